What follows belongs to an exercise in optimizing a design on an open flow for small area; a production flow would make more cautious choices.
The RTL was checked by simulation tests, not by an equivalence proof against the original design.
The runs stand in the order in which they began. Some may have run side by side, so a run need not build on the results above it, and the first need not be the original design.
The series may have gaps, and a smaller design here may also do less where the tests do not look.
In runs 7 to 9 the design's own scripts or RTL, not TritonCTS, make the clock network.
The flow treats the clock pin as an ideal source. Dropping or thinning the clock tree relies on that and would not hold on a real chip.
Power and IR drop assume default switching activity.

==> run.sh <==
#!/bin/bash
# synth_recipe.tcl (not shown) runs the flow's synth.tcl, then flattens the netlist and writes it again
# the make line also repeats each setting of config.mk as NAME=value (left out here)
make -C /OpenROAD-flow-scripts/flow DESIGN_CONFIG=/design/flow/config.mk WORK_HOME=/design/flow/orfs CLKGATE_MAP_FILE= SYNTH_SCRIPT=/design/flow/synth_recipe.tcl finish
==> config.mk <==
export PLATFORM = sky130hd
export DESIGN_NAME = lab4_2
export DESIGN_NICKNAME = lab4_2
export VERILOG_FILES = /design/flow/design.v
export SDC_FILE = /design/flow/constraint.sdc
export NUM_CORES = 4
export LEC_CHECK = 0
export CAP_MARGIN = 20
export CORE_MARGIN = 2
export CORE_UTILIZATION = 40
export SLEW_MARGIN = 20
==> constraint.sdc <==
create_clock -name core_clock -period 10.0 [get_ports {CLK}]
set_input_delay 2.0000 -clock core_clock [delete_from_list [all_inputs] [get_ports {CLK}]]
set_output_delay 2.0000 -clock core_clock [all_outputs]
set_load 0.01 [all_outputs]
==> design.v <==
`timescale 1ns / 1ps
module lab4_2(
	input[3:0] userID, 
	input CLK, 
	input RST,
	input team,
	input [1:0] mode,
	output reg  [7:0] numPlyLP,
	output reg  [7:0] numPlyCF,
	output reg  teamWng,
	output reg capWngLP,
	output reg capWngCF,
	output reg findRes,
	output reg [3:0] listOut,
	output reg  listMode
    );
	reg [3:0] LogicPowerRam[0:4];
	reg [3:0] CengForceRam[0:4];
	integer counterLP;
	integer counterCF;
	always@(posedge CLK) begin
		if (RST) begin
			numPlyLP <= 8'd0;
			numPlyCF <= 8'd0;
			teamWng <= 1'b0;
			capWngLP <= 1'b1;
			capWngCF <= 1'b1;
			findRes <= 1'b0;
			listOut <= 4'b0000;
			listMode <= 1'b0;
			LogicPowerRam[0] <= 4'b0000;
			LogicPowerRam[1] <= 4'b0000;
			LogicPowerRam[2] <= 4'b0000;
			LogicPowerRam[3] <= 4'b0000;
			LogicPowerRam[4] <= 4'b0000;
			CengForceRam[0] <= 4'b0000;
			CengForceRam[1] <= 4'b0000;
			CengForceRam[2] <= 4'b0000;
			CengForceRam[3] <= 4'b0000;
			CengForceRam[4] <= 4'b0000;
			counterLP <= 0;
			counterCF <= 0;
		end
		else if (mode == 2'b00) begin
			counterLP <= 0;
			counterCF <= 0;
			if (team != userID[3] || userID == 4'b0000) begin
				numPlyLP <= numPlyLP;
				numPlyCF <= numPlyCF;
				teamWng <= 1'b0;
				capWngLP <= capWngLP; 
				capWngCF <= capWngCF;
				findRes <= 1'b0;
				listMode <= 1'b0;
			end
			else begin
				case (userID)
					LogicPowerRam[0]: begin
						LogicPowerRam[0] <= 4'b0000;
						numPlyLP <= numPlyLP - 1;
						numPlyCF <= numPlyCF;
						teamWng <= 1'b0;
						capWngLP <= ((numPlyLP - 1 == 0) ? 1'b1 : 1'b0); 
						capWngCF <= capWngCF;
						findRes <= 1'b0;
						listMode <= 1'b0;
					end
					LogicPowerRam[1]: begin
						LogicPowerRam[1] <= 4'b0000;
						numPlyLP <= numPlyLP - 1;
						numPlyCF <= numPlyCF;
						teamWng <= 1'b0;
						capWngLP <= ((numPlyLP - 1 == 0) ? 1'b1 : 1'b0); 
						capWngCF <= capWngCF;
						findRes <= 1'b0;
						listMode <= 1'b0;				
					end
					LogicPowerRam[2]: begin
						LogicPowerRam[2] <= 4'b0000;
						numPlyLP <= numPlyLP - 1;
						numPlyCF <= numPlyCF;
						teamWng <= 1'b0;
						capWngLP <= ((numPlyLP - 1 == 0) ? 1'b1 : 1'b0); 
						capWngCF <= capWngCF;
						findRes <= 1'b0;
						listMode <= 1'b0;				
					end
					LogicPowerRam[3]: begin
						LogicPowerRam[3] <= 4'b0000;
						numPlyLP <= numPlyLP - 1;
						numPlyCF <= numPlyCF;
						teamWng <= 1'b0;
						capWngLP <= ((numPlyLP - 1 == 0) ? 1'b1 : 1'b0); 
						capWngCF <= capWngCF;
						findRes <= 1'b0;
						listMode <= 1'b0;
					end
					LogicPowerRam[4]: begin
						LogicPowerRam[4] <= 4'b0000;
						numPlyLP <= numPlyLP - 1;
						numPlyCF <= numPlyCF;
						teamWng <= 1'b0;
						capWngLP <= ((numPlyLP - 1 == 0) ? 1'b1 : 1'b0); 
						capWngCF <= capWngCF;
						findRes <= 1'b0;
						listMode <= 1'b0;				
					end
					CengForceRam[0]: begin
						CengForceRam[0] <= 4'b0000;
						numPlyLP <= numPlyLP;
						numPlyCF <= numPlyCF - 1;
						teamWng <= 1'b0;
						capWngLP <= capWngLP;
						capWngCF <= ((numPlyCF - 1 == 0) ? 1'b1 : 1'b0); 
						findRes <= 1'b0;
						listMode <= 1'b0;
					end
					CengForceRam[1]: begin
						CengForceRam[1] <= 4'b0000;
						numPlyLP <= numPlyLP;
						numPlyCF <= numPlyCF - 1;
						teamWng <= 1'b0;
						capWngLP <= capWngLP;
						capWngCF <= ((numPlyCF - 1 == 0) ? 1'b1 : 1'b0); 
						findRes <= 1'b0;
						listMode <= 1'b0;
					end
					CengForceRam[2]: begin
						CengForceRam[2] <= 4'b0000;
						numPlyLP <= numPlyLP;
						numPlyCF <= numPlyCF - 1;
						teamWng <= 1'b0;
						capWngLP <= capWngLP;
						capWngCF <= ((numPlyCF - 1 == 0) ? 1'b1 : 1'b0); 
						findRes <= 1'b0;
						listMode <= 1'b0;
					end
					CengForceRam[3]: begin
						CengForceRam[3] <= 4'b0000;
						numPlyLP <= numPlyLP;
						numPlyCF <= numPlyCF - 1;
						teamWng <= 1'b0;
						capWngLP <= capWngLP;
						capWngCF <= ((numPlyCF - 1 == 0) ? 1'b1 : 1'b0); 
						findRes <= 1'b0;
						listMode <= 1'b0;
					end
					CengForceRam[4]: begin
						CengForceRam[4] <= 4'b0000;
						numPlyLP <= numPlyLP;
						numPlyCF <= numPlyCF - 1;
						teamWng <= 1'b0;
						capWngLP <= capWngLP;
						capWngCF <= ((numPlyCF - 1 == 0) ? 1'b1 : 1'b0); 
						findRes <= 1'b0;
						listMode <= 1'b0;
					end
				endcase
			end
		end
		else if (mode == 2'b01) begin
			counterLP <= 0;
			counterCF <= 0;
			if (userID == 4'b0000) begin
				numPlyLP <= numPlyLP;
				numPlyCF <= numPlyCF;
				teamWng <= 1'b0;
				capWngLP <= capWngLP;
				capWngCF <= capWngCF;
				findRes <= 1'b0;
				listMode <= 1'b0;
			end
			else if (team != userID[3]) begin
				numPlyLP <= numPlyLP;
				numPlyCF <= numPlyCF;
				teamWng <= 1'b1;
				capWngLP <= capWngLP;
				capWngCF <= capWngCF;
				findRes <= 1'b0;
				listMode <= 1'b0;
			end
			else begin
				if (team == 1'b0) begin
					if (numPlyLP >= 8'd5) begin
							numPlyLP <= numPlyLP;
							numPlyCF <= numPlyCF;
							teamWng <= 1'b0;
							capWngLP <= 1'b1;
							capWngCF <= capWngCF;
							findRes <= 1'b0;
							listMode <= 1'b0;			
					end
					else begin
						if (LogicPowerRam[0] == userID
						 || LogicPowerRam[1] == userID
						 || LogicPowerRam[2] == userID
						 || LogicPowerRam[3] == userID
						 || LogicPowerRam[4] == userID) begin
							numPlyLP <= numPlyLP;
							numPlyCF <= numPlyCF;
							teamWng <= 1'b0;
							capWngLP <= capWngLP;
							capWngCF <= capWngCF;
							findRes <= 1'b0;
							listMode <= 1'b0;					 
						end
						else begin
							if (LogicPowerRam[0] == 4'b0000) begin
								LogicPowerRam[0] <= userID;
								numPlyLP <= numPlyLP + 1;
								numPlyCF <= numPlyCF;
								teamWng <= 1'b0;
								capWngLP <= ((numPlyLP + 1 == 5) ? 1'b1 : 1'b0);
								capWngCF <= capWngCF;
								findRes <= 1'b0;
								listMode <= 1'b0;
							end
							else if (LogicPowerRam[1] == 4'b0000) begin
								LogicPowerRam[1] <= userID;
								numPlyLP <= numPlyLP + 1;
								numPlyCF <= numPlyCF;
								teamWng <= 1'b0;
								capWngLP <= ((numPlyLP + 1 == 5) ? 1'b1 : 1'b0);
								capWngCF <= capWngCF;
								findRes <= 1'b0;
								listMode <= 1'b0;								
							end
							else if (LogicPowerRam[2] == 4'b0000) begin
								LogicPowerRam[2] <= userID;
								numPlyLP <= numPlyLP + 1;
								numPlyCF <= numPlyCF;
								teamWng <= 1'b0;
								capWngLP <= ((numPlyLP + 1 == 5) ? 1'b1 : 1'b0);
								capWngCF <= capWngCF;
								findRes <= 1'b0;
								listMode <= 1'b0;
							end
							else if (LogicPowerRam[3] == 4'b0000) begin
								LogicPowerRam[3] <= userID;
								numPlyLP <= numPlyLP + 1;
								numPlyCF <= numPlyCF;
								teamWng <= 1'b0;
								capWngLP <= ((numPlyLP + 1 == 5) ? 1'b1 : 1'b0);
								capWngCF <= capWngCF;
								findRes <= 1'b0;
								listMode <= 1'b0;
							end
							else begin
								LogicPowerRam[4] <= userID;
								numPlyLP <= numPlyLP + 1;
								numPlyCF <= numPlyCF;
								teamWng <= 1'b0;
								capWngLP <= ((numPlyLP + 1 == 5) ? 1'b1 : 1'b0);
								capWngCF <= capWngCF;
								findRes <= 1'b0;
								listMode <= 1'b0;
							end
						end
					end	
				end
				else begin
					if (numPlyCF >= 8'd5) begin
							numPlyLP <= numPlyLP;
							numPlyCF <= numPlyCF;
							teamWng <= 1'b0;
							capWngLP <= capWngLP;
							capWngCF <= 1'b1;
							findRes <= 1'b0;
							listMode <= 1'b0;			
					end
					else begin
						if (CengForceRam[0] == userID
						 || CengForceRam[1] == userID
						 || CengForceRam[2] == userID
						 || CengForceRam[3] == userID
						 || CengForceRam[4] == userID) begin
							numPlyLP <= numPlyLP;
							numPlyCF <= numPlyCF;
							teamWng <= 1'b0;
							capWngLP <= capWngLP;
							capWngCF <= capWngCF;
							findRes <= 1'b0;
							listMode <= 1'b0;					 
						end
						else begin
							if (CengForceRam[0] == 4'b0000) begin
								CengForceRam[0] <= userID;
								numPlyLP <= numPlyLP;
								numPlyCF <= numPlyCF + 1;
								teamWng <= 1'b0;
								capWngLP <= capWngLP;
								capWngCF <= ((numPlyCF + 1 == 5) ? 1'b1 : 1'b0);
								findRes <= 1'b0;
								listMode <= 1'b0;
							end
							else if (CengForceRam[1] == 4'b0000) begin
								CengForceRam[1] <= userID;
								numPlyLP <= numPlyLP;
								numPlyCF <= numPlyCF + 1;
								teamWng <= 1'b0;
								capWngLP <= capWngLP;
								capWngCF <= ((numPlyCF + 1 == 5) ? 1'b1 : 1'b0);
								findRes <= 1'b0;
								listMode <= 1'b0;							
							end
							else if (CengForceRam[2] == 4'b0000) begin
								CengForceRam[2] <= userID;
								numPlyLP <= numPlyLP;
								numPlyCF <= numPlyCF + 1;
								teamWng <= 1'b0;
								capWngLP <= capWngLP;
								capWngCF <= ((numPlyCF + 1 == 5) ? 1'b1 : 1'b0);
								findRes <= 1'b0;
								listMode <= 1'b0;
							end
							else if (CengForceRam[3] == 4'b0000) begin
								CengForceRam[3] <= userID;
								numPlyLP <= numPlyLP;
								numPlyCF <= numPlyCF + 1;
								teamWng <= 1'b0;
								capWngLP <= capWngLP;
								capWngCF <= ((numPlyCF + 1 == 5) ? 1'b1 : 1'b0);
								findRes <= 1'b0;
								listMode <= 1'b0;
							end
							else begin
								CengForceRam[4] <= userID;
								numPlyLP <= numPlyLP;
								numPlyCF <= numPlyCF + 1;
								teamWng <= 1'b0;
								capWngLP <= capWngLP;
								capWngCF <= ((numPlyCF + 1 == 5) ? 1'b1 : 1'b0);
								findRes <= 1'b0;
								listMode <= 1'b0;
							end
						end
					end				
				end
			end
		end
		else if (mode == 2'b10) begin
			counterLP <= 0;
			counterCF <= 0;
			if (userID == LogicPowerRam[0] || userID == CengForceRam[0]
			 || userID == LogicPowerRam[1] || userID == CengForceRam[1]
			 || userID == LogicPowerRam[2] || userID == CengForceRam[2]
			 || userID == LogicPowerRam[3] || userID == CengForceRam[3]
			 || userID == LogicPowerRam[4] || userID == CengForceRam[4]) begin
				numPlyLP <= numPlyLP;
				numPlyCF <= numPlyCF;
				teamWng <= 1'b0;
				capWngLP <= capWngLP;
				capWngCF <= capWngCF;
				findRes <= 1'b1;
				listMode <= 1'b0;
			end
			else begin
				numPlyLP <= numPlyLP;
				numPlyCF <= numPlyCF;
				teamWng <= 1'b0;
				capWngLP <= capWngLP;
				capWngCF <= capWngCF;
				findRes <= 1'b0;
				listMode <= 1'b0;
			end
		end
		else begin
			if (team == 1'b0) begin
				numPlyLP <= numPlyLP;
				numPlyCF <= numPlyCF;
				teamWng <= 1'b0;
				capWngLP <= capWngLP;
				capWngCF <= capWngCF;
				findRes <= 1'b0;
				listOut <= LogicPowerRam[counterLP];
				listMode <= 1'b1;
				counterLP <= ((counterLP == 4) ? 0 : (counterLP + 1));
			end
			else begin
				numPlyLP <= numPlyLP;
				numPlyCF <= numPlyCF;
				teamWng <= 1'b0;
				capWngLP <= capWngLP;
				capWngCF <= capWngCF;
				findRes <= 1'b0;
				listOut <= CengForceRam[counterCF];
				listMode <= 1'b1;
				counterCF <= ((counterCF == 4) ? 0 : (counterCF + 1));
			end
		end
	end
endmodule
==> results of run 1 <==
[layout by cell type (no fill, tap or decap), drive strengths merged, types with 4 or more instances in the layout]
cell type	n
dfxtp	129
nor2	126
xor2	66
nand2	44
nand3	42
xnor2	41
a21oi	40
nand2b	35
mux2i	35
inv	34
clkdlybuf4s50	32
o21ai	32
nor4	31
nand4	24
nor3	24
ha	22
clkbuf	19
or3	15
or4	11
and3	11
a211oi	11
a31oi	9
a22oi	8
nor3b	8
and4	7
and2	6
buf	6
a21o	4
mux2	4
a221o	4
a32oi	4
clkinvlp	4
or2	4
nor4b	4
[worst max-delay path by stage]
stage,cells past startpoint,start,to
after CTS,8,userID[3],numPlyCF[7]$_SDFFE_PP0P_
after detailed placement,8,userID[3],numPlyCF[7]$_SDFFE_PP0P_
after global placement,8,userID[3],numPlyCF[5]$_SDFFE_PP0P_
after floorplan,9,userID[1],numPlyLP[5]$_SDFFE_PP0P_
after global routing,8,userID[3],numPlyCF[7]$_SDFFE_PP0P_
final,8,userID[3],numPlyCF[7]$_SDFFE_PP0P_
[registers in the layout (all words and copies together) (netlist names)]
| register | count |
|---|---|
| LogicPowerRam | 20 |
| findRes | 1 |
| listOut | 4 |
| numPlyLP | 8 |
| capWngLP | 1 |
| teamWng | 1 |
| counterLP | 32 |
| listMode | 1 |
| counterCF | 32 |
| numPlyCF | 8 |
| CengForceRam | 20 |
| capWngCF | 1 |
[tightest hold or removal path, stage by stage (launching register included)]
cell and delay, ns:
sky130_fd_sc_hd__dfxtp_1 0.32, sky130_fd_sc_hd__o21ai_0 0.07, sky130_fd_sc_hd__a21oi_1 0.06
[per-layer routing]
layer | vias up | wire [microns] | global-route usage [%]
li1 | 3222 | - | -
met5 | - | 0 | 0
met3 | 23 | 833 | 4.008
met4 | 0 | 309 | 6.474
met2 | 155 | 7979 | 28.74
met1 | 2989 | 8919 | 25.24
[stage by stage]
stage	power, mW	utilization (%)	area, sq um	std cells
final	1.305	46.15	8576	1164
after global routing	1.357	46.15	8576	1164
after CTS	1.316	46.15	8576	1164
after detailed placement	0.6798	42.93	7976	1133
after global placement	0.6786	42.93	7976	1133
after floorplan	0.6410	-	7516	904
[cells by family (layout without fill, tap and decap cells)]
logic type	Yosys count	in the layout	share of synthesized area, %
AO/OA/AOI/OAI	135	135	11.87
XOR/XNOR	107	107	12.47
adder cells (fa/ha/maj)	22	22	3.662
buffers and inverters	75	101	4.295
flip-flops	129	129	34.36
multiplexers	39	39	5.261
AND/OR/NAND/NOR	397	397	28.08
[power groups by stage]
stage | logic, mW | clock network, mW | registers, mW
6_report | 0.137 | 0.636 | 0.532
3_5_place_dp | 0.137 | 0 | 0.543
5_1_grt | 0.152 | 0.672 | 0.533
4_1_cts | 0.137 | 0.647 | 0.532
2_1_floorplan | 0.0999 | 0 | 0.541
3_3_place_gp | 0.136 | 0 | 0.543
[area by class of cell]
class                   count  area, sq um  area share [%]
repair buffers             38        362.8           4.231
well taps                 234        292.8           3.414
clock buffers              19        442.9           5.165
inverters                  32        120.1           1.401
flip-flops and latches    129         2582           30.11
clock inverters            12        156.4           1.824
multi-input cells         700         4618           53.85
==> out/results.env, run 1 <==
STATUS='timing/DRC/antenna clean'
GRT_OVERFLOW=0
ROW_COUNT=50
FINAL_NETS=949
R2R_CELLS=9
IR_WORST_VDD_mV=0.1323
CLK_ROOT_BUFFER_CELL='sky130_fd_sc_hd__clkbuf_16'
DETAIL_ROUTED_NET_LENGTH_PER_STANDARD_CELL_MICRONS=15.50
GP_ROUTABILITY_CONGESTION=0.8675
FINAL_WORST_SLACK_NS=5.014
HOLDPATHSTAGES=2
MAX-CAP-VIOLATIONS=0
FIN_WORST_SKEW_NS=0.005108
CLOCK_POWER_SHARE_PCT=48.7
POST-ROUTE-DRC-COUNT=0
SYNTH_ENABLE_FLOP_CELLS=0
TIMING.FINAL.CRIT_SHARE_PCT=49.86
SYNTHTOLAYOUTAREAGROWTH_PCT=14.10
POWER_SWITCHING_SHARE_PCT=25.49
IO_PINS=34
DRT-INITIAL-DRC-COUNT=429
YS_FF_LATCH=129
ASYNCSETRESETFLOPFRACSYNTH_PCT=0
RSZ_0062_RAISED_AFTER_GLOBAL_ROUTING='no'
WORST_TRAN_PIN_VALUE_NS=0.9043
FILLERS=1836
WORST-SETUP-PATH-TYPE='input port to register'
FINAL_ANTENNA_NET_COUNT=0
TOTAL_OF_CELLS_RESIZED_AFTER_CLOCK_TREE_SYNTHESIS=0
TIMING.FINAL.SETUP_VIOLATIONS=0
DRV_SLEW=0
PATH_BUF_INV=1
FLOORPLAN.DIE_AREA_SQ_MM=0.01990
POSTCTSSETUPREPAIRBUFS=0
HTREE_LEVELS=4
WORST_PATH_CELL_WITH_THE_LONGEST_STAGE_DELAY='sky130_fd_sc_hd__clkdlybuf4s50_1'
CRIT_FANOUT=16
POST_SYNTH_MOST_FREQUENT_CELLS='sky130_fd_sc_hd__dfxtp_1 (129), sky130_fd_sc_hd__nor2_1 (124), sky130_fd_sc_hd__xor2_1 (66)'
CELL_AREA_AFTER_TECHNOLOGY_MAPPING_SQ_MM=0.007516
SHARE_COMB_OF_TOTAL_POWER_PCT=10.5
POST-SYNTH-TOP-COUNT-CELL='sky130_fd_sc_hd__dfxtp_1'
POWER_DENSITY_OVER_THE_CELLS_mW_PER_MM2=152.2
CLOCK_PATH_BUFFERS=2
HOLD_PATH_END='counterCF[31]$_SDFFE_PP0P_'
WORST-ENDPOINT-REQUIRED_NS=10.32
YOSYSTOPAREACELL='sky130_fd_sc_hd__dfxtp_1'
NUMPORTBUFFERS=33
VIAS=6389
POST_SYNTH_INST_COUNT=904
DOMINANTREGCELLSYNTH='sky130_fd_sc_hd__dfxtp_1'
SYNTH-WARNING-COUNT=3
WORSTPATHARRIVAL_NS=5.30
PATH_DELAY_FAMILY='compound AO/OA/AOI/OAI gates'
PLACE_HPWL_MICRONS=12800
FIRSTDRTPASSITERS=5
GRT_FIRST_PASS_WIRELENGTH_MICRONS=29980
CTS_HOLD_REPAIR.BUFFERS=0
START_UTIL_PCT=40.45
MAXIMUM_NUMBER_OF_PINS_ON_ONE_NET_BEFORE_GLOBAL_ROUTE_REPAIR=71
ANTENNA_FOUND_INITIAL=0
INTPOWER_mW=0.9726
DP_SLACK_NS=4.578
SETUP_TOTAL_NEG_SLACK_NS=0
STATIC-LEAKAGE-POWER_nW=3.005
P_SW_mW=0.3327
CRIT-REG2REG-CAPTURE='numPlyCF[7]$_SDFFE_PP0P_'
MIN_DELAY_WORST_TYPE='register to register'
NUMBER_OF_GLOBAL_ROUTE_VIAS_BEFORE_REPAIR=5929
YS_TYPES=64
TIMING.FMAX_MHz=200.6
TIMING.FINAL.HOLD_VIOLATIONS=0
WHS_NS=0.4894
WORSTSETUPENDPOINTTYPE='register'
MIN_PERIOD_NS=4.986
DIE-HEIGHT_MICRONS=141.1
AVG_SYNTHESIZED_CELL_AREA_SQ_UM=8.314
RELSLEWSLACK_PCT=39.60
SEQPWRFRAC_PCT=40.7
POST_SYNTH_MAIN_AREA_CONTRIBUTORS='sky130_fd_sc_hd__dfxtp_1 (34%), sky130_fd_sc_hd__xor2_1 (7.7%), sky130_fd_sc_hd__nor2_1 (6.2%), sky130_fd_sc_hd__xnor2_1 (4.8%), sky130_fd_sc_hd__mux2i_1 (4.7%)'
DRT-VIAS-PER-INSTANCE=5.489
NUM_ANTENNA_CELLS=0
NETLIST.AREA_LEADER.SHARE_PCT=34.36
DETAIL_ROUTE.WIRELENGTH_MICRONS=18040
GRT.TOTAL_USAGE_PCT=18.45
TIMING.CRITICAL_PATH.CELLS='clkdlybuf4s50_1 -> xor2_1 -> nor4_1 -> or3_1 -> o21bai_1 -> a211oi_2 -> a21oi_1 -> o21ba_2'
CLK_LAT_WORST_SKEW_NS=0.42
DIE_WIDTH_MICRONS=141.1
NUMCLOCKSINKS=129
REG2REG_SLACK_NS=6.86
CTS_INSERTED_BUFFERS=17
HOLD_PATH.STARTPOINT='counterCF[31]$_SDFFE_PP0P_'
CTS_TREE='yes'
MAX_STAGE_DELAY_NS=0.84
REGISTER_AREA_SHARE_AFTER_SYNTHESIS_PCT=34.36
DRIVE_GT1_SHARE_PCT=6.989
WORST_R2R_SRC='numPlyCF[1]$_SDFFE_PP0P_'
CRIT_PATH_START_KIND='input port'
COREAREA_SQ_MM=0.01858
CLOCK_EDGE_TRANSITION_AT_THE_REGISTERS_ON_THE_REPORTED_SETUP_AND_HOLD_PATHS_NS=0.06
==> inputs of run 2 (changes only) <==
==> design.v (replaced) <==
`timescale 1ns / 1ps
module lab4_2(
	input [3:0] userID,
	input CLK,
	input RST,
	input team,
	input [1:0] mode,
	output [7:0] numPlyLP,
	output [7:0] numPlyCF,
	output reg teamWng,
	output capWngLP,
	output capWngCF,
	output reg findRes,
	output reg [3:0] listOut,
	output reg listMode
    );
	reg [2:0] lp [0:4];
	reg [3:0] cf [0:4];
	reg [2:0] cntLP;
	reg [2:0] cntCF;
	wire m_out  = (mode == 2'd0);
	wire m_in   = (mode == 2'd1);
	wire m_find = (mode == 2'd2);
	wire m_list = (mode == 2'd3);
	wire uid_ok = |userID;
	wire tmatch = (team == userID[3]);
	wire [4:0] lpv, cfv, mlp, mcf;
	genvar i;
	generate
		for (i = 0; i < 5; i = i + 1) begin : g_slot
			assign lpv[i] = |lp[i];
			assign cfv[i] = cf[i][3];
			assign mlp[i] = ({1'b0, lp[i]} == userID);
			assign mcf[i] = (cf[i] == userID);
		end
	endgenerate
	wire anymatch = |{mlp, mcf};
	wire [4:0] ffl = {lpv[3:0] == 4'hf & ~lpv[4], lpv[2:0] == 3'h7 & ~lpv[3],
	                  lpv[1:0] == 2'h3 & ~lpv[2], lpv[0] & ~lpv[1], ~lpv[0]};
	wire [4:0] ffc = {cfv[3:0] == 4'hf & ~cfv[4], cfv[2:0] == 3'h7 & ~cfv[3],
	                  cfv[1:0] == 2'h3 & ~cfv[2], cfv[0] & ~cfv[1], ~cfv[0]};
	wire add_lp = m_in & ~team & ~userID[3] & ~anymatch;
	wire add_cf = m_in & team & userID[3] & ~anymatch;
	wire del_lp = m_out & ~team;
	wire del_cf = m_out & team;
	wire keep = m_out & tmatch & uid_ok & ~anymatch;
	integer k;
	always @(posedge CLK) begin
		for (k = 0; k < 5; k = k + 1) begin
			if (RST || (del_lp && mlp[k]))
				lp[k] <= 3'd0;
			else if (add_lp && ffl[k])
				lp[k] <= userID[2:0];
			if (RST || (del_cf && mcf[k]))
				cf[k] <= 4'd0;
			else if (add_cf && ffc[k])
				cf[k] <= userID;
		end
	end
	always @(posedge CLK) begin
		if (RST) begin
			teamWng <= 1'b0;
			findRes <= 1'b0;
			listMode <= 1'b0;
			cntLP <= 3'd0;
			cntCF <= 3'd0;
			listOut <= 4'd0;
		end else begin
			teamWng <= (keep & teamWng) | (m_in & uid_ok & ~tmatch);
			findRes <= (keep & findRes) | (m_find & anymatch);
			listMode <= (keep & listMode) | m_list;
			if (m_list) begin
				if (team) begin
					listOut <= cf[cntCF];
					cntCF <= (cntCF == 3'd4) ? 3'd0 : cntCF + 3'd1;
				end else begin
					listOut <= {1'b0, lp[cntLP]};
					cntLP <= (cntLP == 3'd4) ? 3'd0 : cntLP + 3'd1;
				end
			end else begin
				cntLP <= 3'd0;
				cntCF <= 3'd0;
			end
		end
	end
	wire [2:0] nlp = lpv[0] + lpv[1] + lpv[2] + lpv[3] + lpv[4];
	wire [2:0] ncf = cfv[0] + cfv[1] + cfv[2] + cfv[3] + cfv[4];
	assign numPlyLP = {5'd0, nlp};
	assign numPlyCF = {5'd0, ncf};
	assign capWngLP = ~|lpv | &lpv;
	assign capWngCF = ~|cfv | &cfv;
endmodule
==> out/results.env, run 2 <==
STATUS='timing/DRC/antenna clean'
IR_WORST_VDD_mV=0.05170  # -61%
PLACED_CELLS=489  # -57%
MIN_DELAY_WORST_TYPE='register to register'
IO_PINS=34  # unchanged
SYNTH_ENABLE_FLOP_CELLS=0  # unchanged
STATIC-LEAKAGE-POWER_nW=1.448  # -52%
TIMING.FINAL.HOLD_VIOLATIONS=0  # unchanged
SYNTH-WARNING-COUNT=3  # unchanged
AVG_SYNTHESIZED_CELL_AREA_SQ_UM=8.370  # +0.67%
R2R_CELLS=6  # -3
CRIT_PATH_START_KIND='register'
CTS_TREE='yes'
YS_TYPES=48  # -25%
FINAL_WORST_SLACK_NS=5.108  # +0.09342 ns
HTREE_LEVELS=2  # -2
CLOCK_EDGE_TRANSITION_AT_THE_REGISTERS_ON_THE_REPORTED_SETUP_AND_HOLD_PATHS_NS=0.08  # +0.02 ns
WORSTSETUPENDPOINTTYPE='output pin'
P_SW_mW=0.09675  # -71%
HOLD_PATH_END='listOut[3]$_SDFFE_PP0N_'
WORST_PATH_CELL_WITH_THE_LONGEST_STAGE_DELAY='sky130_fd_sc_hd__nor3_1'
POST_SYNTH_INST_COUNT=383  # -58%
MAX_FLOP_REGISTER='cf'
GRT_FIRST_PASS_WIRELENGTH_MICRONS=12530  # -58%
GRT.TOTAL_USAGE_PCT=18.40  # -0.054 points
CLK_ROOT_BUFFER_CELL='sky130_fd_sc_hd__clkbuf_8'
DOMINANTREGCELLSYNTH='sky130_fd_sc_hd__dfxtp_1'
LAYOUT.CELLS.MOST_COMMON_LIST='sky130_fd_sc_hd__dfxtp_1 (48), sky130_fd_sc_hd__nand2_1 (35), sky130_fd_sc_hd__xor2_1 (35)'
NUMCLOCKSINKS=48  # -63%
DIE_WIDTH_MICRONS=93.52  # -34%
REG2REG_SLACK_NS=7.83  # +0.97 ns
CRIT_FANOUT=7  # -9
TIMING.FINAL.SETUP_VIOLATIONS=0  # unchanged
POST-SYNTH-TOP-COUNT-CELL='sky130_fd_sc_hd__dfxtp_1'
HOLD_PATH.STARTPOINT='listOut[3]$_SDFFE_PP0N_'
DRT-INITIAL-DRC-COUNT=168  # -61%
COREAREA_SQ_MM=0.007727  # -58%
FINAL_NETS=424  # -55%
INTPOWER_mW=0.2678  # -72%
WORST-ENDPOINT-REQUIRED_NS=8.00  # -2.32 ns
TIMING.FINAL.CRIT_SHARE_PCT=48.92  # -0.93 points
DIE-HEIGHT_MICRONS=93.52  # -34%
VIAS=2708  # -58%
WORST_R2R_SRC='cf[2][3]$_SDFFE_PP0P_'
CLOCK_PATH_BUFFERS=2  # unchanged
DETAILED_PLACE.AREA_SQ_MM=0.003420  # -57%
FINAL_ANTENNA_NET_COUNT=0  # unchanged
POWER_SWITCHING_SHARE_PCT=26.54  # +1.0 points
REGISTER_AREA_SHARE_AFTER_SYNTHESIS_PCT=29.98  # -4.4 points
DETAIL_ROUTE.WIRELENGTH_MICRONS=7646  # -58%
NUMPORTBUFFERS=23  # -30%
MOSTFREQUENTLAYOUTCELL='sky130_fd_sc_hd__dfxtp_1'
NETLIST.AREA_LEADER.SHARE_PCT=29.98  # -4.4 points
RELSLEWSLACK_PCT=28.72  # -11 points
WORST_TRAN_PIN_VALUE_NS=1.066  # +0.1615 ns
MAX_STAGE_DELAY_NS=0.66  # -0.18 ns
WORST-SETUP-PATH-TYPE='register to output pin'
PATH_BUF_INV=2  # +1
DESIGN_AREA_SQ_MM=0.003510  # -59%
DP_SLACK_NS=4.973  # +0.3945 ns
CELL_AREA_AFTER_TECHNOLOGY_MAPPING_SQ_MM=0.003206  # -57%
BIGGESTREGSBYFLOPS='cf x20, lp x15, listOut x4'
LARGEST_REGISTER_FF_COUNT=20
PLACE_HPWL_MICRONS=5745  # -55%
FINISH.UTILIZATION_PCT=45.42  # -0.74 points
CELL_REPEATED_MOST_ALONG_THE_WORST_PATH='sky130_fd_sc_hd__fa_1'
ROW_COUNT=32  # -36%
DRT-VIAS-PER-INSTANCE=5.449  # -0.73%
YOSYSTOPAREACELL='sky130_fd_sc_hd__dfxtp_1'
POWER_DENSITY_OVER_THE_CELLS_mW_PER_MM2=103.9  # -32%
HOLDPATHSTAGES=2  # unchanged
NUMBER_OF_GLOBAL_ROUTE_VIAS_BEFORE_REPAIR=2479  # -58%
POST_SYNTH_MAIN_AREA_CONTRIBUTORS='sky130_fd_sc_hd__dfxtp_1 (30%), sky130_fd_sc_hd__xor2_1 (9.6%), sky130_fd_sc_hd__mux2i_1 (6.9%), sky130_fd_sc_hd__ha_1 (6.6%), sky130_fd_sc_hd__nand2_1 (4.1%)'
TIMING.FMAX_MHz=204.4  # +1.9%
START_UTIL_PCT=41.48  # +1.0 points
POST-ROUTE-DRC-COUNT=0  # unchanged
FIN_WORST_SKEW_NS=0.007455  # +0.002347 ns
YS_FF_LATCH=48  # -63%
MIN_PERIOD_NS=4.892  # -0.09342 ns
CLK_LAT_WORST_SKEW_NS=0.30  # -0.12 ns
GP_ROUTABILITY_CONGESTION=0.8750  # +0.86%
SEQPWRFRAC_PCT=53.5  # +13 points
GRT_OVERFLOW=0  # unchanged
NUM_ANTENNA_CELLS=0  # unchanged
RSZ_0062_RAISED_AFTER_GLOBAL_ROUTING='no'
SHARE_COMB_OF_TOTAL_POWER_PCT=13.5  # +3.0 points
ASYNCSETRESETFLOPFRACSYNTH_PCT=0  # unchanged
PATH_DELAY_FAMILY='adder cells'
MAXIMUM_NUMBER_OF_PINS_ON_ONE_NET_BEFORE_GLOBAL_ROUTE_REPAIR=24  # -66%
CTS_HOLD_REPAIR.BUFFERS=0  # unchanged
DRIVE_GT1_SHARE_PCT=5.570  # -1.4 points
SYNTHTOLAYOUTAREAGROWTH_PCT=9.485
CLOCK_POWER_SHARE_PCT=33.0  # -16 points
POST_SYNTH_MOST_FREQUENT_CELLS='sky130_fd_sc_hd__dfxtp_1 (48), sky130_fd_sc_hd__nand2_1 (35), sky130_fd_sc_hd__xor2_1 (35)'
DRV_SLEW=0  # unchanged
SETUP_TOTAL_NEG_SLACK_NS=0  # unchanged
TIMING.CRITICAL_PATH.CELLS='nor3_1 -> fa_1 -> inv_1 -> fa_1 -> ha_1 -> clkdlybuf4s50_1'
WORSTPATHARRIVAL_NS=2.89  # -2.41 ns
ANTENNA_FOUND_INITIAL=0  # unchanged
FLOORPLAN.DIE_AREA_SQ_MM=0.008746  # -56%
DETAIL_ROUTED_NET_LENGTH_PER_STANDARD_CELL_MICRONS=15.38  # -0.74%
CRIT-REG2REG-CAPTURE='lp[2][2]$_SDFFE_PP0P_'
LAYOUTNONFILLERINSTCOUNT=497  # -57%
CTS_INSERTED_BUFFERS=5  # -12
POSTCTSSETUPREPAIRBUFS=0  # unchanged
TOTAL_OF_CELLS_RESIZED_AFTER_CLOCK_TREE_SYNTHESIS=0  # unchanged
MAX-CAP-VIOLATIONS=0  # unchanged
FIRSTDRTPASSITERS=4  # -1
[run 2: cell types whose count changed in the layout (fill, tap and decap cells not counted), sizes merged, moves of 19 or more]
cell	before	now
dfxtp	129	48
inv	34	15
nand2b	35	2
nand3	42	17
nor2	126	34
nor4	31	10
xnor2	41	1
xor2	66	35
[run 2: metrics by stage]
step | hold slack, ns | total power, mW
after CTS | 0.4667 | 0.3681
after detailed placement | 0.4552 | 0.2487
final | 0.4668 | 0.3646
after floorplan | 0.4595 | 0.2380
after global placement | 0.4534 | 0.2482
after global routing | 0.5082 | 0.3820
[run 2: how the worst max path moves through the flow]
| stage | from | endpoint | cells past startpoint |
|---|---|---|---|
| 4_1_cts | lp[3][2]$_SDFFE_PP0P_ | numPlyLP[1] | 6 |
| 6_report | lp[3][2]$_SDFFE_PP0P_ | numPlyLP[1] | 6 |
| 3_3_place_gp | userID[1] | lp[3][2]$_SDFFE_PP0P_ | 7 |
| 3_5_place_dp | userID[1] | lp[2][2]$_SDFFE_PP0P_ | 7 |
| 2_1_floorplan | lp[3][2]$_SDFFE_PP0P_ | numPlyLP[1] | 5 |
| 5_1_grt | lp[3][0]$_SDFFE_PP0P_ | numPlyLP[1] | 6 |
[run 2: cells by family (layout without fill, tap and decap cells)]
family | after synthesis | after routing | synth area share (%)
other | 1 | 10 | 0.1170
flip-flops | 48 | 48 | 29.98
AO/OA/AOI/OAI | 76 | 76 | 15.97
multiplexers | 22 | 22 | 6.870
buffers and inverters | 43 | 46 | 7.299
adder cells (fa/ha/maj) | 21 | 21 | 9.133
AND/OR/NAND/NOR | 136 | 136 | 20.80
XOR/XNOR | 36 | 36 | 9.836
[run 2: power by group through the flow]
stage / Combinational (mW) / Sequential [mW] / Clock [mW]
after CTS: 0.0491 / 0.195 / 0.124
final: 0.0492 / 0.195 / 0.120
after floorplan: 0.0383 / 0.200 / 0
after global routing: 0.0543 / 0.196 / 0.132
after global placement: 0.0485 / 0.200 / 0
after detailed placement: 0.0491 / 0.200 / 0
[run 2: worst reg2reg max path: cells and delay by family (launching register included)]
kind | cells | cell delay (ns)
AO/OA/AOI/OAI | 1 | 0.11
XOR/XNOR | 1 | 0.11
flip-flops | 1 | 0.48
AND/OR/NAND/NOR | 4 | 1.35
[run 2: area by class of cell]
type | instances | area [sq um]
Timing Repair Buffer | 23 | 230.2
Clock buffer | 8 | 90.09
Fill cell | 772 | 4218
Multi-Input combinational cell | 301 | 2044
Tap cell | 102 | 127.6
Sequential cell | 48 | 960.9
Inverter | 15 | 56.30
[run 2: layer usage]
metal / routed length (microns) / track usage (%) / vias up
met5: 0 / 0 / -
met4: 69 / 4.167 / 0
met3: 510 / 3.626 / 5
met2: 3298 / 27.58 / 73
met1: 3767 / 27.10 / 1288
li1: - / - / 1342
==> inputs of run 3 (changes only) <==
--- a/design.v
+++ b/design.v
@@ -45,17 +45,32 @@
 	wire del_cf = m_out & team;
 	wire keep = m_out & tmatch & uid_ok & ~anymatch;
+	wire [2:0] dlp = userID[2:0] & {3{add_lp & ~RST}};
+	wire [3:0] dcf = userID & {4{add_cf & ~RST}};
+	wire [4:0] wlp = {5{RST}} | (mlp & {5{del_lp}}) | (ffl & {5{add_lp}});
+	wire [4:0] wcf = {5{RST}} | (mcf & {5{del_cf}}) | (ffc & {5{add_cf}});
 	integer k;
 	always @(posedge CLK) begin
 		for (k = 0; k < 5; k = k + 1) begin
-			if (RST || (del_lp && mlp[k]))
-				lp[k] <= 3'd0;
-			else if (add_lp && ffl[k])
-				lp[k] <= userID[2:0];
-			if (RST || (del_cf && mcf[k]))
-				cf[k] <= 4'd0;
-			else if (add_cf && ffc[k])
-				cf[k] <= userID;
+			if (wlp[k])
+				lp[k] <= dlp;
+			if (wcf[k])
+				cf[k] <= dcf;
 		end
 	end
+	function [2:0] nxt;
+		input [2:0] c;
+		nxt = {c[1] & c[0], c[0], ~c[2]};
+	endfunction
+	function [3:0] pick;
+		input [2:0] c;
+		input [3:0] s0, s1, s2, s3, s4;
+		case (c)
+			3'b001: pick = s1;
+			3'b011: pick = s2;
+			3'b111: pick = s3;
+			3'b110: pick = s4;
+			default: pick = s0;
+		endcase
+	endfunction
 	always @(posedge CLK) begin
 		if (RST) begin
@@ -72,9 +87,9 @@
 			if (m_list) begin
 				if (team) begin
-					listOut <= cf[cntCF];
-					cntCF <= (cntCF == 3'd4) ? 3'd0 : cntCF + 3'd1;
+					listOut <= pick(cntCF, cf[0], cf[1], cf[2], cf[3], cf[4]);
+					cntCF <= nxt(cntCF);
 				end else begin
-					listOut <= {1'b0, lp[cntLP]};
-					cntLP <= (cntLP == 3'd4) ? 3'd0 : cntLP + 3'd1;
+					listOut <= pick(cntLP, {1'b0, lp[0]}, {1'b0, lp[1]}, {1'b0, lp[2]}, {1'b0, lp[3]}, {1'b0, lp[4]});
+					cntLP <= nxt(cntLP);
 				end
 			end else begin
==> out/results.env, run 3 <==
CLOCK_POWER_SHARE_PCT=28.4  # -4.6 points
STATIC-LEAKAGE-POWER_nW=1.182  # -18%
START_UTIL_PCT=41.80  # +0.32 points
MAX-CAP-VIOLATIONS=0  # unchanged
NUM_ANTENNA_CELLS=0  # unchanged
CRIT_FANOUT=5  # -2
WORST_R2R_SRC='cf[0][3]$_DFFE_PP_'
POST_SYNTH_MAIN_AREA_CONTRIBUTORS='sky130_fd_sc_hd__edfxtp_1 (34%), sky130_fd_sc_hd__dfxtp_1 (8.4%), sky130_fd_sc_hd__xor2_1 (7.7%), sky130_fd_sc_hd__buf_4 (3.2%), sky130_fd_sc_hd__ha_1 (2.8%)'
FLOORPLAN.DIE_AREA_SQ_MM=0.008419  # -3.7%
MET1_GLOBAL_ROUTE_USAGE_PCT=24.76  # -2.3 points
MIN_PERIOD_NS=5.088  # +0.1955 ns
CELL_AREA_AFTER_TECHNOLOGY_MAPPING_SQ_MM=0.003080  # -3.9%
NETLIST.AREA_LEADER.SHARE_PCT=34.12  # +4.1 points
R2R_CELLS=5  # -1
FINAL_ANTENNA_NET_COUNT=0  # unchanged
CLOCK_PATH_BUFFERS=2  # unchanged
IR_WORST_VDD_mV=0.05476  # +5.9%
TIMING.FINAL.SETUP_VIOLATIONS=0  # unchanged
NUMCLOCKSINKS=48  # unchanged
CLK_LAT_WORST_SKEW_NS=0.31  # about the same
LAYOUTNONFILLERINSTCOUNT=409  # -18%
RELSLEWSLACK_PCT=32.57  # +3.8 points
CLK_ROOT_BUFFER_CELL='sky130_fd_sc_hd__clkbuf_8'
POST-ROUTE-DRC-COUNT=0  # unchanged
DP_SLACK_NS=4.745  # -0.2282 ns
STATUS='timing/DRC/antenna clean'
TIMING.FMAX_MHz=196.5  # -3.8%
FINISH.UTILIZATION_PCT=45.91  # +0.49 points
CTS_INSERTED_BUFFERS=5  # unchanged
YS_FF_LATCH=48  # unchanged
RSZ_0062_RAISED_AFTER_GLOBAL_ROUTING='no'
SEQPWRFRAC_PCT=53.5  # about the same
POWER_DENSITY_OVER_THE_CELLS_mW_PER_MM2=127.3  # +23%
IO_PINS=34  # unchanged
MAXIMUM_NUMBER_OF_PINS_ON_ONE_NET_BEFORE_GLOBAL_ROUTE_REPAIR=27  # +13%
POST_SYNTH_INST_COUNT=300  # -22%
NUMBER_OF_GLOBAL_ROUTE_VIAS_BEFORE_REPAIR=2240  # -9.6%
DETAIL_ROUTED_NET_LENGTH_PER_STANDARD_CELL_MICRONS=16.59  # +7.8%
FINAL_NETS=329  # -22%
SETUP_TOTAL_NEG_SLACK_NS=0  # unchanged
PLACED_CELLS=401  # -18%
REGISTER_AREA_SHARE_AFTER_SYNTHESIS_PCT=42.57  # +13 points
POWER_mW=0.4307  # +18%
SYNTH_ENABLE_FLOP_CELLS=35  # +35
COREAREA_SQ_MM=0.007370  # -4.6%
DIE-HEIGHT_MICRONS=91.76  # -1.9%
TOTAL_OF_CELLS_RESIZED_AFTER_CLOCK_TREE_SYNTHESIS=0  # unchanged
SHARE_COMB_OF_TOTAL_POWER_PCT=18.1  # +4.6 points
BIGGESTREGSBYFLOPS='cf x20, lp x15, listOut x4'
DETAIL_ROUTE.WIRELENGTH_MICRONS=6784  # -11%
HOLDPATHSTAGES=2  # unchanged
LAYOUT.CELLS.MOST_COMMON_LIST='sky130_fd_sc_hd__edfxtp_1 (35), sky130_fd_sc_hd__xor2_1 (27), sky130_fd_sc_hd__clkdlybuf4s50_1 (23)'
GLOBAL_ROUTE_HOTTEST_LAYER='met2'
P_SW_mW=0.1244  # +29%
CRIT-REG2REG-CAPTURE='lp[4][1]$_DFFE_PP_'
SYNTHTOLAYOUTAREAGROWTH_PCT=9.829
MOSTFREQUENTLAYOUTCELL='sky130_fd_sc_hd__edfxtp_1'
POST-SYNTH-TOP-COUNT-CELL='sky130_fd_sc_hd__edfxtp_1'
FINAL_WORST_SLACK_NS=4.912  # -0.1955 ns
POWER_SWITCHING_SHARE_PCT=28.89  # +2.4 points
DOMINANTREGCELLSYNTH='sky130_fd_sc_hd__edfxtp_1'
GRT_USE_MET3_PCT=3.287  # -0.34 points
GRT_OVERFLOW=0  # unchanged
ANTENNA_FOUND_INITIAL=0  # unchanged
HOLD_PATH_END='listOut[2]$_SDFFE_PP0N_'
MET2_USAGE_PCT=25.43  # -2.1 points
ROW_COUNT=31  # -3.1%
CTS_HOLD_REPAIR.BUFFERS=0  # unchanged
DETAILED_PLACE.AREA_SQ_MM=0.003289  # -3.8%
VIAS=2216  # -18%
FILLERS=713  # -7.6%
FIN_WORST_SKEW_NS=0.01279  # +0.005331 ns
GP_ROUTABILITY_CONGESTION=0.8392  # -4.1%
WORSTPATHARRIVAL_NS=3.09  # +0.20 ns
YOSYSTOPAREACELL='sky130_fd_sc_hd__edfxtp_1'
WORSTSETUPENDPOINTTYPE='output pin'
WHS_NS=0.4851  # +0.01835 ns
FIRSTDRTPASSITERS=4  # unchanged
DESIGN_AREA_SQ_MM=0.003383  # -3.6%
AVG_SYNTHESIZED_CELL_AREA_SQ_UM=10.27  # +23%
HTREE_LEVELS=2  # unchanged
CRIT_PATH_START_KIND='register'
LARGEST_REGISTER_FF_COUNT=20  # unchanged
WORST-SETUP-PATH-TYPE='register to output pin'
REG2REG_SLACK_NS=7.12  # -0.71 ns
DRIVE_GT1_SHARE_PCT=7.742  # +2.2 points
WORST_TRAN_PIN_VALUE_NS=1.008  # -0.05753 ns
MAX_FLOP_REGISTER='cf'
POST_SYNTH_MOST_FREQUENT_CELLS='sky130_fd_sc_hd__edfxtp_1 (35), sky130_fd_sc_hd__xor2_1 (27), sky130_fd_sc_hd__nor2_1 (20)'
MIN_DELAY_WORST_TYPE='register to register'
DRT-VIAS-PER-INSTANCE=5.418  # -0.56%
YS_TYPES=53  # +10%
SYNTH-WARNING-COUNT=3  # unchanged
GRT_FIRST_PASS_WIRELENGTH_MICRONS=11360  # -9.4%
POSTCTSSETUPREPAIRBUFS=0  # unchanged
INTPOWER_mW=0.3062  # +14%
HOLD_PATH.STARTPOINT='listOut[2]$_SDFFE_PP0N_'
DRV_SLEW=0  # unchanged
TIMING.FINAL.CRIT_SHARE_PCT=50.88  # +2.0 points
CTS_TREE='yes'
DRT-INITIAL-DRC-COUNT=161  # -4.2%
CLOCK_EDGE_TRANSITION_AT_THE_REGISTERS_ON_THE_REPORTED_SETUP_AND_HOLD_PATHS_NS=0.10  # +0.02 ns
PLACE_HPWL_MICRONS=5043  # -12%
WORST-ENDPOINT-REQUIRED_NS=8.00  # about the same
DIE_WIDTH_MICRONS=91.76  # -1.9%
GRT.TOTAL_USAGE_PCT=17.01  # -1.4 points
NUMPORTBUFFERS=23  # unchanged
TIMING.FINAL.HOLD_VIOLATIONS=0  # unchanged
ASYNCSETRESETFLOPFRACSYNTH_PCT=0  # unchanged
## run 3: power by group through the flow
stage	Clock (mW)	Sequential, mW	Combinational (mW)
after floorplan	0	0.232	0.0580
after global placement	0	0.235	0.0773
after detailed placement	0	0.235	0.0780
after CTS	0.126	0.230	0.0786
after global routing	0.133	0.232	0.0876
final	0.122	0.230	0.0781
## run 3: cells by family (layout without fill, tap and decap cells)
family	count (synthesis)	count (layout)	share of synthesized area, %
other cells	1	10	0.1217
buf+inv	45	46	7.636
compound gates	60	60	13.97
flops	48	48	42.57
simple gates	92	92	17.06
mux	10	10	3.331
fa+ha+maj	11	11	5.443
xor+xnor	33	33	9.870
## run 3: layout make-up
| type | instances | area, sq um | share of cell area [%] |
|---|---|---|---|
| multi-input cells | 216 | 1568 | 46.34 |
| repair buffers | 23 | 230.2 | 6.805 |
| clock buffers | 5 | 68.82 | 2.034 |
| clock inverters | 3 | 25.02 | 0.7396 |
| well taps | 99 | 123.9 | 3.661 |
| inverters | 15 | 56.30 | 1.664 |
| flip-flops and latches | 48 | 1311 | 38.76 |
## run 3: worst max-delay path, stage by stage, from the launching register on
cell and delay [ns]:
sky130_fd_sc_hd__edfxtp_1 0.47, sky130_fd_sc_hd__or3_1 0.52, sky130_fd_sc_hd__fa_1 0.55, sky130_fd_sc_hd__fa_1 0.44, sky130_fd_sc_hd__ha_1 0.28, sky130_fd_sc_hd__clkdlybuf4s50_1 0.52
## run 3: routing by layer
layer / wire length [microns] / vias to the layer above
met5: 0 / -
met4: 114 / 0
met3: 390 / 8
met2: 3087 / 61
met1: 3192 / 1059
li1: - / 1088
## run 3: worst max path at each step
stage / end / from
final: numPlyLP[1] / lp[0][2]$_DFFE_PP_
after CTS: numPlyLP[1] / lp[0][2]$_DFFE_PP_
after detailed placement: lp[4][2]$_DFFE_PP_ / userID[2]
after floorplan: numPlyLP[1] / lp[0][2]$_DFFE_PP_
after global routing: numPlyLP[1] / lp[0][2]$_DFFE_PP_
after global placement: lp[4][0]$_DFFE_PP_ / userID[1]
==> inputs of run 4 (changes only) <==
--- a/config.mk
+++ b/config.mk
@@ -9,3 +9,6 @@
 export CORE_MARGIN = 2
 export CORE_UTILIZATION = 40
+export CTS_BUF_LIST = sky130_fd_sc_hd__clkbuf_8
+export CTS_CLUSTER_DIAMETER = 200
+export CTS_CLUSTER_SIZE = 50
 export SLEW_MARGIN = 20
==> out/results.env, run 4 <==
WORST_PATH_CELL_WITH_THE_LONGEST_STAGE_DELAY='sky130_fd_sc_hd__fa_1'
HTREE_LEVELS=2  # unchanged
WORST-ENDPOINT-REQUIRED_NS=8.00  # about the same
CRIT_FANOUT=5  # unchanged
DIE_WIDTH_MICRONS=91.76  # unchanged
POWER_mW=0.4307  # unchanged
SYNTHTOLAYOUTAREAGROWTH_PCT=9.829  # unchanged
DRT-VIAS-PER-INSTANCE=5.418  # unchanged
MAX-CAP-VIOLATIONS=0  # unchanged
PLACE_HPWL_MICRONS=5043  # unchanged
TIMING.FMAX_MHz=196.5  # unchanged
DETAIL_ROUTED_NET_LENGTH_PER_STANDARD_CELL_MICRONS=16.59  # unchanged
STATUS='timing/DRC/antenna clean'
HOLD_PATH_END='listOut[2]$_SDFFE_PP0N_'
CLK_ROOT_BUFFER_CELL='sky130_fd_sc_hd__clkbuf_8'
POST_SYNTH_MOST_FREQUENT_CELLS='sky130_fd_sc_hd__edfxtp_1 (35), sky130_fd_sc_hd__xor2_1 (27), sky130_fd_sc_hd__nor2_1 (20)'
YOSYS.AREA_SHARE.ADDER_PCT=5.443  # unchanged
WORSTSETUPENDPOINTTYPE='output pin'
WORST-SETUP-PATH-TYPE='register to output pin'
FINAL_NETS=329  # unchanged
HOLDPATHSTAGES=2  # unchanged
TOTAL_OF_CELLS_RESIZED_AFTER_CLOCK_TREE_SYNTHESIS=0  # unchanged
LAYOUT.CELLS.MOST_COMMON_LIST='sky130_fd_sc_hd__edfxtp_1 (35), sky130_fd_sc_hd__xor2_1 (27), sky130_fd_sc_hd__clkdlybuf4s50_1 (23)'
CLK_LAT_WORST_SKEW_NS=0.31  # about the same
CELL_REPEATED_MOST_ALONG_THE_WORST_PATH='sky130_fd_sc_hd__fa_1'
CTS_HOLD_REPAIR.BUFFERS=0  # unchanged
DRIVE_GT1_SHARE_PCT=7.742  # unchanged
CRIT_PATH_START_KIND='register'
CTS_INSERTED_BUFFERS=5  # unchanged
SYNTH_COMPOUND_AREA_SHARE_PCT=13.97  # unchanged
NETLIST.AREA_LEADER.SHARE_PCT=34.12  # unchanged
INTPOWER_mW=0.3062  # unchanged
YS_FF_LATCH=48  # unchanged
FLOORPLAN.DIE_AREA_SQ_MM=0.008419  # unchanged
DRV_SLEW=0  # unchanged
POWER_DENSITY_OVER_THE_CELLS_mW_PER_MM2=127.3  # unchanged
LARGEST_REGISTER_FF_COUNT=20  # unchanged
SEQPWRFRAC_PCT=53.5  # about the same
GRT_FIRST_PASS_WIRELENGTH_MICRONS=11360  # unchanged
NUMBER_OF_GLOBAL_ROUTE_VIAS_BEFORE_REPAIR=2240  # unchanged
START_UTIL_PCT=41.80  # unchanged
FINAL_ANTENNA_NET_COUNT=0  # unchanged
REGISTER_AREA_SHARE_AFTER_SYNTHESIS_PCT=42.57  # unchanged
IR_WORST_VDD_mV=0.05476  # unchanged
ANTENNA_FOUND_INITIAL=0  # unchanged
TIMING.FINAL.HOLD_VIOLATIONS=0  # unchanged
WORST_R2R_SRC='cf[0][3]$_DFFE_PP_'
RSZ_0062_RAISED_AFTER_GLOBAL_ROUTING='no'
WHS_NS=0.4851  # unchanged
AVG_SYNTHESIZED_CELL_AREA_SQ_UM=10.27  # unchanged
SYNTH_TOP_FAMILY_BY_AREA='simple AND/OR/NAND/NOR gates'
WORSTPATHARRIVAL_NS=3.09  # about the same
STATIC-LEAKAGE-POWER_nW=1.182  # unchanged
FINISH.UTILIZATION_PCT=45.91  # unchanged
R2R_CELLS=5  # unchanged
POST_SYNTH_INST_COUNT=300  # unchanged
MOSTFREQUENTLAYOUTCELL='sky130_fd_sc_hd__edfxtp_1'
BIGGESTREGSBYFLOPS='cf x20, lp x15, listOut x4'
CELL_AREA_AFTER_TECHNOLOGY_MAPPING_SQ_MM=0.003080  # unchanged
NUM_ANTENNA_CELLS=0  # unchanged
TIMING.FINAL.CRIT_SHARE_PCT=50.88  # unchanged
MAX_STAGE_DELAY_NS=0.55  # about the same
VIAS=2216  # unchanged
GRT_OVERFLOW=0  # unchanged
POST-SYNTH-TOP-COUNT-CELL='sky130_fd_sc_hd__edfxtp_1'
GRT.TOTAL_USAGE_PCT=17.01  # unchanged
SETUP_TOTAL_NEG_SLACK_NS=0  # unchanged
POST-ROUTE-DRC-COUNT=0  # unchanged
MIN_PERIOD_NS=5.088  # unchanged
MAXIMUM_NUMBER_OF_PINS_ON_ONE_NET_BEFORE_GLOBAL_ROUTE_REPAIR=27  # unchanged
PATH_DELAY_FAMILY='adder cells'
PATH_BUF_INV=1  # unchanged
FIRSTDRTPASSITERS=4  # unchanged
CLOCK_EDGE_TRANSITION_AT_THE_REGISTERS_ON_THE_REPORTED_SETUP_AND_HOLD_PATHS_NS=0.10  # about the same
YS_TYPES=53  # unchanged
ASYNCSETRESETFLOPFRACSYNTH_PCT=0  # unchanged
FIN_WORST_SKEW_NS=0.01279  # unchanged
PLACED_CELLS=401  # unchanged
SYNTH_ENABLE_FLOP_CELLS=35  # unchanged
CLOCK_POWER_SHARE_PCT=28.4  # about the same
WORST_TRAN_PIN_VALUE_NS=1.008  # unchanged
REG2REG_SLACK_NS=7.12  # about the same
CRIT-REG2REG-CAPTURE='lp[4][1]$_DFFE_PP_'
POST_SYNTH_MAIN_AREA_CONTRIBUTORS='sky130_fd_sc_hd__edfxtp_1 (34%), sky130_fd_sc_hd__dfxtp_1 (8.4%), sky130_fd_sc_hd__xor2_1 (7.7%), sky130_fd_sc_hd__buf_4 (3.2%), sky130_fd_sc_hd__ha_1 (2.8%)'
ROW_COUNT=31  # unchanged
MULTIPLEXER_AREA_FRACTION_AFTER_SYNTHESIS_PCT=3.331  # unchanged
GP_ROUTABILITY_CONGESTION=0.8392  # unchanged
POWER_SWITCHING_SHARE_PCT=28.89  # unchanged
NUMCLOCKSINKS=48  # unchanged
MAX_FLOP_REGISTER='cf'
SYNTH_XOR_XNOR_AREA_SHARE_PCT=9.870  # unchanged
HOLD_PATH.STARTPOINT='listOut[2]$_SDFFE_PP0N_'
P_SW_mW=0.1244  # unchanged
DIE-HEIGHT_MICRONS=91.76  # unchanged
SYNTH-WARNING-COUNT=3  # unchanged
TIMING.CRITICAL_PATH.CELLS='or3_1 -> fa_1 -> fa_1 -> ha_1 -> clkdlybuf4s50_1'
SYNTH_SIMPLE_GATE_AREA_SHARE_PCT=17.06  # unchanged
RELSLEWSLACK_PCT=32.57  # unchanged
CTS_TREE='yes'
TIMING.FINAL.SETUP_VIOLATIONS=0  # unchanged
LAYOUTNONFILLERINSTCOUNT=409  # unchanged
DRT-INITIAL-DRC-COUNT=161  # unchanged
YOSYSTOPAREACELL='sky130_fd_sc_hd__edfxtp_1'
CLOCK_PATH_BUFFERS=2  # unchanged
MIN_DELAY_WORST_TYPE='register to register'
COREAREA_SQ_MM=0.007370  # unchanged
NUMPORTBUFFERS=23  # unchanged
DOMINANTREGCELLSYNTH='sky130_fd_sc_hd__edfxtp_1'
POSTCTSSETUPREPAIRBUFS=0  # unchanged
DETAIL_ROUTE.WIRELENGTH_MICRONS=6784  # unchanged
IO_PINS=34  # unchanged
SHARE_COMB_OF_TOTAL_POWER_PCT=18.1  # about the same
==> run 4: worst max path at each step <==
stage | start | endpoint | slack (ns) | cells past startpoint
floorplan | lp[0][2]$_DFFE_PP_ | numPlyLP[1] | 5.86 | 4
detailed placement | userID[2] | lp[4][2]$_DFFE_PP_ | 4.74 | 6
global placement | userID[1] | lp[4][0]$_DFFE_PP_ | 4.82 | 6
finish | lp[0][2]$_DFFE_PP_ | numPlyLP[1] | 4.91 | 5
global route | lp[0][2]$_DFFE_PP_ | numPlyLP[1] | 4.76 | 5
CTS | lp[0][2]$_DFFE_PP_ | numPlyLP[1] | 4.88 | 5
==> run 4: worst register-to-register path: stages (launching register included) <==
cell and delay, ns:
sky130_fd_sc_hd__edfxtp_1 0.56, sky130_fd_sc_hd__xor2_1 0.25, sky130_fd_sc_hd__nor4_1 0.10, sky130_fd_sc_hd__nor4_2 0.31, sky130_fd_sc_hd__nand3_1 0.50, sky130_fd_sc_hd__o41ai_1 0.81
==> run 4: logic make-up after synthesis <==
kind of cell	Yosys count
adders and majority gates	11
AOI/OAI and AO/OA	60
xor gates and xnor gates	33
muxes	10
DFF	48
and+or+nand+nor	92
buffers and inverters	45
other	1
==> run 4: layout make-up <==
type                    instances  area (sq um)
repair buffers                 23         230.2
clock inverters                 3         25.02
multi-input cells             216          1568
fillers                       713          3986
well taps                      99         123.9
flip-flops and latches         48          1311
inverters                      15         56.30
clock buffers                   5         68.82
==> run 4: routing by layer <==
| metal | global-route usage (%) | up-vias | share of wire, % |
|---|---|---|---|
| met5 | 0 | - | 0 |
| met1 | 24.76 | 1059 | 47 |
| met3 | 3.287 | 8 | 5.7 |
| li1 | - | 1088 | - |
| met4 | 5.597 | 0 | 1.7 |
| met2 | 25.43 | 61 | 46 |
==> run 4: power by group through the flow <==
stage               Sequential (mW)  Combinational (mW)  Clock (mW)
floorplan                     0.232              0.0580           0
global placement              0.235              0.0773           0
detailed placement            0.235              0.0780           0
CTS                           0.230              0.0786       0.126
global route                  0.232              0.0876       0.133
finish                        0.230              0.0781       0.122
==> run 4: through the flow <==
stage,area [sq um],setup slack [ns]
2_1_floorplan,3114,5.863
3_3_place_gp,3289,4.819
3_5_place_dp,3289,4.745
4_1_cts,3383,4.884
5_1_grt,3383,4.761
6_report,3383,4.912
==> inputs of run 5 (changes only) <==
==> flow/run.sh (new file) <==
#!/bin/bash
# Layout flow: the standard flow, with two changes:
#  - synthesis maps with an area-oriented ABC script (flow/area.abc) and
#    without full/half-adder extraction; registers are unchanged;
#  - port buffers use the smallest buffer, sky130_fd_sc_hd__buf_1.
set -euo pipefail
W=$(pwd)
cat flow/abc_wrap.tcl synth_recipe.tcl > area_synth.tcl
export AREA_ABC_SCRIPT=$W/flow/area.abc
export BUFFER_PORTS_ARGS="-buffer_cell sky130_fd_sc_hd__buf_1"
export CTS_ARGS="-sink_clustering_enable -repair_clock_nets -dont_use_dummy_load -sink_clustering_size 50 -sink_clustering_max_diameter 500 -buf_list sky130_fd_sc_hd__clkbuf_8"
bash standard.sh SYNTH_SCRIPT=$W/area_synth.tcl ADDER_MAP_FILE= finish > flow.log 2>&1
==> flow/abc_wrap.tcl (new file) <==
# Run ABC with the area script in flow/area.abc instead of ORFS's speed script.
proc abc {args} {
  set i [lsearch -exact $args -script]
  if {$i >= 0} {
    set args [lreplace $args $i [expr {$i + 1}] -script $::env(AREA_ABC_SCRIPT)]
  }
  yosys abc {*}$args
}
==> flow/area.abc (new file) <==
strash; dc2; dch -f; amap; topo
==> standard.sh (new file) <==
#!/bin/bash
# synth_recipe.tcl (not shown) runs the flow's synth.tcl, then flattens the netlist and writes it again
# the make line also repeats each setting of config.mk as NAME=value (left out here)
make -C /OpenROAD-flow-scripts/flow DESIGN_CONFIG=/design/flow/config.mk WORK_HOME=/design/flow/orfs CLKGATE_MAP_FILE= SYNTH_SCRIPT=/design/flow/synth_recipe.tcl "${@:-finish}"
--- a/config.mk
+++ b/config.mk
@@ -8,7 +8,4 @@
 export CAP_MARGIN = 20
 export CORE_MARGIN = 2
-export CORE_UTILIZATION = 40
-export CTS_BUF_LIST = sky130_fd_sc_hd__clkbuf_8
-export CTS_CLUSTER_DIAMETER = 200
-export CTS_CLUSTER_SIZE = 50
+export CORE_UTILIZATION = 45
 export SLEW_MARGIN = 20
removed: run.sh
==> out/results.env, run 5 <==
NUM_ANTENNA_CELLS=0  # unchanged
SYNTH-WARNING-COUNT=3  # unchanged
RELSLEWSLACK_PCT=56.47  # +24 points
FIN_WORST_SKEW_NS=0.01792  # +0.005137 ns
SYNTHTOLAYOUTAREAGROWTH_PCT=7.742
CRIT_PATH_START_KIND='input port'
VIAS=2440  # +10%
DIE-HEIGHT_MICRONS=81.21  # -11%
SEQPWRFRAC_PCT=58.1  # +4.6 points
LARGEST_REGISTER_FF_COUNT=20  # unchanged
FINAL_NETS=345  # +4.9%
POST-SYNTH-TOP-COUNT-CELL='sky130_fd_sc_hd__clkinv_1'
DETAIL_ROUTE.WIRELENGTH_MICRONS=7047  # +3.9%
START_UTIL_PCT=45.85  # +4.1 points
FLOORPLAN.DIE_AREA_SQ_MM=0.006595  # -22%
FINISH.UTILIZATION_PCT=49.40  # +3.5 points
FINAL_ANTENNA_NET_COUNT=0  # unchanged
RSZ_0062_RAISED_AFTER_GLOBAL_ROUTING='no'
PLACE_HPWL_MICRONS=5444  # +8.0%
GRT_FIRST_PASS_WIRELENGTH_MICRONS=10900  # -4.1%
GRT_OVERFLOW=0  # unchanged
DIE_WIDTH_MICRONS=81.21  # -11%
WORST-SETUP-PATH-TYPE='input port to register'
STATUS='timing/DRC/antenna clean'
PLACED_CELLS=404  # +0.75%
YS_FF_LATCH=48  # unchanged
LAYOUT.CELLS.MOST_COMMON_LIST='sky130_fd_sc_hd__clkinv_1 (49), sky130_fd_sc_hd__nor2_1 (41), sky130_fd_sc_hd__edfxtp_1 (35)'
WORST_TRAN_PIN_VALUE_NS=0.6479  # -0.3604 ns
CTS_INSERTED_BUFFERS=5  # unchanged
CTS_TREE='yes'
MIN_DELAY_WORST_TYPE='register to register'
TIMING.FMAX_MHz=188.6  # -4.0%
CELL_AREA_AFTER_TECHNOLOGY_MAPPING_SQ_MM=0.002683  # -13%
DRIVE_GT1_SHARE_PCT=1.497  # -6.2 points
WORST-ENDPOINT-REQUIRED_NS=10.11  # +2.11 ns
TIMING.FINAL.CRIT_SHARE_PCT=53.01  # +2.1 points
POSTCTSSETUPREPAIRBUFS=0  # unchanged
MOSTFREQUENTLAYOUTCELL='sky130_fd_sc_hd__clkinv_1'
CLOCK_EDGE_TRANSITION_AT_THE_REGISTERS_ON_THE_REPORTED_SETUP_AND_HOLD_PATHS_NS=0.09  # about the same
DP_SLACK_NS=4.520  # -0.2247 ns
DETAIL_ROUTED_NET_LENGTH_PER_STANDARD_CELL_MICRONS=17.23  # +3.9%
YOSYSTOPAREACELL='sky130_fd_sc_hd__edfxtp_1'
DETAILED_PLACE.AREA_SQ_MM=0.002821  # -14%
MAX-CAP-VIOLATIONS=0  # unchanged
POST_SYNTH_INST_COUNT=307  # +2.3%
CTS_HOLD_REPAIR.BUFFERS=0  # unchanged
ASYNCSETRESETFLOPFRACSYNTH_PCT=0  # unchanged
DRV_SLEW=0  # unchanged
GP_ROUTABILITY_CONGESTION=0.9431  # +12%
POST-ROUTE-DRC-COUNT=0  # unchanged
ANTENNA_FOUND_INITIAL=0  # unchanged
INTPOWER_mW=0.2839  # -7.3%
CLOCK_PATH_BUFFERS=2  # unchanged
TIMING.FINAL.HOLD_VIOLATIONS=0  # unchanged
POWER_SWITCHING_SHARE_PCT=27.72  # -1.2 points
NUMPORTBUFFERS=23  # unchanged
MAX_FLOP_REGISTER='cf'
ROW_COUNT=28  # -9.7%
POST_SYNTH_MAIN_AREA_CONTRIBUTORS='sky130_fd_sc_hd__edfxtp_1 (39%), sky130_fd_sc_hd__dfxtp_1 (9.7%), sky130_fd_sc_hd__clkinv_1 (6.9%), sky130_fd_sc_hd__o22ai_1 (6.5%), sky130_fd_sc_hd__nor2_1 (5.7%)'
DRT-INITIAL-DRC-COUNT=250  # +55%
NUMCLOCKSINKS=48  # unchanged
CLOCK_POWER_SHARE_PCT=27.1  # -1.3 points
LAYOUTNONFILLERINSTCOUNT=409  # unchanged
IR_WORST_VDD_mV=0.07281  # +33%
MAXIMUM_NUMBER_OF_PINS_ON_ONE_NET_BEFORE_GLOBAL_ROUTE_REPAIR=17  # -37%
P_SW_mW=0.1089  # -13%
DRT-VIAS-PER-INSTANCE=5.966  # +10%
CRIT_FANOUT=14  # +9
REGISTER_AREA_SHARE_AFTER_SYNTHESIS_PCT=48.88  # +6.3 points
SYNTH_ENABLE_FLOP_CELLS=35  # unchanged
SETUP_TOTAL_NEG_SLACK_NS=0  # unchanged
YS_TYPES=30  # -43%
SHARE_COMB_OF_TOTAL_POWER_PCT=14.8  # -3.3 points
NUMBER_OF_GLOBAL_ROUTE_VIAS_BEFORE_REPAIR=2150  # -4.0%
IO_PINS=34  # unchanged
WORSTPATHARRIVAL_NS=5.41  # +2.32 ns
AVG_SYNTHESIZED_CELL_AREA_SQ_UM=8.738  # -15%
FIRSTDRTPASSITERS=5  # +1
HTREE_LEVELS=2  # unchanged
FILLERS=561  # -21%
MIN_PERIOD_NS=5.301  # +0.2131 ns
DESIGN_AREA_SQ_MM=0.002890  # -15%
DOMINANTREGCELLSYNTH='sky130_fd_sc_hd__edfxtp_1'
FINAL_WORST_SLACK_NS=4.699  # -0.2131 ns
POST_SYNTH_MOST_FREQUENT_CELLS='sky130_fd_sc_hd__clkinv_1 (49), sky130_fd_sc_hd__nor2_1 (41), sky130_fd_sc_hd__edfxtp_1 (35)'
CLK_LAT_WORST_SKEW_NS=0.30  # about the same
TIMING.FINAL.SETUP_VIOLATIONS=0  # unchanged
STATIC-LEAKAGE-POWER_nW=0.9011  # -24%
BIGGESTREGSBYFLOPS='cf x20, lp x15, listOut x4'
GRT.TOTAL_USAGE_PCT=22.32  # +5.3 points
POWER_DENSITY_OVER_THE_CELLS_mW_PER_MM2=135.9  # +6.8%
COREAREA_SQ_MM=0.005851  # -21%
CLK_ROOT_BUFFER_CELL='sky130_fd_sc_hd__clkbuf_8'
WORSTSETUPENDPOINTTYPE='register'
TOTAL_OF_CELLS_RESIZED_AFTER_CLOCK_TREE_SYNTHESIS=0  # unchanged
MULTI_INPUT_AREA_SQ_MM=0.001146  # -27%
FINAL-SEQ-AREA_SQ_MM=0.001311  # unchanged
NETLIST.AREA_LEADER.SHARE_PCT=39.18  # +5.1 points
[run 5: changes by cell type after synthesis, sizes merged, moves of 8 or more]
cell | before | now
o22ai | 3 | 28
nor4 | 11 | 3
buf | 20 | 10
nor2 | 20 | 41
inv | 15 | 0
clkinv | 0 | 49
mux2i | 8 | 0
o21ai | 9 | 21
clkbuf | 10 | 0
nand2 | 14 | 23
xor2 | 29 | 0
[run 5: cells by family (layout without fill, tap and decap cells)]
kind of cell / count (synthesis) / count (layout) / share of synthesized area, %
simple gates: 100 / 100 / 16.51
compound gates: 99 / 99 / 24.81
buf+inv: 59 / 77 / 9.655
flops: 48 / 48 / 48.88
other cells: 1 / 10 / 0.1398
[run 5: layout make-up]
class | count | area share [%]
inverter | 49 | 6.364
timing repair buffer | 23 | 2.987
tap | 75 | 3.247
sequential | 48 | 45.37
clock buffer | 5 | 2.381
multi-input combinational | 209 | 39.65
[run 5: power groups by stage]
stage          sequential [mW]  combinational [mW]  clock (mW)
2_1_floorplan            0.231              0.0414           0
3_3_place_gp             0.233              0.0566           0
3_5_place_dp             0.233              0.0570           0
4_1_cts                  0.228              0.0571       0.110
5_1_grt                  0.229              0.0653       0.118
6_report                 0.228              0.0581       0.106
[run 5: per-stage QoR]
stage	hold slack, ns	total power, mW
2_1_floorplan	0.4734	0.2724
3_3_place_gp	0.4561	0.2894
3_5_place_dp	0.4721	0.2896
4_1_cts	0.4827	0.3954
5_1_grt	0.5272	0.4124
6_report	0.4773	0.3928
[run 5: worst max-delay path, stage by stage]
cell and delay [ns]:
sky130_fd_sc_hd__buf_1 0.36, sky130_fd_sc_hd__clkinv_1 0.46, sky130_fd_sc_hd__o22ai_1 0.29, sky130_fd_sc_hd__a2111oi_0 0.09
sky130_fd_sc_hd__o21ai_0 0.15, sky130_fd_sc_hd__nand3_1 0.11, sky130_fd_sc_hd__nor3_1 0.36, sky130_fd_sc_hd__nand3_1 0.15
sky130_fd_sc_hd__nor3_1 0.45, sky130_fd_sc_hd__clkinv_1 0.19, sky130_fd_sc_hd__nor2_1 0.36, sky130_fd_sc_hd__clkinv_1 0.18
sky130_fd_sc_hd__nor2_1 0.27
[run 5: path summary, 6_finish.rpt]
| path | startpoint | end | slack [ns] | cells past startpoint |
|---|---|---|---|---|
| setup / recovery | userID[1] | cf[0][2]$_DFFE_PP_ | 4.70 | 13 |
| hold / removal | listMode$_SDFF_PP0_ | listMode$_SDFF_PP0_ | 0.48 | 2 |
| setup reg to reg | cf[2][3]$_DFFE_PP_ | cf[0][2]$_DFFE_PP_ | 6.66 | 11 |
| hold reg to reg | listMode$_SDFF_PP0_ | listMode$_SDFF_PP0_ | 0.48 | 2 |
[run 5: routing by layer]
metal | track usage, % | vias to the layer above | wire (microns)
met3 | 6.333 | 12 | 589
li1 | - | 1203 | -
met1 | 31.06 | 1114 | 3257
met4 | 6.780 | 0 | 104
met5 | 0 | - | 0
met2 | 33.72 | 111 | 3096
==> inputs of run 6 (changes only) <==
--- a/design.v
+++ b/design.v
@@ -73,4 +73,17 @@
 		endcase
 	endfunction
+	always @(posedge CLK)
+		if (RST | m_list)
+			listOut <= lsel & {4{~RST}};
+	wire [2:0] cl = cntLP, cc = cntCF;
+	wire [4:0] sl = {cl[2] & ~cl[0], cl[2] & cl[0], ~cl[2] & cl[1], cl[0] & ~cl[1], ~cl[0] & ~cl[1]} & {5{~team}};
+	wire [4:0] sc = {cc[2] & ~cc[0], cc[2] & cc[0], ~cc[2] & cc[1], cc[0] & ~cc[1], ~cc[0] & ~cc[1]} & {5{team}};
+	reg [3:0] lsel;
+	integer j;
+	always @(*) begin
+		lsel = 4'd0;
+		for (j = 0; j < 5; j = j + 1)
+			lsel = lsel | ({1'b0, lp[j]} & {4{sl[j]}}) | (cf[j] & {4{sc[j]}});
+	end
 	always @(posedge CLK) begin
 		if (RST) begin
@@ -80,5 +93,4 @@
 			cntLP <= 3'd0;
 			cntCF <= 3'd0;
-			listOut <= 4'd0;
 		end else begin
 			teamWng <= (keep & teamWng) | (m_in & uid_ok & ~tmatch);
@@ -87,8 +99,6 @@
 			if (m_list) begin
 				if (team) begin
-					listOut <= pick(cntCF, cf[0], cf[1], cf[2], cf[3], cf[4]);
 					cntCF <= nxt(cntCF);
 				end else begin
-					listOut <= pick(cntLP, {1'b0, lp[0]}, {1'b0, lp[1]}, {1'b0, lp[2]}, {1'b0, lp[3]}, {1'b0, lp[4]});
 					cntLP <= nxt(cntLP);
 				end
==> flow/run.sh (replaced) <==
#!/bin/bash
# Layout flow: the standard flow, with two changes:
#  - synthesis maps with the area-oriented ABC scripts flow/area*.abc, keeps
#    the smallest result, and runs
#    without full/half-adder extraction; registers are unchanged;
#  - port buffers use the smallest buffer, sky130_fd_sc_hd__buf_1.
set -euo pipefail
W=$(pwd)
cat flow/abc_wrap.tcl synth_recipe.tcl > area_synth.tcl
export AREA_ABC_SCRIPTS="$W/flow/area1.abc $W/flow/area2.abc $W/flow/area3.abc $W/flow/area4.abc"
export BUFFER_PORTS_ARGS="-buffer_cell sky130_fd_sc_hd__buf_1"
export CTS_ARGS="-sink_clustering_enable -repair_clock_nets -dont_use_dummy_load -sink_clustering_size 50 -sink_clustering_max_diameter 500 -buf_list sky130_fd_sc_hd__clkbuf_8"
bash standard.sh SYNTH_SCRIPT=$W/area_synth.tcl ADDER_MAP_FILE= finish > flow.log 2>&1
==> flow/abc_wrap.tcl (replaced) <==
# Map with each ABC script in AREA_ABC_SCRIPTS in place of ORFS's speed
# script, and keep the mapping with the smallest cell area.
proc abc {args} {
  set i [lsearch -exact $args -script]
  set lib [lindex $args [expr {[lsearch -exact $args -liberty] + 1}]]
  set best_area 1e18
  yosys design -save pre_abc
  foreach s $::env(AREA_ABC_SCRIPTS) {
    yosys design -load pre_abc
    yosys abc {*}[lreplace $args $i [expr {$i + 1}] -script $s]
    set st [tee -q -s result.string stat -liberty $lib]
    regexp {Chip area for module [^:]*: ([0-9.]+)} $st -> area
    puts "ABC script $s: area $area"
    if {$area < $best_area} {
      set best_area $area
      yosys design -save best_abc
    }
  }
  yosys design -load best_abc
}
==> flow/area1.abc (new file) <==
strash; dc2; dch -f; amap; topo
==> flow/area2.abc (new file) <==
strash; dc2; dch -f; amap -F 5 -A 5; topo
==> flow/area3.abc (new file) <==
strash; &get -n; &deepsyn -T 60; &put; dc2; dch -f; amap; topo
==> flow/area4.abc (new file) <==
strash; &get -n; &deepsyn -T 20; &put; dch -f; amap; topo
removed: flow/area.abc
==> out/results.env, run 6 <==
WORST-SETUP-PATH-TYPE='input port to register'
NUMPORTBUFFERS=23  # unchanged
SYNTH_ENABLE_FLOP_CELLS=39  # +11%
PLACED_CELLS=375  # -7.2%
SETUP_TOTAL_NEG_SLACK_NS=0  # unchanged
TIMING.FINAL.SETUP_VIOLATIONS=0  # unchanged
DRV_SLEW=0  # unchanged
DRIVE_GT1_SHARE_PCT=1.623  # +0.13 points
WORST_TRAN_PIN_VALUE_NS=0.9178  # +0.2699 ns
CTS_INSERTED_BUFFERS=5  # unchanged
IR_WORST_VDD_mV=0.06477  # -11%
DETAIL_ROUTE.WIRELENGTH_MICRONS=6592  # -6.5%
GP_ROUTABILITY_CONGESTION=0.9777  # +3.7%
MAX-CAP-VIOLATIONS=0  # unchanged
RELSLEWSLACK_PCT=38.17  # -18 points
CRIT_PATH_START_KIND='input port'
TOTAL_OF_CELLS_RESIZED_AFTER_CLOCK_TREE_SYNTHESIS=0  # unchanged
HOLDPATHSTAGES=2  # unchanged
LAYOUTNONFILLERINSTCOUNT=380  # -7.1%
CLK_LAT_WORST_SKEW_NS=0.30  # about the same
FINISH.UTILIZATION_PCT=50.61  # +1.2 points
DETAIL_ROUTED_NET_LENGTH_PER_STANDARD_CELL_MICRONS=17.35  # +0.68%
DRT-INITIAL-DRC-COUNT=216  # -14%
COREAREA_SQ_MM=0.005540  # -5.3%
CELL_AREA_AFTER_TECHNOLOGY_MAPPING_SQ_MM=0.002600  # -3.1%
GRT_OVERFLOW=0  # unchanged
VIAS=2269  # -7.0%
FIN_WORST_SKEW_NS=0.01232  # -0.005598 ns
REG2REG_SLACK_NS=6.67  # about the same
BIGGESTREGSBYFLOPS='cf x20, lp x15, listOut x4'
TIMING.FINAL.HOLD_VIOLATIONS=0  # unchanged
LARGEST_REGISTER_FF_COUNT=20  # unchanged
NUM_ANTENNA_CELLS=0  # unchanged
POST-SYNTH-TOP-COUNT-CELL='sky130_fd_sc_hd__nor2_1'
RSZ_0062_RAISED_AFTER_GLOBAL_ROUTING='no'
DIE-HEIGHT_MICRONS=80.01  # -1.5%
FINAL_NETS=319  # -7.5%
PLACE_HPWL_MICRONS=5210  # -4.3%
HTREE_LEVELS=2  # unchanged
WORST-ENDPOINT-REQUIRED_NS=10.09  # -0.02 ns
GRT_FIRST_PASS_WIRELENGTH_MICRONS=10700  # -1.8%
ROW_COUNT=27  # -3.6%
AVG_SYNTHESIZED_CELL_AREA_SQ_UM=9.253  # +5.9%
POST-ROUTE-DRC-COUNT=0  # unchanged
IO_PINS=34  # unchanged
NETLIST.AREA_LEADER.SHARE_PCT=45.04  # +5.9 points
YS_TYPES=29  # -3.3%
POST_SYNTH_MOST_FREQUENT_CELLS='sky130_fd_sc_hd__nor2_1 (40), sky130_fd_sc_hd__edfxtp_1 (39), sky130_fd_sc_hd__clkinv_1 (26), sky130_fd_sc_hd__nand2_1 (26), sky130_fd_sc_hd__o21ai_0 (24)'
WORSTPATHARRIVAL_NS=5.54  # +0.13 ns
YOSYSTOPAREACELL='sky130_fd_sc_hd__edfxtp_1'
POST_SYNTH_INST_COUNT=281  # -8.5%
CLOCK_EDGE_TRANSITION_AT_THE_REGISTERS_ON_THE_REPORTED_SETUP_AND_HOLD_PATHS_NS=0.08  # about the same
FIRSTDRTPASSITERS=5  # unchanged
YS_FF_LATCH=48  # unchanged
DIE_WIDTH_MICRONS=80.01  # -1.5%
CLK_ROOT_BUFFER_CELL='sky130_fd_sc_hd__clkbuf_8'
MIN_PERIOD_NS=5.447  # +0.1457 ns
FINAL_ANTENNA_NET_COUNT=0  # unchanged
CTS_TREE='yes'
DOMINANTREGCELLSYNTH='sky130_fd_sc_hd__edfxtp_1'
SYNTH-WARNING-COUNT=3  # unchanged
R2R_CELLS=11  # unchanged
POWER_DENSITY_OVER_THE_CELLS_mW_PER_MM2=139.0  # +2.3%
NUMCLOCKSINKS=48  # unchanged
MOSTFREQUENTLAYOUTCELL='sky130_fd_sc_hd__nor2_1'
DRT-VIAS-PER-INSTANCE=5.971  # about the same
TIMING.FINAL.CRIT_SHARE_PCT=54.47  # +1.5 points
ANTENNA_FOUND_INITIAL=0  # unchanged
STATUS='timing/DRC/antenna clean'
TIMING.FMAX_MHz=183.6  # -2.7%
MAXIMUM_NUMBER_OF_PINS_ON_ONE_NET_BEFORE_GLOBAL_ROUTE_REPAIR=23  # +6
CTS_HOLD_REPAIR.BUFFERS=0  # unchanged
CRIT_FANOUT=11  # -3
MIN_DELAY_WORST_TYPE='register to register'
FLOORPLAN.DIE_AREA_SQ_MM=0.006402  # -2.9%
GRT.TOTAL_USAGE_PCT=22.22  # -0.10 points
SYNTHTOLAYOUTAREAGROWTH_PCT=7.844  # about the same
FINAL_WORST_SLACK_NS=4.553  # -0.1457 ns
POST_SYNTH_MAIN_AREA_CONTRIBUTORS='sky130_fd_sc_hd__edfxtp_1 (45%), sky130_fd_sc_hd__dfxtp_1 (6.9%), sky130_fd_sc_hd__nor2_1 (5.8%), sky130_fd_sc_hd__o21ai_0 (4.6%), sky130_fd_sc_hd__clkinv_1 (3.8%)'
ASYNCSETRESETFLOPFRACSYNTH_PCT=0  # unchanged
STATIC-LEAKAGE-POWER_nW=0.8889  # -1.4%
DESIGN_AREA_SQ_MM=0.002804  # -3.0%
NUMBER_OF_GLOBAL_ROUTE_VIAS_BEFORE_REPAIR=2080  # -3.3%
CLOCK_PATH_BUFFERS=2  # unchanged
REGISTER_AREA_SHARE_AFTER_SYNTHESIS_PCT=51.97  # +3.1 points
START_UTIL_PCT=46.93  # +1.1 points
WORSTSETUPENDPOINTTYPE='register'
LAYOUT.CELLS.MOST_COMMON_LIST='sky130_fd_sc_hd__nor2_1 (40), sky130_fd_sc_hd__edfxtp_1 (39), sky130_fd_sc_hd__nand2_1 (26), sky130_fd_sc_hd__clkinv_1 (26), sky130_fd_sc_hd__o21ai_0 (24)'
DETAILED_PLACE.AREA_SQ_MM=0.002735  # -3.1%
POSTCTSSETUPREPAIRBUFS=0  # unchanged
DP_SLACK_NS=4.282  # -0.2380 ns
MAX_FLOP_REGISTER='cf'
-- run 6: worst paths after layout --
check	from	end
worst max-delay path	userID[3]	cf[0][2]$_DFFE_PP_
worst min-delay path	teamWng$_SDFF_PP0_	teamWng$_SDFF_PP0_
worst max register to register	cf[4][3]$_DFFE_PP_	cf[0][2]$_DFFE_PP_
worst min register to register	teamWng$_SDFF_PP0_	teamWng$_SDFF_PP0_
-- run 6: logic make-up after synthesis --
logic type             share of synthesized area, %
other                                        0.1442
and+or+nand+nor                               17.81
DFF                                           51.97
buffers and inverters                         6.641
AOI/OAI and AO/OA                             23.44
-- run 6: through the flow --
stage,hold slack [ns],power [mW]
after floorplan,0.4700,0.2741
after global placement,0.4455,0.2908
after detailed placement,0.4486,0.2908
after CTS,0.4579,0.3909
after global routing,0.4897,0.4099
final,0.4593,0.3899
-- run 6: routing by layer --
| metal | share of wire [%] | global-route usage (%) | up-vias | wire length, microns |
|---|---|---|---|---|
| met5 | 0 | 0 | - | 0 |
| met3 | 6.3 | 3.733 | 11 | 413 |
| met4 | 1.2 | 5.085 | 0 | 81 |
| met1 | 45 | 31.04 | 1045 | 2970 |
| li1 | - | - | 1126 | - |
| met2 | 47 | 36.25 | 87 | 3127 |
-- run 6: area by class of cell --
class,instances,area (sq um)
sequential,48,1351
timing repair buffer,23,86.33
clock buffer,5,68.82
multi-input combinational,206,1110
tap,72,90.09
fill,532,2736
inverter,26,97.59
-- run 6: critical path, stage by stage --
cell and delay, ns:
sky130_fd_sc_hd__buf_1 0.41, sky130_fd_sc_hd__clkinv_1 0.48, sky130_fd_sc_hd__o22ai_1 0.30, sky130_fd_sc_hd__or4_1 0.15
sky130_fd_sc_hd__nand3_1 0.09, sky130_fd_sc_hd__nor4_1 0.50, sky130_fd_sc_hd__nand3_1 0.17, sky130_fd_sc_hd__nor3_1 0.43
sky130_fd_sc_hd__clkinv_1 0.21, sky130_fd_sc_hd__nor2_1 0.31, sky130_fd_sc_hd__clkinv_1 0.20, sky130_fd_sc_hd__nor2_1 0.28
-- run 6: power breakdown --
group	leakage [nW]	switching (mW)	internal (mW)
clock	0.0359	0.0576	0.0451
combinational	0.377	0.0381	0.0165
sequential	0.476	0.00796	0.225
total	0.889	0.104	0.286
==> inputs of run 7 (changes only) <==
==> flow/run.sh (replaced) <==
#!/bin/bash
# Layout flow: the standard flow (standard.sh), with these changes:
#  - synthesis: ORFS's synthesis without full/half-adder extraction, mapped
#    by each of the area-oriented ABC scripts flow/area*.abc, keeping the
#    smallest result (flow/abc_wrap.tcl); registers are unchanged;
#  - port buffers use the smallest buffer, sky130_fd_sc_hd__buf_1;
#  - the constant outputs share one tie cell;
#  - clock: three sky130_fd_sc_hd__clkbuf_8, each driving a third of the
#    registers, in place of TritonCTS's tree (flow/clock_buffer.tcl).
# ORFS writes each step's full log under orfs/logs/; make's output goes to
# flow.log.
set -euo pipefail
W=$(pwd)
cat flow/abc_wrap.tcl synth_recipe.tcl > area_synth.tcl
export AREA_ABC_SCRIPTS="$W/flow/area1.abc $W/flow/area2.abc $W/flow/area3.abc $W/flow/area4.abc"
export BUFFER_PORTS_ARGS="-buffer_cell sky130_fd_sc_hd__buf_1"
export SKIP_REPAIR_TIE_FANOUT=1
export PRE_CTS_TCL=$W/flow/clock_buffer.tcl
export CLOCK_BUF=sky130_fd_sc_hd__clkbuf_8
export CLOCK_BUF_COUNT=3
bash standard.sh SYNTH_SCRIPT=$W/area_synth.tcl ADDER_MAP_FILE= finish > flow.log 2>&1
==> flow/clock_buffer.tcl (new file) <==
# Sourced before ORFS's CTS step (PRE_CTS_TCL). In place of TritonCTS's
# H-tree, splits the registers into CLOCK_BUF_COUNT groups by location
# (repeated splitting at the median) and gives each group one clock buffer
# of type CLOCK_BUF, driven by the clock port and placed at the group's
# centre. The CTS step then legalizes the buffers and repairs timing as usual.
proc clock_groups {items k} {
  if {$k <= 1 || [llength $items] < 2} {
    return [list $items]
  }
  set xs [lmap i $items {lindex $i 1}]
  set ys [lmap i $items {lindex $i 2}]
  set dx [expr {[tcl::mathfunc::max {*}$xs] - [tcl::mathfunc::min {*}$xs]}]
  set dy [expr {[tcl::mathfunc::max {*}$ys] - [tcl::mathfunc::min {*}$ys]}]
  set axis [expr {$dx >= $dy ? 1 : 2}]
  set sorted [lsort -integer -index $axis $items]
  set k2 [expr {$k / 2}]
  set half [expr {[llength $sorted] * $k2 / $k}]
  return [concat [clock_groups [lrange $sorted 0 [expr {$half - 1}]] $k2] \
            [clock_groups [lrange $sorted $half end] [expr {$k - $k2}]]]
}

proc clock_tree_synthesis {args} {
  set db [ord::get_db]
  set block [ord::get_db_block]
  set clk_net [$block findNet CLK]
  set master [$db findMaster $::env(CLOCK_BUF)]
  set items {}
  foreach it [$clk_net getITerms] {
    set loc [[$it getInst] getLocation]
    lappend items [list $it [lindex $loc 0] [lindex $loc 1]]
  }
  set g 0
  foreach group [clock_groups $items $::env(CLOCK_BUF_COUNT)] {
    set buf [odb::dbInst_create $block $master clkbuf_$g]
    set leaf [odb::dbNet_create $block clknet_$g]
    $leaf setSigType CLOCK
    set xs 0
    set ys 0
    foreach item $group {
      set it [lindex $item 0]
      $it disconnect
      $it connect $leaf
      set xs [expr {$xs + [lindex $item 1]}]
      set ys [expr {$ys + [lindex $item 2]}]
    }
    set n [llength $group]
    [$buf findITerm A] connect $clk_net
    [$buf findITerm X] connect $leaf
    $buf setLocation [expr {$xs / $n}] [expr {$ys / $n}]
    $buf setPlacementStatus PLACED
    puts "clock_buffer: clkbuf_$g ($::env(CLOCK_BUF)) drives $n registers"
    incr g
  }
  set_propagated_clock [all_clocks]
}
==> out/results.env, run 7 <==
STATUS='timing/DRC/antenna clean'
CLK_LAT_WORST_SKEW_NS=0.16  # -0.14 ns
RELSLEWSLACK_PCT=46.55  # +8.4 points
AVG_SYNTHESIZED_CELL_AREA_SQ_UM=9.253  # unchanged
CRIT_FANOUT=11  # unchanged
TIMING.FINAL.SETUP_VIOLATIONS=0  # unchanged
POST_SYNTH_MOST_FREQUENT_CELLS='sky130_fd_sc_hd__nor2_1 (40), sky130_fd_sc_hd__edfxtp_1 (39), sky130_fd_sc_hd__clkinv_1 (26), sky130_fd_sc_hd__nand2_1 (26), sky130_fd_sc_hd__o21ai_0 (24)'
GRT_FIRST_PASS_WIRELENGTH_MICRONS=10310  # -3.7%
VIAS=2283  # +0.62%
CRIT_PATH_START_KIND='input port'
LARGEST_REGISTER_FF_COUNT=20  # unchanged
MET1WIRELENGTH_MICRONS=2881  # -3.0%
POST_SYNTH_MAIN_AREA_CONTRIBUTORS='sky130_fd_sc_hd__edfxtp_1 (45%), sky130_fd_sc_hd__dfxtp_1 (6.9%), sky130_fd_sc_hd__nor2_1 (5.8%), sky130_fd_sc_hd__o21ai_0 (4.6%), sky130_fd_sc_hd__clkinv_1 (3.8%)'
ASYNCSETRESETFLOPFRACSYNTH_PCT=0  # unchanged
SYNTH_ENABLE_FLOP_CELLS=39  # unchanged
DIE-HEIGHT_MICRONS=80.01  # unchanged
CLOCK_EDGE_TRANSITION_AT_THE_REGISTERS_ON_THE_REPORTED_SETUP_AND_HOLD_PATHS_NS=0.10  # +0.02 ns
FLOORPLAN.DIE_AREA_SQ_MM=0.006402  # unchanged
POWER_DENSITY_OVER_THE_CELLS_mW_PER_MM2=131.7  # -5.3%
YS_FF_LATCH=48  # unchanged
CTS_HOLD_REPAIR.BUFFERS=0  # unchanged
IR_WORST_VDD_mV=0.1236  # +91%
GRT_OVERFLOW=0  # unchanged
ROUTED-WL-MET2_MICRONS=3108  # -0.61%
WORSTSETUPENDPOINTTYPE='register'
ROW_COUNT=27  # unchanged
YS_TYPES=29  # unchanged
RSZ_0062_RAISED_AFTER_GLOBAL_ROUTING='no'
STATIC-LEAKAGE-POWER_nW=0.8454  # -4.9%
GRT.TOTAL_USAGE_PCT=20.71  # -1.5 points
FINISH.UTILIZATION_PCT=49.50  # -1.1 points
SETUP_TOTAL_NEG_SLACK_NS=0  # unchanged
MAXIMUM_NUMBER_OF_PINS_ON_ONE_NET_BEFORE_GLOBAL_ROUTE_REPAIR=23  # unchanged
LAYOUTNONFILLERINSTCOUNT=369  # -2.9%
DRT-VIAS-PER-INSTANCE=6.187  # +3.6%
CELL_AREA_AFTER_TECHNOLOGY_MAPPING_SQ_MM=0.002600  # unchanged
DESIGN_AREA_SQ_MM=0.002743  # -2.2%
NETLIST.AREA_LEADER.SHARE_PCT=45.04  # unchanged
MOSTFREQUENTLAYOUTCELL='sky130_fd_sc_hd__nor2_1'
GP_ROUTABILITY_CONGESTION=0.8917  # -8.8%
NUMBER_OF_GLOBAL_ROUTE_VIAS_BEFORE_REPAIR=2025  # -2.6%
POST-ROUTE-DRC-COUNT=0  # unchanged
TIMING.FMAX_MHz=176.4  # -3.9%
FIRSTDRTPASSITERS=6  # +1
WORST-ENDPOINT-REQUIRED_NS=9.94  # -0.15 ns
PLACE_HPWL_MICRONS=5144  # -1.3%
MIN_PERIOD_NS=5.670  # +0.2236 ns
DRIVE_GT1_SHARE_PCT=1.010  # -0.61 points
DRT-INITIAL-DRC-COUNT=308  # +43%
DOMINANTREGCELLSYNTH='sky130_fd_sc_hd__edfxtp_1'
DETAIL_ROUTE.WIRELENGTH_MICRONS=6591  # about the same
IO_PINS=34  # unchanged
POSTCTSSETUPREPAIRBUFS=0  # unchanged
MAX-CAP-VIOLATIONS=0  # unchanged
ROUTE.MET3.WL_MICRONS=556  # +35%
PLACED_CELLS=366  # -2.4%
WORST-SETUP-PATH-TYPE='input port to register'
DIE_WIDTH_MICRONS=80.01  # unchanged
COREAREA_SQ_MM=0.005540  # unchanged
BIGGESTREGSBYFLOPS='cf x20, lp x15, listOut x4'
SYNTH-WARNING-COUNT=3  # unchanged
WORST_TRAN_PIN_VALUE_NS=0.7934  # -0.1244 ns
ROUTE.TOP_LAYER_USED='met4'
POST_SYNTH_INST_COUNT=281  # unchanged
MIN_DELAY_WORST_TYPE='register to register'
NUM_ANTENNA_CELLS=0  # unchanged
TIMING.FINAL.CRIT_SHARE_PCT=56.70  # +2.2 points
DETAIL_ROUTED_NET_LENGTH_PER_STANDARD_CELL_MICRONS=17.86  # +3.0%
DRV_SLEW=0  # unchanged
DETAILED_PLACE.AREA_SQ_MM=0.002701  # -1.2%
FINAL_ANTENNA_NET_COUNT=0  # unchanged
POST-SYNTH-TOP-COUNT-CELL='sky130_fd_sc_hd__nor2_1'
FINAL_NETS=308  # -3.4%
TIMING.FINAL.HOLD_VIOLATIONS=0  # unchanged
ANTENNA_FOUND_INITIAL=0  # unchanged
REGISTER_AREA_SHARE_AFTER_SYNTHESIS_PCT=51.97  # unchanged
WORSTPATHARRIVAL_NS=5.61  # +0.07 ns
TOTAL_OF_CELLS_RESIZED_AFTER_CLOCK_TREE_SYNTHESIS=0  # unchanged
START_UTIL_PCT=46.93  # unchanged
SYNTHTOLAYOUTAREAGROWTH_PCT=5.486
MAX_FLOP_REGISTER='cf'
LAYOUT.CELLS.MOST_COMMON_LIST='sky130_fd_sc_hd__nor2_1 (40), sky130_fd_sc_hd__edfxtp_1 (39), sky130_fd_sc_hd__nand2_1 (26), sky130_fd_sc_hd__clkinv_1 (26), sky130_fd_sc_hd__o21ai_0 (24)'
YOSYSTOPAREACELL='sky130_fd_sc_hd__edfxtp_1'
FIN_WORST_SKEW_NS=0.01461  # +0.002287 ns
NUMPORTBUFFERS=23  # unchanged
[run 7: cell counts after synthesis]
Identical to the previous run, type by type.
[run 7: metrics by stage]
step,hold slack [ns],setup WS [ns],power [mW]
after detailed placement,0.4529,4.293,0.2908
final,0.4675,4.330,0.3611
after global placement,0.4422,4.359,0.2910
after floorplan,0.4700,5.552,0.2741
after CTS,0.4684,4.451,0.3629
after global routing,0.4908,4.029,0.3789
[run 7: report_power, final]
part / total (mW) / leakage, nW / internal (mW) / switching [mW]
Clock: 0.0741 / 0.0216 / 0.0278 / 0.0463
Sequential: 0.232 / 0.476 / 0.224 / 0.00780
Combinational: 0.0547 / 0.348 / 0.0165 / 0.0382
Total: 0.361 / 0.845 / 0.269 / 0.0923
[run 7: cell type report]
type	count	area [sq um]
Tap cell	72	90.09
Buffer	3	41.29
Timing Repair Buffer	23	86.33
Inverter	26	97.59
Multi-Input combinational cell	197	1076
Fill cell	523	2798
Sequential cell	48	1351
[run 7: critical path, cell delays in order]
cell and delay [ns]:
sky130_fd_sc_hd__buf_1 0.43, sky130_fd_sc_hd__clkinv_1 0.48, sky130_fd_sc_hd__o22ai_1 0.30, sky130_fd_sc_hd__or4_1 0.18, sky130_fd_sc_hd__nand3_1 0.09, sky130_fd_sc_hd__nor4_1 0.48
sky130_fd_sc_hd__nand3_1 0.16, sky130_fd_sc_hd__nor3_1 0.42, sky130_fd_sc_hd__clkinv_1 0.20, sky130_fd_sc_hd__nor2_1 0.37, sky130_fd_sc_hd__clkinv_1 0.21, sky130_fd_sc_hd__nor2_1 0.28
[run 7: final timing paths]
check | slack (ns) | to | cells after the start | start
max | 4.33 | cf[1][1]$_DFFE_PP_ | 12 | userID[3]
min | 0.47 | teamWng$_SDFF_PP0_ | 2 | teamWng$_SDFF_PP0_
max reg2reg | 6.62 | cf[1][1]$_DFFE_PP_ | 11 | cf[4][3]$_DFFE_PP_
min reg2reg | 0.47 | teamWng$_SDFF_PP0_ | 2 | teamWng$_SDFF_PP0_
[run 7: layer usage]
| metal | up-vias | GRT usage, % |
|---|---|---|
| met2 | 102 | 35.33 |
| met3 | 5 | 1.697 |
| met5 | - | 0 |
| li1 | 1108 | - |
| met4 | 0 | 1.695 |
| met1 | 1068 | 29.99 |
[run 7: kinds of logic after synthesis]
family                 count (synthesis)  synth area share, %
AND/OR/NAND/NOR                      105                17.81
AO/OA/AOI/OAI                         91                23.44
flip-flops                            48                51.97
buffers and inverters                 36                6.641
other                                  1               0.1442
==> inputs of run 8 (changes only) <==
--- a/design.v
+++ b/design.v
@@ -16,5 +16,6 @@
     );
 	reg [2:0] lp [0:4];
-	reg [3:0] cf [0:4];
+	reg [2:0] cf [0:4];
+	reg [4:0] cfe;
 	reg [2:0] cntLP;
 	reg [2:0] cntCF;
@@ -30,7 +31,7 @@
 		for (i = 0; i < 5; i = i + 1) begin : g_slot
 			assign lpv[i] = |lp[i];
-			assign cfv[i] = cf[i][3];
+			assign cfv[i] = ~cfe[i];
 			assign mlp[i] = ({1'b0, lp[i]} == userID);
-			assign mcf[i] = (cf[i] == userID);
+			assign mcf[i] = ({~cfe[i], cf[i]} == userID);
 		end
 	endgenerate
@@ -46,5 +47,5 @@
 	wire keep = m_out & tmatch & uid_ok & ~anymatch;
 	wire [2:0] dlp = userID[2:0] & {3{add_lp & ~RST}};
-	wire [3:0] dcf = userID & {4{add_cf & ~RST}};
+	wire [2:0] dcf = userID[2:0] & {3{add_cf & ~RST}};
 	wire [4:0] wlp = {5{RST}} | (mlp & {5{del_lp}}) | (ffl & {5{add_lp}});
 	wire [4:0] wcf = {5{RST}} | (mcf & {5{del_cf}}) | (ffc & {5{add_cf}});
@@ -54,6 +55,8 @@
 			if (wlp[k])
 				lp[k] <= dlp;
-			if (wcf[k])
+			if (wcf[k]) begin
 				cf[k] <= dcf;
+				cfe[k] <= ~(add_cf & ~RST);
+			end
 		end
 	end
@@ -62,18 +65,4 @@
 		nxt = {c[1] & c[0], c[0], ~c[2]};
 	endfunction
-	function [3:0] pick;
-		input [2:0] c;
-		input [3:0] s0, s1, s2, s3, s4;
-		case (c)
-			3'b001: pick = s1;
-			3'b011: pick = s2;
-			3'b111: pick = s3;
-			3'b110: pick = s4;
-			default: pick = s0;
-		endcase
-	endfunction
-	always @(posedge CLK)
-		if (RST | m_list)
-			listOut <= lsel & {4{~RST}};
 	wire [2:0] cl = cntLP, cc = cntCF;
 	wire [4:0] sl = {cl[2] & ~cl[0], cl[2] & cl[0], ~cl[2] & cl[1], cl[0] & ~cl[1], ~cl[0] & ~cl[1]} & {5{~team}};
@@ -84,6 +73,9 @@
 		lsel = 4'd0;
 		for (j = 0; j < 5; j = j + 1)
-			lsel = lsel | ({1'b0, lp[j]} & {4{sl[j]}}) | (cf[j] & {4{sc[j]}});
+			lsel = lsel | ({1'b0, lp[j]} & {4{sl[j]}}) | ({~cfe[j], cf[j]} & {4{sc[j]}});
 	end
+	always @(posedge CLK)
+		if (RST | m_list)
+			listOut <= lsel & {4{~RST}};
 	always @(posedge CLK) begin
 		if (RST) begin
@@ -98,9 +90,8 @@
 			listMode <= (keep & listMode) | m_list;
 			if (m_list) begin
-				if (team) begin
+				if (team)
 					cntCF <= nxt(cntCF);
-				end else begin
+				else
 					cntLP <= nxt(cntLP);
-				end
 			end else begin
 				cntLP <= 3'd0;
@@ -109,6 +100,6 @@
 		end
 	end
-	wire [2:0] nlp = lpv[0] + lpv[1] + lpv[2] + lpv[3] + lpv[4];
-	wire [2:0] ncf = cfv[0] + cfv[1] + cfv[2] + cfv[3] + cfv[4];
+	wire [2:0] nlp = {2'd0, lpv[0]} + {2'd0, lpv[1]} + {2'd0, lpv[2]} + {2'd0, lpv[3]} + {2'd0, lpv[4]};
+	wire [2:0] ncf = {2'd0, cfv[0]} + {2'd0, cfv[1]} + {2'd0, cfv[2]} + {2'd0, cfv[3]} + {2'd0, cfv[4]};
 	assign numPlyLP = {5'd0, nlp};
 	assign numPlyCF = {5'd0, ncf};
--- a/flow/run.sh
+++ b/flow/run.sh
@@ -13,5 +13,5 @@
 W=$(pwd)
 cat flow/abc_wrap.tcl synth_recipe.tcl > area_synth.tcl
-export AREA_ABC_SCRIPTS="$W/flow/area1.abc $W/flow/area2.abc $W/flow/area3.abc $W/flow/area4.abc"
+export AREA_ABC_SCRIPTS="$(ls $W/flow/area*.abc | tr "\n" " ")"
 export BUFFER_PORTS_ARGS="-buffer_cell sky130_fd_sc_hd__buf_1"
 export SKIP_REPAIR_TIE_FANOUT=1
==> flow/area5.abc (new file) <==
strash; dc2; dch -f; amap -F 10 -A 10; topo
==> flow/area6.abc (new file) <==
strash; dch -f; amap -F 5 -A 5; topo
==> out/results.env, run 8 <==
STATUS='timing/DRC/antenna clean'
POST_SYNTH_INST_COUNT=277  # -1.4%
NUMPORTBUFFERS=23  # unchanged
DIE-HEIGHT_MICRONS=79.85  # -0.21%
MAX-CAP-VIOLATIONS=0  # unchanged
FILLERS=514  # -1.7%
MULTIPLEXER_AREA_FRACTION_AFTER_SYNTHESIS_PCT=0  # unchanged
WORSTPATHARRIVAL_NS=5.04  # -0.57 ns
DETAIL_ROUTE.WIRELENGTH_MICRONS=6676  # +1.3%
NUMBER_OF_GLOBAL_ROUTE_VIAS_BEFORE_REPAIR=2020  # -0.25%
STATIC-LEAKAGE-POWER_nW=0.8324  # -1.5%
REG2REG_SLACK_NS=6.79  # +0.17 ns
IO_PINS=34  # unchanged
SEQPWRFRAC_PCT=65.1  # +0.8 points
WORST-ENDPOINT-REQUIRED_NS=9.78  # -0.16 ns
SYNTHTOLAYOUTAREAGROWTH_PCT=5.510  # about the same
REGISTER_AREA_SHARE_AFTER_SYNTHESIS_PCT=52.20  # +0.23 points
CTS_HOLD_REPAIR.BUFFERS=0  # unchanged
ANTENNA_FOUND_INITIAL=0  # unchanged
HOLD_PATH_END='listMode$_SDFF_PP0_'
SYNTH_XOR_XNOR_AREA_SHARE_PCT=0  # unchanged
YOSYS.AREA_SHARE.ADDER_PCT=0  # unchanged
CLOCK_POWER_SHARE_PCT=21.2  # +0.7 points
POWER_mW=0.3537  # -2.0%
DETAIL_ROUTED_NET_LENGTH_PER_STANDARD_CELL_MICRONS=18.29  # +2.4%
NETLIST.AREA_LEADER.SHARE_PCT=45.24  # +0.20 points
FIN_WORST_SKEW_NS=0.01763  # +0.003023 ns
WORST_R2R_SRC='cfe[2]$_DFFE_PP_'
YOSYSTOPAREACELL='sky130_fd_sc_hd__edfxtp_1'
START_UTIL_PCT=46.73  # -0.20 points
GRT.TOTAL_USAGE_PCT=20.85  # +0.14 points
DOMINANTREGCELLSYNTH='sky130_fd_sc_hd__edfxtp_1'
FINISH.UTILIZATION_PCT=49.30  # -0.20 points
POST_SYNTH_MOST_FREQUENT_CELLS='sky130_fd_sc_hd__nor2_1 (44), sky130_fd_sc_hd__edfxtp_1 (39), sky130_fd_sc_hd__nand2_1 (28)'
SETUP_TOTAL_NEG_SLACK_NS=0  # unchanged
DRV_SLEW=0  # unchanged
FINAL_WORST_SLACK_NS=4.743  # +0.4132 ns
SYNTH-WARNING-COUNT=3  # unchanged
HOLDPATHSTAGES=2  # unchanged
PLACE_HPWL_MICRONS=5158  # +0.28%
WORST-SETUP-PATH-TYPE='input port to register'
SYNTH_TOP_FAMILY_BY_AREA='compound AO/OA/AOI/OAI gates'
POST-ROUTE-DRC-COUNT=0  # unchanged
MAXIMUM_NUMBER_OF_PINS_ON_ONE_NET_BEFORE_GLOBAL_ROUTE_REPAIR=23  # unchanged
AVG_SYNTHESIZED_CELL_AREA_SQ_UM=9.346  # +1.0%
VIAS=2310  # +1.2%
CRIT_PATH_START_KIND='input port'
COREAREA_SQ_MM=0.005540  # unchanged
CLK_LAT_WORST_SKEW_NS=0.16  # about the same
FLOORPLAN.DIE_AREA_SQ_MM=0.006375  # -0.41%
BIGGESTREGSBYFLOPS='cf x15, lp x15, cfe x5'
YS_FF_LATCH=48  # unchanged
POSTCTSSETUPREPAIRBUFS=0  # unchanged
WORST_TRAN_PIN_VALUE_NS=0.8011  # +0.007762 ns
CELL_AREA_AFTER_TECHNOLOGY_MAPPING_SQ_MM=0.002589  # -0.43%
FINAL_NETS=304  # -1.3%
FINAL-SEQ-AREA_SQ_MM=0.001351  # unchanged
DP_SLACK_NS=4.704  # +0.4104 ns
POWER_DENSITY_OVER_THE_CELLS_mW_PER_MM2=129.5  # -1.6%
GRT_FIRST_PASS_WIRELENGTH_MICRONS=10450  # +1.3%
ASYNCSETRESETFLOPFRACSYNTH_PCT=0  # unchanged
SHARE_COMB_OF_TOTAL_POWER_PCT=13.7  # -1.4 points
SYNTH_SIMPLE_GATE_AREA_SHARE_PCT=18.46  # +0.66 points
PLACED_CELLS=362  # -1.1%
FINAL_ANTENNA_NET_COUNT=0  # unchanged
CLOCK_EDGE_TRANSITION_AT_THE_REGISTERS_ON_THE_REPORTED_SETUP_AND_HOLD_PATHS_NS=0.10  # about the same
TIMING.FINAL.HOLD_VIOLATIONS=0  # unchanged
RELSLEWSLACK_PCT=46.18  # -0.37 points
MOSTFREQUENTLAYOUTCELL='sky130_fd_sc_hd__nor2_1'
SYNTH_ENABLE_FLOP_CELLS=39  # unchanged
CRIT-REG2REG-CAPTURE='cf[4][0]$_DFFE_PP_'
IR_WORST_VDD_mV=0.1037  # -16%
LAYOUTNONFILLERINSTCOUNT=365  # -1.1%
MIN_DELAY_WORST_TYPE='register to register'
TIMING.FMAX_MHz=190.2  # +7.9%
POWER_SWITCHING_SHARE_PCT=24.95  # -0.61 points
POST-SYNTH-TOP-COUNT-CELL='sky130_fd_sc_hd__nor2_1'
DRT-VIAS-PER-INSTANCE=6.329  # +2.3%
SYNTH_COMPOUND_AREA_SHARE_PCT=22.96  # -0.48 points
MULTI_INPUT_AREA_SQ_MM=0.001076  # unchanged
HOLD_PATH.STARTPOINT='listMode$_SDFF_PP0_'
CRIT_FANOUT=22  # +11
MIN_PERIOD_NS=5.257  # -0.4132 ns
TIMING.FINAL.SETUP_VIOLATIONS=0  # unchanged
WORSTSETUPENDPOINTTYPE='register'
GRT_OVERFLOW=0  # unchanged
FIRSTDRTPASSITERS=8  # +2
RSZ_0062_RAISED_AFTER_GLOBAL_ROUTING='no'
DRIVE_GT1_SHARE_PCT=1.024  # +0.014 points
DRT-INITIAL-DRC-COUNT=434  # +41%
YS_TYPES=26  # -10%
ROW_COUNT=27  # unchanged
TOTAL_OF_CELLS_RESIZED_AFTER_CLOCK_TREE_SYNTHESIS=0  # unchanged
DIE_WIDTH_MICRONS=79.85  # -0.21%
P_SW_mW=0.08824  # -4.4%
NUM_ANTENNA_CELLS=0  # unchanged
TIMING.FINAL.CRIT_SHARE_PCT=52.57  # -4.1 points
INTPOWER_mW=0.2654  # -1.2%
GP_ROUTABILITY_CONGESTION=0.9985  # +12%
LAYOUT.CELLS.MOST_COMMON_LIST='sky130_fd_sc_hd__nor2_1 (44), sky130_fd_sc_hd__edfxtp_1 (39), sky130_fd_sc_hd__nand2_1 (28)'
R2R_CELLS=9  # -2
POST_SYNTH_MAIN_AREA_CONTRIBUTORS='sky130_fd_sc_hd__edfxtp_1 (45%), sky130_fd_sc_hd__dfxtp_1 (7.0%), sky130_fd_sc_hd__nor2_1 (6.4%), sky130_fd_sc_hd__nand2_1 (4.1%), sky130_fd_sc_hd__o21ai_0 (4.1%)'
[run 8: changes by cell type after synthesis, sizes merged, moves of 2 or more]
cell | before | now
a21o | 2 | 4
a21oi | 18 | 13
a31oi | 2 | 0
a41oi | 2 | 4
clkinv | 26 | 23
nand2 | 26 | 28
nor2 | 40 | 44
nor4 | 3 | 1
o21ai | 24 | 21
[run 8: cells by family (layout without fill, tap and decap cells)]
logic type | count (synthesis) | in the layout
AO/OA/AOI/OAI | 85 | 85
buffers and inverters | 33 | 49
flip-flops | 48 | 48
other | 1 | 1
AND/OR/NAND/NOR | 110 | 110
[run 8: worst max-delay path, stage by stage]
cell                        delay (ns)
sky130_fd_sc_hd__buf_1            0.14
sky130_fd_sc_hd__clkinv_1         0.48
sky130_fd_sc_hd__o22ai_1          0.34
sky130_fd_sc_hd__a21oi_1          0.06
sky130_fd_sc_hd__o2111ai_1        0.15
sky130_fd_sc_hd__nand3_1          0.12
sky130_fd_sc_hd__nor3_1           0.35
sky130_fd_sc_hd__nand3_1          0.15
sky130_fd_sc_hd__nor3_1           0.55
sky130_fd_sc_hd__nand2_1          0.12
sky130_fd_sc_hd__o221ai_1         0.57
[run 8: per-layer routing]
layer	part of all wire [%]	GRT usage [%]
met5	0	0
met4	2.6	4.915
met3	8.5	1.471
met2	44	32.94
met1	44	31.39
[run 8: layout make-up]
class	count	area share [%]
inverters	23	3.161
well taps	72	3.298
flip-flops and latches	48	49.47
repair buffers	23	3.161
plain buffers	3	1.512
multi-input cells	196	39.40
[run 8: how the worst max path moves through the flow]
| stage | slack, ns | start | end | cells past startpoint |
|---|---|---|---|---|
| after global routing | 4.48 | userID[1] | cf[3][0]$_DFFE_PP_ | 10 |
| final | 4.74 | userID[0] | cf[4][0]$_DFFE_PP_ | 11 |
| after global placement | 4.69 | userID[1] | cf[4][1]$_DFFE_PP_ | 10 |
| after floorplan | 5.64 | userID[0] | cf[0][0]$_DFFE_PP_ | 10 |
| after detailed placement | 4.70 | userID[1] | cf[3][0]$_DFFE_PP_ | 10 |
| after CTS | 4.86 | userID[0] | cf[3][0]$_DFFE_PP_ | 11 |
[run 8: power by group through the flow]
stage,clock network [mW],registers [mW],logic (mW)
after floorplan,0,0.233,0.0349
after global placement,0,0.235,0.0476
after detailed placement,0,0.234,0.0475
after CTS,0.0778,0.230,0.0477
after global routing,0.0859,0.231,0.0536
final,0.0752,0.230,0.0484
[run 8: stage by stage]
stage	hold slack (ns)	area [sq um]
floorplan	0.4894	2589
global placement	0.4554	2690
detailed placement	0.4699	2690
CTS	0.4861	2731
global route	0.5220	2731
finish	0.4886	2731
==> inputs of run 9 (changes only) <==
--- a/design.v
+++ b/design.v
@@ -8,10 +8,10 @@
 	output [7:0] numPlyLP,
 	output [7:0] numPlyCF,
-	output reg teamWng,
+	output teamWng,
 	output capWngLP,
 	output capWngCF,
-	output reg findRes,
+	output findRes,
 	output reg [3:0] listOut,
-	output reg listMode
+	output listMode
     );
 	reg [2:0] lp [0:4];
@@ -61,9 +61,16 @@
 		end
 	end
+	localparam [2:0] P0 = 3'b000, P1 = 3'b001, P2 = 3'b011, P3 = 3'b111, P4 = 3'b110;
+	localparam [2:0] FN = 3'b100, FT = 3'b101, FF = 3'b010;
 	function [2:0] nxt;
 		input [2:0] c;
 		nxt = {c[1] & c[0], c[0], ~c[2]};
 	endfunction
-	wire [2:0] cl = cntLP, cc = cntCF;
+	wire isflag = (cntLP == FN) | (cntLP == FT) | (cntLP == FF);
+	wire [2:0] effLP = isflag ? P0 : cntLP;
+	assign listMode = ~isflag;
+	assign teamWng = (cntLP == FT);
+	assign findRes = (cntLP == FF);
+	wire [2:0] cl = effLP, cc = cntCF;
 	wire [4:0] sl = {cl[2] & ~cl[0], cl[2] & cl[0], ~cl[2] & cl[1], cl[0] & ~cl[1], ~cl[0] & ~cl[1]} & {5{~team}};
 	wire [4:0] sc = {cc[2] & ~cc[0], cc[2] & cc[0], ~cc[2] & cc[1], cc[0] & ~cc[1], ~cc[0] & ~cc[1]} & {5{team}};
@@ -80,21 +87,24 @@
 	always @(posedge CLK) begin
 		if (RST) begin
-			teamWng <= 1'b0;
-			findRes <= 1'b0;
-			listMode <= 1'b0;
-			cntLP <= 3'd0;
-			cntCF <= 3'd0;
+			cntLP <= FN;
+			cntCF <= P0;
 		end else begin
-			teamWng <= (keep & teamWng) | (m_in & uid_ok & ~tmatch);
-			findRes <= (keep & findRes) | (m_find & anymatch);
-			listMode <= (keep & listMode) | m_list;
+			cntCF <= P0;
 			if (m_list) begin
-				if (team)
+				if (team) begin
 					cntCF <= nxt(cntCF);
-				else
-					cntLP <= nxt(cntLP);
+					cntLP <= effLP;
+				end else begin
+					cntCF <= cntCF;
+					cntLP <= nxt(effLP);
+				end
+			end else if (keep) begin
+				cntLP <= isflag ? cntLP : P0;
+			end else if (m_find & anymatch) begin
+				cntLP <= FF;
+			end else if (m_in & uid_ok & ~tmatch) begin
+				cntLP <= FT;
 			end else begin
-				cntLP <= 3'd0;
-				cntCF <= 3'd0;
+				cntLP <= FN;
 			end
 		end
==> out/results.env, run 9 <==
START_UTIL_PCT=46.51  # -0.21 points
FIRSTDRTPASSITERS=5  # -3
FINAL_NETS=306  # +0.66%
LAYOUT.CELLS.MOST_COMMON_LIST='sky130_fd_sc_hd__nor2_1 (44), sky130_fd_sc_hd__edfxtp_1 (39), sky130_fd_sc_hd__nand2_1 (32)'
POWER_mW=0.3481  # -1.6%
TIMING.FINAL.HOLD_VIOLATIONS=0  # unchanged
GRT.TOTAL_USAGE_PCT=21.02  # +0.17 points
DRT-INITIAL-DRC-COUNT=258  # -41%
POST_SYNTH_MAIN_AREA_CONTRIBUTORS='sky130_fd_sc_hd__edfxtp_1 (46%), sky130_fd_sc_hd__nor2_1 (6.4%), sky130_fd_sc_hd__o21ai_0 (4.9%), sky130_fd_sc_hd__dfxtp_1 (4.7%), sky130_fd_sc_hd__nand2_1 (4.7%)'
POSTCTSSETUPREPAIRBUFS=0  # unchanged
YS_FF_LATCH=45  # -6.3%
MIN_PERIOD_NS=5.318  # +0.06099 ns
TOTAL_OF_CELLS_RESIZED_AFTER_CLOCK_TREE_SYNTHESIS=0  # unchanged
NUMPORTBUFFERS=23  # unchanged
FINAL_ANTENNA_NET_COUNT=0  # unchanged
MAX-CAP-VIOLATIONS=0  # unchanged
RELSLEWSLACK_PCT=47.57  # +1.4 points
DETAIL_ROUTE.WIRELENGTH_MICRONS=6669  # -0.10%
SYNTH-WARNING-COUNT=3  # unchanged
GP_ROUTABILITY_CONGESTION=0.9868  # -1.2%
NUM_ANTENNA_CELLS=0  # unchanged
FINAL-SEQ-AREA_SQ_MM=0.001291  # -4.4%
YOSYSTOPAREACELL='sky130_fd_sc_hd__edfxtp_1'
POWER_DENSITY_OVER_THE_CELLS_mW_PER_MM2=128.8  # -0.57%
DETAIL_ROUTED_NET_LENGTH_PER_STANDARD_CELL_MICRONS=18.17  # -0.65%
DIE_WIDTH_MICRONS=79.44  # -0.51%
STATUS='timing/DRC/antenna clean'
BIGGESTREGSBYFLOPS='cf x15, lp x15, cfe x5'
SYNTH_ENABLE_FLOP_CELLS=39  # unchanged
MIN_DELAY_WORST_TYPE='register to register'
WHS_NS=0.5307  # +0.04204 ns
WORSTSETUPENDPOINTTYPE='register'
CRIT_PATH_START_KIND='input port'
FLOORPLAN.DIE_AREA_SQ_MM=0.006311  # -1.0%
CLOCK_EDGE_TRANSITION_AT_THE_REGISTERS_ON_THE_REPORTED_SETUP_AND_HOLD_PATHS_NS=0.11  # about the same
POST_SYNTH_INST_COUNT=279  # +0.72%
DRV_SLEW=0  # unchanged
VIAS=2317  # +0.30%
DRIVE_GT1_SHARE_PCT=1.017  # -0.0069 points
CLK_LAT_WORST_SKEW_NS=0.16  # about the same
REGISTER_AREA_SHARE_AFTER_SYNTHESIS_PCT=50.42  # -1.8 points
TIMING.FINAL.CRIT_SHARE_PCT=53.18  # +0.61 points
WORST-ENDPOINT-REQUIRED_NS=9.80  # +0.02 ns
MAXIMUM_NUMBER_OF_PINS_ON_ONE_NET_BEFORE_GLOBAL_ROUTE_REPAIR=23  # unchanged
MULTI_INPUT_AREA_SQ_MM=0.001112  # +3.4%
CELL_AREA_AFTER_TECHNOLOGY_MAPPING_SQ_MM=0.002561  # -1.1%
YS_TYPES=31  # +19%
SETUP_TOTAL_NEG_SLACK_NS=0  # unchanged
WORSTPATHARRIVAL_NS=5.11  # +0.07 ns
POST-SYNTH-TOP-COUNT-CELL='sky130_fd_sc_hd__nor2_1'
NUMBER_OF_GLOBAL_ROUTE_VIAS_BEFORE_REPAIR=2021  # +0.050%
PLACED_CELLS=364  # +0.55%
GRT_OVERFLOW=0  # unchanged
STATIC-LEAKAGE-POWER_nW=0.8388  # +0.77%
CRIT_FANOUT=11  # -50%
DIE-HEIGHT_MICRONS=79.44  # -0.51%
MOSTFREQUENTLAYOUTCELL='sky130_fd_sc_hd__nor2_1'
WORST-SETUP-PATH-TYPE='input port to register'
ANTENNA_FOUND_INITIAL=0  # unchanged
NETLIST.AREA_LEADER.SHARE_PCT=45.73  # +0.49 points
FIN_WORST_SKEW_NS=0.02060  # +0.002967 ns
IR_WORST_VDD_mV=0.1245  # +20%
POST_SYNTH_MOST_FREQUENT_CELLS='sky130_fd_sc_hd__nor2_1 (44), sky130_fd_sc_hd__edfxtp_1 (39), sky130_fd_sc_hd__nand2_1 (32)'
SYNTHTOLAYOUTAREAGROWTH_PCT=5.569  # about the same
RSZ_0062_RAISED_AFTER_GLOBAL_ROUTING='no'
TIMING.FMAX_MHz=188.0  # -1.1%
AVG_SYNTHESIZED_CELL_AREA_SQ_UM=9.180  # -1.8%
IO_PINS=34  # unchanged
DOMINANTREGCELLSYNTH='sky130_fd_sc_hd__edfxtp_1'
GRT_FIRST_PASS_WIRELENGTH_MICRONS=10620  # +1.7%
LAYOUTNONFILLERINSTCOUNT=367  # +0.55%
POST-ROUTE-DRC-COUNT=0  # unchanged
ASYNCSETRESETFLOPFRACSYNTH_PCT=0  # unchanged
TIMING.FINAL.SETUP_VIOLATIONS=0  # unchanged
ROW_COUNT=27  # unchanged
DRT-VIAS-PER-INSTANCE=6.313  # -0.24%
FILLERS=515  # +0.19%
PLACE_HPWL_MICRONS=5055  # -2.0%
COREAREA_SQ_MM=0.005507  # -0.61%
WORST_TRAN_PIN_VALUE_NS=0.7782  # -0.02298 ns
CTS_HOLD_REPAIR.BUFFERS=0  # unchanged
[run 9: changes by cell type after synthesis, moves of 3 or more]
cell                      change
sky130_fd_sc_hd__o21ai_0      +4
sky130_fd_sc_hd__and3_1       +3
sky130_fd_sc_hd__nand3_1      -5
sky130_fd_sc_hd__dfxtp_1      -3
sky130_fd_sc_hd__nand2_1      +4
sky130_fd_sc_hd__nor3_1       -5
[run 9: logic make-up after synthesis]
group	count (synthesis)	synth area share [%]
other	1	0.1464
DFF	45	50.42
AOI/OAI and AO/OA	90	24.13
buffers and inverters	32	6.155
and+or+nand+nor	111	19.15
[run 9: final timing paths]
kind,startpoint,end,slack (ns),cells past startpoint
worst max register to register,cfe[4]$_DFFE_PP_,cf[0][0]$_DFFE_PP_,6.93,9
worst min register to register,cntCF[2]$_SDFFE_PP0P_,cntCF[2]$_SDFFE_PP0P_,0.53,2
worst max-delay path,userID[3],cf[0][0]$_DFFE_PP_,4.68,10
worst min-delay path,cntCF[2]$_SDFFE_PP0P_,cntCF[2]$_SDFFE_PP0P_,0.53,2
[run 9: area by class of cell]
cell class / instances / area share (%)
multi-input cells: 202 / 41.14
plain buffers: 3 / 1.527
flip-flops and latches: 45 / 47.76
repair buffers: 23 / 3.193
inverters: 22 / 3.054
well taps: 72 / 3.332
[run 9: metal layers]
| metal | vias up | GRT usage (%) | wire [microns] |
|---|---|---|---|
| met5 | - | 0 | 0 |
| met4 | 0 | 4.655 | 119 |
| met3 | 10 | 1.018 | 505 |
| met2 | 122 | 32.52 | 2991 |
| met1 | 1075 | 32.62 | 3052 |
| li1 | 1110 | - | - |
[run 9: metrics by stage]
| step | setup WS [ns] | instance area, sq um | util (%) |
|---|---|---|---|
| 2_1_floorplan | 5.690 | 2561 | - |
| 3_3_place_gp | 4.538 | 2663 | 48.35 |
| 3_5_place_dp | 4.678 | 2663 | 48.35 |
| 4_1_cts | 4.841 | 2704 | 49.10 |
| 5_1_grt | 4.428 | 2704 | 49.10 |
| 6_report | 4.682 | 2704 | 49.10 |
[run 9: critical path: stages]
cell	delay (ns)
sky130_fd_sc_hd__buf_1	0.40
sky130_fd_sc_hd__clkinv_1	0.49
sky130_fd_sc_hd__o22ai_1	0.30
sky130_fd_sc_hd__or4_1	0.17
sky130_fd_sc_hd__nand3_1	0.09
sky130_fd_sc_hd__nor3_1	0.36
sky130_fd_sc_hd__nand3_1	0.16
sky130_fd_sc_hd__nor3_1	0.48
sky130_fd_sc_hd__clkinv_1	0.18
sky130_fd_sc_hd__o221ai_1	0.47
[run 9: report_power, final]
part	switching, mW	internal, mW
logic	0.0396	0.0170
clock network	0.0455	0.0278
registers	0.00658	0.212
total	0.0917	0.256

## separate check: timing with driven ports
In the flow no input, the clock included, has a driving cell. The finished layouts below were timed again as built, in two steps.
Step 1, drivers: a clkbuf_16 drives CLK and a buf_2 each remaining input, both assumed.
Step 2 adds t to the input delays and takes it off the output delays; t is the mean of the earliest and latest rising clock arrival at the registers after step 1. Input paths then give back, and output paths get back, about the clock's delay inside the block.
a / b / c = no drivers / after step 1 / after step 2; a / b = the first two.
run	t, ns	setup WS [ns]	hold WS [ns]	worst data-port slew with drivers (ns)
run 1	0.466	5.014 / 5.017 / 4.551	0.489 / 0.489 / 0.489	0.05
run 2	0.330	5.108 / 5.078 / 5.038	0.467 / 0.467 / 0.467	0.03
run 3	0.333	4.912 / 4.881 / 4.705	0.485 / 0.485 / 0.485	0.04
run 4	0.333	4.912 / 4.881 / 4.705	0.485 / 0.485 / 0.485	0.04
run 5	0.326	4.699 / 4.690 / 4.364	0.477 / 0.477 / 0.477	0.04
run 6	0.319	4.553 / 4.554 / 4.235	0.459 / 0.459 / 0.459	0.03
run 7	0.201	4.330 / 4.355 / 4.155	0.467 / 0.467 / 0.467	0.03
run 8	0.199	4.743 / 4.764 / 4.566	0.489 / 0.489 / 0.489	0.03
run 9	0.203	4.682 / 4.705 / 4.503	0.531 / 0.531 / 0.531	0.04
After both steps every run listed still meets setup and hold. For run 1, which loses most, drivers alone change the setup slack by +0.003 ns; drivers and shift together by -0.463 ns.
